Context: an optimization exercise on an open-source flow, tuned for small area. The choices shown serve that exercise and are no tape-out recipe. Where RTL was checked, it was by simulation tests only, not by an equivalence proof against the original. The runs stand in the order in which they began. Some may have run side by side, so a run need not build on the results above it, and the first need not be the original design. Some runs may be left out. An edit can pass the tests and still lose a function that they never use. The RTL of runs 1 and 3 to 5 was laid out without a check of its function. Power and IR drop assume default switching activity.

[design/flow/config.mk]
export PLATFORM = sky130hd
export DESIGN_NAME = synth_core
export DESIGN_NICKNAME = synth_core
export VERILOG_FILES = /design/flow/design.v
export SDC_FILE = /design/flow/constraint.sdc
export NUM_CORES = 4
export LEC_CHECK = 0
export CAP_MARGIN = 20
export CORE_MARGIN = 2
export CORE_UTILIZATION = 30
export PLACE_DENSITY = 0.5
export SLEW_MARGIN = 20
[design/flow/constraint.sdc]
create_clock -name core_clock -period 45.0 [get_ports {clk}]
set_input_delay 9.0000 -clock core_clock [delete_from_list [all_inputs] [get_ports {clk}]]
set_output_delay 9.0000 -clock core_clock [all_outputs]
set_load 0.01 [all_outputs]
[design/flow/design.v]
module coefficient_mapper(
    input [2:0] coefficient_select,      
    output reg [7:0] coefficient         
);
    always @(*) begin
        case(coefficient_select)
            3'b000: coefficient = 8'd0;     
            3'b001: coefficient = 8'd36;    
            3'b010: coefficient = 8'd73;    
            3'b011: coefficient = 8'd109;   
            3'b100: coefficient = 8'd146;   
            3'b101: coefficient = 8'd182;   
            3'b110: coefficient = 8'd219;   
            3'b111: coefficient = 8'd255;   
            default: coefficient = 8'd0;
        endcase
    end
endmodule
module configurable_filter #(
    parameter DATA_WIDTH = 32,
    parameter FILTER_ORDER = 4
)(
    input                               clk,
    input                               reset,
    input                               enable,
    input [2:0]                         coefficient_select,
    input signed [DATA_WIDTH-1:0]       audio_in,
    output reg signed [DATA_WIDTH-1:0]  audio_out
);
    reg signed [DATA_WIDTH-1:0] delay_line [0:FILTER_ORDER-1];
    reg signed [DATA_WIDTH+8-1:0] weighted_sum;  
    reg signed [DATA_WIDTH-1:0] delay_line_average;
    wire [7:0] coefficient;
    integer i;
    coefficient_mapper coeff_map(
        .coefficient_select(coefficient_select),
        .coefficient(coefficient)
    );
    always @(posedge clk) begin
        if (reset) begin
            for (i = 0; i < FILTER_ORDER; i = i + 1) begin
                delay_line[i] <= 0;
            end
            audio_out <= 0;
            weighted_sum <= 0;
            delay_line_average <= 0;
        end
        else if (enable) begin
            for (i = FILTER_ORDER-1; i > 0; i = i - 1) begin
                delay_line[i] <= delay_line[i-1];
            end
            delay_line[0] <= audio_in;
            delay_line_average <= 0;
            for (i = 0; i < FILTER_ORDER; i = i + 1) begin
                delay_line_average <= delay_line_average + (delay_line[i] / FILTER_ORDER);
            end
            weighted_sum <= (audio_in * (8'd255 - coefficient) + 
                           delay_line_average * coefficient);
            audio_out <= weighted_sum[DATA_WIDTH+8-1:8];  
        end
        else begin
            audio_out <= audio_in;
        end
    end
endmodule
module individual_note_selector (
    input sel,
    input [1:0] octave_sel,
    input [18:0] note_period_low,
    input [18:0] note_period_high,
    output reg [18:0] output_period
);
    always @(*) begin
        if (sel && octave_sel[1])
            output_period = note_period_low;
        else if (sel && octave_sel[0])
            output_period = note_period_high;
        else
            output_period = 19'b0;
    end
endmodule
module waveform_generator(
    input CLOCK_50,
    input reset,                  
    input [18:0] note_period,     
    input [1:0] wave_select,
    input note_enable,
    output reg signed [31:0] wave_out
);
    parameter AMPLITUDE = 32'd10000000;
    reg [18:0] phase_counter;
    wire [19:0] full_period = {note_period, 1'b0};  
    always @(posedge CLOCK_50) begin
        if (reset) begin
            phase_counter <= 0;
            wave_out <= 0;
        end else begin
        if (phase_counter >= full_period)
            phase_counter <= 0;
        else
            phase_counter <= phase_counter + 1;
        if (!note_enable)
            wave_out <= 0;
        else begin
            case (wave_select)
                2'b00: begin  
                    wave_out <= (phase_counter < note_period) ?   
                               AMPLITUDE : -AMPLITUDE;
                end
                2'b01: begin  
                    wave_out <= (phase_counter < (note_period >> 1)) ? 
                               AMPLITUDE : -AMPLITUDE;
                end
                2'b10: begin  
                    wave_out <= (phase_counter < note_period) ?   
                               (AMPLITUDE >> 2) : -(AMPLITUDE >> 2);
                end
                2'b11: begin  
                    wave_out <= (phase_counter < (note_period >> 2)) ? 
                               AMPLITUDE : -AMPLITUDE;
                end
            endcase
        end
        end
    end
endmodule
module total_tone_generator(
    input [11:0] GPIO_0,
    input [1:0] octave_sel,
    input [1:0] wave_select,
    output [31:0] total_sound,
    input CLOCK_50,
    input reset,
    input [7:0] uart_data,
    input SW
);
    parameter C4   = 19'b0010111010100000101;
    parameter Cs4  = 19'b0010110000001001010;
    parameter D4   = 19'b0010100110001111110;
    parameter Ds4  = 19'b0010011101000100101;
    parameter E4   = 19'b0010010100010110011;
    parameter F4   = 19'b0010001100000010100;
    parameter Fs4  = 19'b0010000111111011111;
    parameter G4   = 19'b0001111101000111111;
    parameter Gs4  = 19'b0001110101101100110;
    parameter A4   = 19'b0001101110111110010;
    parameter As4  = 19'b0001101001001001101;
    parameter B4   = 19'b0001100011110111010;
    parameter C5   = 19'b0001011101010000010;
    parameter Cs5  = 19'b0001010111111100101;
    parameter D5   = 19'b0001010011000111110;
    parameter Ds5  = 19'b0001001110100010101;
    parameter E5   = 19'b0001001010001011001;
    parameter F5   = 19'b0001000110000001010;
    parameter Fs5  = 19'b0001000011111101111;
    parameter G5   = 19'b0000111110100011111;
    parameter Gs5  = 19'b0000111010110011001;
    parameter A5   = 19'b0000110111101110010;
    parameter As5  = 19'b0000110101001001101;
    parameter B5   = 19'b0000110011110111010;
    reg [18:0] delay_cnt[0:11];
    wire [18:0] delay[0:11];
    wire [18:0] delay_prime[0:11];
    reg snd[0:11];
    wire signed [31:0] note_sounds[0:11];  
    individual_note_selector U1  (GPIO_0[0],  octave_sel, C4,  C5,  delay[0]);
    individual_note_selector U2  (GPIO_0[1],  octave_sel, Cs4, Cs5, delay[1]);
    individual_note_selector U3  (GPIO_0[2],  octave_sel, D4,  D5,  delay[2]);
    individual_note_selector U4  (GPIO_0[3],  octave_sel, Ds4, Ds5, delay[3]);
    individual_note_selector U5  (GPIO_0[4],  octave_sel, E4,  E5,  delay[4]);
    individual_note_selector U6  (GPIO_0[5],  octave_sel, F4,  F5,  delay[5]);
    individual_note_selector U7  (GPIO_0[6],  octave_sel, Fs4, Fs5, delay[6]);
    individual_note_selector U8  (GPIO_0[7],  octave_sel, G4,  G5,  delay[7]);
    individual_note_selector U9  (GPIO_0[8],  octave_sel, Gs4, Gs5, delay[8]);
    individual_note_selector U10 (GPIO_0[9],  octave_sel, A4,  A5,  delay[9]);
    individual_note_selector U11 (GPIO_0[10], octave_sel, As4, As5, delay[10]);
    individual_note_selector U12 (GPIO_0[11], octave_sel, B4,  B5,  delay[11]);
    genvar i;
    generate
        for (i = 0; i < 6; i = i + 1) begin : wave_gen_first_half
            assign delay_prime[i] = SW ? (delay[i] * (200 - uart_data) / 100) : delay[i];
            waveform_generator wave_gen (
                .CLOCK_50(CLOCK_50),
                .reset(reset),
                .note_period(delay_prime[i]),
                .wave_select(wave_select),
                .note_enable(GPIO_0[i]),
                .wave_out(note_sounds[i])
            );
        end
    endgenerate
    generate
        for (i = 6; i < 12; i = i + 1) begin : wave_gen_second_half
            assign delay_prime[i] = SW ? (delay[i] * (200 - uart_data) / 100) : delay[i];
            waveform_generator wave_gen (
                .CLOCK_50(CLOCK_50),
                .reset(reset),
                .note_period(delay_prime[i]),
                .wave_select(wave_select),
                .note_enable(GPIO_0[i]),
                .wave_out(note_sounds[i])
            );
        end
    endgenerate
    wire signed [31:0] sound [0:11];
    genvar j;
    generate
        for (j = 0; j < 12; j = j + 1) begin : sound_gen
            assign sound[j] = (GPIO_0[j] == 0) ? 0 : 
                            snd[j] ? 32'd10000000 : -32'd10000000;
        end
    endgenerate
    reg [31:0] total_sound_reg;
    integer k;
    always @(*) begin
        total_sound_reg = 0;
        for (k = 0; k < 12; k = k + 1) begin
            total_sound_reg = total_sound_reg + note_sounds[k];
        end
    end
    assign total_sound = total_sound_reg;
endmodule
module note_decoder (
    input [18:0] note_freq,
    output reg [11:0] note_select
);
    parameter C4   = 19'b0010111010100000101;
    parameter Cs4  = 19'b0010110000001001010;
    parameter D4   = 19'b0010100110001111110;
    parameter Ds4  = 19'b0010011101000100101;
    parameter E4   = 19'b0010010100010110011;
    parameter F4   = 19'b0010001100000010100;
    parameter Fs4  = 19'b0010000111111011111;
    parameter G4   = 19'b0001111101000111111;
    parameter Gs4  = 19'b0001110101101100110;
    parameter A4   = 19'b0001101110111110010;
    parameter As4  = 19'b0001101001001001101;
    parameter B4   = 19'b0001100011110111010;
    parameter Rest = 19'b0000000000000000000;
    always @(*) begin
        case(note_freq)
            C4:  note_select = 12'b000000000001;
            Cs4: note_select = 12'b000000000010;
            D4:  note_select = 12'b000000000100;
            Ds4: note_select = 12'b000000001000;
            E4:  note_select = 12'b000000010000;
            F4:  note_select = 12'b000000100000;
            Fs4: note_select = 12'b000001000000;
            G4:  note_select = 12'b000010000000;
            Gs4: note_select = 12'b000100000000;
            A4:  note_select = 12'b001000000000;
            As4: note_select = 12'b010000000000;
            B4:  note_select = 12'b100000000000;
            Rest: note_select = 12'b000000000000;
            default: note_select = 12'b000000000000;
        endcase
    end
endmodule
module song_player (
    input CLOCK_50,  
    input [9:0] SW,
    input [1:0] KEY,          
    output reg [18:0] out_note  
);
    parameter C4   = 19'b0010111010100000101;
    parameter Cs4  = 19'b0010110000001001010;
    parameter D4   = 19'b0010100110001111110;
    parameter Ds4  = 19'b0010011101000100101;
    parameter E4   = 19'b0010010100010110011;
    parameter F4   = 19'b0010001100000010100;
    parameter Fs4  = 19'b0010000111111011111;
    parameter G4   = 19'b0001111101000111111;
    parameter Gs4  = 19'b0001110101101100110;
    parameter A4   = 19'b0001101110111110010;
    parameter As4  = 19'b0001101001001001101;
    parameter B4   = 19'b0001100011110111010;
    parameter C5   = 19'b0001011101010000010;
    parameter Cs5  = 19'b0001010111111100101;
    parameter D5   = 19'b0001010011000111110;
    parameter Ds5  = 19'b0001001110100010101;
    parameter E5   = 19'b0001001010001011001;
    parameter F5   = 19'b0001000110000001010;
    parameter Fs5  = 19'b0001000011111101111;
    parameter G5   = 19'b0000111110100011111;
    parameter Gs5  = 19'b0000111010110011001;
    parameter A5   = 19'b0000110111101110010;
    parameter As5  = 19'b0000110101001001101;
    parameter B5   = 19'b0000110011110111010;
    parameter Rest = 19'b0000000000000000000;
    parameter QUARTER_NOTE = 3_000;   
    parameter EIGHTH_NOTE = QUARTER_NOTE/2;
    parameter HALF_NOTE = QUARTER_NOTE*2;
    parameter WHOLE_NOTE = QUARTER_NOTE*4;
    parameter SIXTEENTH_NOTE = QUARTER_NOTE/4;
    reg [18:0] song_note_rom;        
    reg [31:0] note_duration_rom;    
    integer note_index;              
    reg [31:0] note_timer;
    always @(*) begin
        case (note_index)
            0:  begin song_note_rom = E5;   note_duration_rom = QUARTER_NOTE;   end
            1:  begin song_note_rom = Rest; note_duration_rom = SIXTEENTH_NOTE; end
            2:  begin song_note_rom = E5;   note_duration_rom = QUARTER_NOTE;   end
            3:  begin song_note_rom = Rest; note_duration_rom = SIXTEENTH_NOTE; end
            4:  begin song_note_rom = E5;   note_duration_rom = QUARTER_NOTE;   end
            5:  begin song_note_rom = Rest; note_duration_rom = QUARTER_NOTE;   end
            6:  begin song_note_rom = C5;   note_duration_rom = QUARTER_NOTE;   end
            7:  begin song_note_rom = E5;   note_duration_rom = QUARTER_NOTE;   end
            8:  begin song_note_rom = G5;   note_duration_rom = HALF_NOTE;      end
            9:  begin song_note_rom = Rest; note_duration_rom = QUARTER_NOTE;   end
            10: begin song_note_rom = G4;   note_duration_rom = QUARTER_NOTE;   end
            11: begin song_note_rom = Rest; note_duration_rom = QUARTER_NOTE;   end
            12: begin song_note_rom = C5;   note_duration_rom = QUARTER_NOTE;   end
            13: begin song_note_rom = Rest; note_duration_rom = EIGHTH_NOTE;    end
            14: begin song_note_rom = G4;   note_duration_rom = QUARTER_NOTE;   end
            15: begin song_note_rom = Rest; note_duration_rom = EIGHTH_NOTE;    end
            16: begin song_note_rom = E4;   note_duration_rom = QUARTER_NOTE;   end
            17: begin song_note_rom = Rest; note_duration_rom = EIGHTH_NOTE;    end
            18: begin song_note_rom = A4;   note_duration_rom = QUARTER_NOTE;   end
            19: begin song_note_rom = Rest; note_duration_rom = SIXTEENTH_NOTE; end
            20: begin song_note_rom = B4;   note_duration_rom = QUARTER_NOTE;   end
            21: begin song_note_rom = Rest; note_duration_rom = SIXTEENTH_NOTE; end
            22: begin song_note_rom = As4;  note_duration_rom = QUARTER_NOTE;   end
            23: begin song_note_rom = A4;   note_duration_rom = QUARTER_NOTE;   end
            24: begin song_note_rom = G4;   note_duration_rom = QUARTER_NOTE * 3/2; end
            25: begin song_note_rom = E5;   note_duration_rom = QUARTER_NOTE * 3/2; end
            26: begin song_note_rom = G5;   note_duration_rom = QUARTER_NOTE * 3/2; end
            27: begin song_note_rom = A5;   note_duration_rom = QUARTER_NOTE;   end
            default: begin song_note_rom = Rest; note_duration_rom = QUARTER_NOTE; end
        endcase
    end
    reg playing;
    reg prev_key;
    always @(posedge CLOCK_50) begin
        if (!KEY[0]) begin   
            note_index <= 0;
            note_timer <= 0;
            out_note <= Rest;
            playing <= 0;
            prev_key <= 1;
        end else begin
            if (prev_key && !KEY[1]) begin   
                playing <= !playing;          
            end
            prev_key <= KEY[1];
            if (playing) begin
                if (note_timer == 0) begin
                    out_note <= song_note_rom;
                    note_timer <= note_duration_rom;
                    if (note_index >= 31)
                        note_index <= 0;
                    else
                        note_index <= note_index + 1;
                end else begin
                    note_timer <= note_timer - 1;
                end
            end else begin
                out_note <= Rest;
                note_timer <= 0;
                note_index <= 0;
            end
        end
    end
endmodule
module uart_receiver(
    input              CLOCK_50,
    input      [1:0]   KEY,
    input      [9:0]   SW,
    output reg [9:0]   LEDR,     
    output reg [6:0]   HEX0,      
    output reg [6:0]   HEX1,      
    output reg [6:0]   HEX2,      
    input              GPIO_1,    
    output [7:0] output_data
);
    wire reset_n = KEY[0];
    wire rxd;
    assign rxd = GPIO_1 ? 1'b1 : 1'b0;
    reg [2:0] rx_sync;
    reg rx_data;
    reg [7:0] buffer_reg;
    reg rx_data_prev;
    wire rx_falling_edge;
    function [6:0] seg7_patterns;
        input [7:0] digit;
        case (digit)
            8'd0: seg7_patterns = 7'b1000000;
            8'd1: seg7_patterns = 7'b1111001;
            8'd2: seg7_patterns = 7'b0100100;
            8'd3: seg7_patterns = 7'b0110000;
            8'd4: seg7_patterns = 7'b0011001;
            8'd5: seg7_patterns = 7'b0010010;
            8'd6: seg7_patterns = 7'b0000010;
            8'd7: seg7_patterns = 7'b1111000;
            8'd8: seg7_patterns = 7'b0000000;
            8'd9: seg7_patterns = 7'b0010000;
            default: seg7_patterns = 7'b0000000;
        endcase
    endfunction
    always @(posedge CLOCK_50) begin
        if (!reset_n) begin
            rx_sync <= 3'b111;
            rx_data <= 1'b1;
            rx_data_prev <= 1'b1;
        end else begin
            rx_sync <= {rx_sync[1:0], rxd};
            rx_data <= rx_sync[2];
            rx_data_prev <= rx_data;
        end
    end
    assign rx_falling_edge = rx_data_prev & ~rx_data;
    parameter IDLE = 0, START_BIT = 1, DATA_BITS = 2, STOP_BIT = 3;
    parameter CLOCK_FREQ = 50000000;
    parameter BAUD_RATE = 9600;
    parameter CLKS_PER_BIT = CLOCK_FREQ/BAUD_RATE;
    parameter CLKS_PER_HALF_BIT = CLKS_PER_BIT/2;
    reg [15:0] clk_count;
    reg [2:0] bit_index;
    reg [7:0] rx_byte;
    reg [2:0] state;
    reg data_valid;
    reg [7:0] prev_rx_byte;
    always @(posedge CLOCK_50) begin
        if (!reset_n) begin
            state <= IDLE;
            clk_count <= 0;
            bit_index <= 0;
            rx_byte <= 0;
            buffer_reg <= 0;
            data_valid <= 0;
            prev_rx_byte <= 0;
            LEDR <= 0;
            HEX0 <= 7'b1111111;
            HEX1 <= 7'b1111111;
            HEX2 <= 7'b1111111;
        end else begin
            case (state)
                IDLE: begin
                    clk_count <= 0;
                    bit_index <= 0;
                    data_valid <= 0;
                    if (rx_falling_edge) begin
                        state <= START_BIT;
                    end
                end
                START_BIT: begin
                    if (clk_count < CLKS_PER_HALF_BIT - 1) begin
                        clk_count <= clk_count + 1;
                    end else begin
                        if (rx_data == 0) begin
                            clk_count <= 0;
                            state <= DATA_BITS;
                        end else
                            state <= IDLE;
                    end
                end
                DATA_BITS: begin
                    if (clk_count < CLKS_PER_BIT - 1)
                        clk_count <= clk_count + 1;
                    else begin
                        clk_count <= 0;
                        rx_byte[bit_index] <= rx_data;
                        bit_index <= bit_index + 1;
                        if (bit_index == 7) begin
                            bit_index <= 0;
                            state <= STOP_BIT;
                        end
                    end
                end
                STOP_BIT: begin
                    if (clk_count < CLKS_PER_BIT - 1)
                        clk_count <= clk_count + 1;
                    else begin
                        state <= IDLE;
                        if (rx_data == 1) begin
                            if (rx_byte <= 200) begin
                                buffer_reg <= rx_byte;
                                LEDR[7:0] <= rx_byte;
                                HEX0 <= seg7_patterns(rx_byte % 10);
                                HEX1 <= seg7_patterns((rx_byte / 10) % 10);
                                HEX2 <= seg7_patterns(rx_byte / 100);
                                prev_rx_byte <= rx_byte;
                                data_valid <= 1;
                            end
                        end
                    end
                end
                default: state <= IDLE;
            endcase
        end
    end
    assign output_data = rx_byte;
endmodule
module synth_core (
    input             clk,       
    input             rst_n,     
    input             play_n,    
    input      [9:0]  SW,
    input      [11:0] GPIO_0,    
    input             uart_rx,   
    output     [31:0] audio_out,
    output     [9:0]  LEDR,
    output     [6:0]  HEX0,
    output     [6:0]  HEX1,
    output     [6:0]  HEX2
);
wire [1:0]  KEY = {play_n, rst_n};
wire [31:0] sound;
wire [31:0] filtered_sound;
wire [7:0]  uart_rx_data;
wire [18:0] song_note;
wire [11:0] note_select;
wire [11:0] final_note_select;
wire [11:0] gpio_notes = GPIO_0[11:0];
song_player song_inst (
    .CLOCK_50(clk),
    .KEY(KEY),
    .SW(SW),
    .out_note(song_note)
);
note_decoder decoder_inst (
    .note_freq(song_note),
    .note_select(note_select)
);
assign final_note_select = SW[0] ? note_select : gpio_notes;
total_tone_generator T1 (
    .GPIO_0(final_note_select),
    .octave_sel(SW[9:8]),
    .wave_select(SW[6:5]),
    .total_sound(sound),
    .CLOCK_50(clk),
    .reset(~KEY[0]),
    .uart_data(uart_rx_data),
    .SW(SW[7])
);
uart_receiver uart_rx_inst (
    .CLOCK_50(clk),
    .KEY(KEY),
    .SW(SW),
    .LEDR(LEDR),
    .HEX0(HEX0),
    .HEX1(HEX1),
    .HEX2(HEX2),
    .GPIO_1(uart_rx),
    .output_data(uart_rx_data)
);
configurable_filter #(
    .DATA_WIDTH(32),
    .FILTER_ORDER(4)
) audio_filter (
    .clk(clk),
    .reset(~KEY[0]),
    .enable(SW[4]),
    .coefficient_select(SW[3:1]),
    .audio_in(sound),
    .audio_out(filtered_sound)
);
assign audio_out = filtered_sound;
endmodule
[design/flow/run.sh]
#!/bin/bash
# synth_recipe.tcl (not shown) runs the flow's synth.tcl, then flattens the netlist and writes it again
# the make line also repeats each setting of config.mk as NAME=value (left out here)
make -C /OpenROAD-flow-scripts/flow DESIGN_CONFIG=/design/flow/config.mk WORK_HOME=/design/flow/orfs CLKGATE_MAP_FILE= SYNTH_SCRIPT=/design/flow/synth_recipe.tcl finish
==> run notes, run 1 <==
Timing
The shortest period the worst path allows is 40.12 ns. Adding up every negative setup slack in the final design gives 0 ns. Setup slack closes at 4.88 ns. The count of final max-slew check failures is 0. The clock skew is about 0.11 ns. Setup violations remaining at the end of the flow were counted as 0.

Setup repair after global routing left no endpoint under its margin. The headroom to the max-slew limit is 0.248. Final hold analysis gives a worst-case slack of 0.416 ns.

The hold violation total from the final report was 0. Based on the critical path, the design can be clocked at up to 0.0249 GHz. At the pin with the least slew margin, the transition time is 1.12 ns. The share of the cycle needed by the critical path after routing is 0.892.

Placed design
The number of buffer cells added on primary ports is 86. The cell area reported after detailed placement is 0.208 mm². OpenSTA, run right after detailed placement, puts the worst setup slack at 4.07 ns. Summed over all nets, the half-perimeter wirelength after detailed placement is 480,000 µm. The placer congestion estimate is 0.867.

Routing
The number of DRC markers in iteration 0 is 11,900. The number of vias in the routed layout is 177,000. The pre-antenna-repair detailed-routing pass consisted of 7 iterations. Using the TritonRoute via totals, the vias-per-cell ratio works out to 5.34. The count of antenna-violating nets left after detailed routing is 0. The DRC violation count after routing is 0. In the final routed layout, each cell accounts on average for 17.8 µm. For this block, the routed nets add up to 588,000 µm of wire.

Critical path
The worst register-to-register path begins at uart_rx_inst.rx_byte[0]. The cell that appears most often on the critical path is a21oi_1. The setup path with the least slack is of type in2reg. The worst reg-to-reg setup slack is 12.07 ns.

The category of the worst setup path capture point is a flip-flop. STA puts the critical path data arrival time at 40.88 ns. The source of the critical timing path is SW[0].

The largest individual stage delay along the critical path comes from the cell clkdlybuf4s50_1. The worst setup path is launched from an input pin. The delay of the slowest critical-path stage is 1.13 ns.

The number of cells on the worst reg-to-reg path is 115. The largest fanout on the critical path is 19. The required time of the critical path is between 40 and 50 ns.

Clock network
TritonCTS built the clock tree. The clock tree buffer depth is 4. The CTS buffer count is 95. Clock-pin slew was measured on the worst setup and hold paths at 0.06 ns.

The worst-skew pair later-pin latency is 0.90 ns. The buffer cell driving the clock tree root is clkbuf_16. In this run, post-CTS repair resized a total of 0 instances. The H-tree level count is 3. The number of hold buffers added after CTS is 0. The tree built by TritonCTS fans out to 685 sinks. The number of setup buffers added after CTS is 0.

Die
After floorplanning, the core was divided into around 300 placement rows. Measured along the x axis, the die boundary spans 815 µm. The floorplan die area is 0.664 mm². The initial standard-cell utilization of the core is 0.301. The die outline height is 815 µm. In this run the count of I/O pins placed on the die edge is 89.

The core region is 0.654 mm².

Synth
The synthesized design contains 685 register bits. Of the total synthesized cell area, the portion taken by full adders, half adders and majority gates is 0.338. In this run, synthesis inferred 0 flip-flops with an integrated enable.

For this run, the leading register cell type out of synthesis is dfxtp_1. The XOR/XNOR share of the synthesized area is 0.0583. The synthesized netlist occupies a cell area of between 0.15 and 0.2 mm². A synthesized cell averages roughly 8.0 µm². The synthesized-area fraction occupied by ao, oa, aoi and oai cells is 0.244. The post-synthesis async set-or-reset flop share is 0.

The count of mapped cells out of synthesis is 24,600. The number of warnings reported in the yosys synthesis log is 9. By area, the combinational part of the netlist is dominated by adder cells. The multiplexer share of the synthesized area is 0.0288. The sequential area share after synthesis is 0.0695. The simple-gate share of the synthesized area is 0.186. The count of distinct cell types in the synthesized netlist is 192.

Global route
The global-route usage over all layers is 0.172. The first global-routing pass estimated 956,000 µm of wire. The number of global-route vias before repair is 173,000. The maximum number of pins on one net before global-route repair is 165. The aggregate global routing overflow is 0.

The number of antenna violations at the first check in global routing is 30.

Worst hold path
The cell count of the worst hold path is 1. The startpoint identified for the worst hold timing path is uart_rx_inst.rx_sync[1]. The class of the tightest hold or removal check is reg2reg.

Finish
The total area of sequential cells is 0.0137 mm². Of the cells placed in the final design, the portion with a size suffix greater than 1 is 0.0548. Counting the fill cells in the layout gives 69,300.

The area of the multi-input gates is 0.169 mm². Summing all non-filler instances in the final layout gives an area of 0.211 mm². After the last flow step, the layout net total stands at 28,500. The library cells used most frequently in the layout, excluding fill and tap cells, are 3,082 x inv_1, 2,262 x ha_1, 1,894 x nor2_1. The leading cell type in the layout, fill and taps excluded is inv_1. Relative to the synthesized area, the layout overhead comes to 6.89%.

Status
The run finished with no timing, DRC or antenna violations.

Job
Max-cap violations in this run came to 0.
-- flip-flops by register name (all words and copies together) (netlist names), 2 cells and up, named ones only --
| register | cells |
|---|---|
| uart_rx_inst.LEDR | 8 |
| T1.wave_gen_second_half.wave_gen.wave_out | 42 |
| song_inst.out_note | 17 |
| song_inst.note_timer | 32 |
| T1.wave_gen_first_half.wave_gen.wave_out | 42 |
| uart_rx_inst.HEX0 | 7 |
| audio_filter.delay_line | 108 |
| T1.wave_gen_first_half.wave_gen.phase_counter | 114 |
| song_inst.note_index | 32 |
| audio_filter.delay_line_average | 29 |
| uart_rx_inst.state | 2 |
| uart_rx_inst.clk_count | 16 |
| uart_rx_inst.rx_byte | 8 |
| uart_rx_inst.bit_index | 3 |
| audio_filter.audio_out | 32 |
| uart_rx_inst.HEX2 | 6 |
| T1.wave_gen_second_half.wave_gen.phase_counter | 114 |
| audio_filter.weighted_sum | 32 |
| uart_rx_inst.rx_sync | 3 |
| uart_rx_inst.HEX1 | 7 |
-- Yosys cell counts, types with 65 or more instances --
library cell / instances / area [µm²]
o21ai_1: 213 / 1070
a311oi_1: 81 / 709
xor2_1: 437 / 3830
ha_1: 2263 / 28300
a2111oi_0: 71 / 622
a22o_1: 65 / 569
or3_1: 175 / 1090
a31oi_1: 293 / 1830
and2_1: 395 / 2470
clkbuf_1: 467 / 1750
a21oi_1: 1369 / 6850
o21ai_0: 1020 / 5100
nor2b_1: 429 / 2680
nand3_1: 647 / 3240
nand2b_1: 316 / 1980
mux2i_1: 400 / 4000
o31ai_1: 166 / 1250
a31o_2: 73 / 639
a211o_1: 132 / 1160
dfxtp_1: 685 / 13700
xnor2_1: 808 / 7080
a211oi_1: 285 / 2140
inv_1: 3083 / 11600
nand4_1: 271 / 1700
nor2_1: 1899 / 7130
o221ai_1: 83 / 727
nor4_1: 143 / 895
nand2_1: 1619 / 6080
fa_1: 1876 / 37600
o2111ai_1: 90 / 788
o22ai_1: 134 / 838
a21boi_0: 80 / 601
mux2_2: 125 / 1410
a21o_1: 472 / 3540
o211a_1: 95 / 951
buf_2: 104 / 521
o211ai_1: 309 / 2320
or2_2: 146 / 913
and3_1: 255 / 1600
nor3_1: 537 / 2690
o21a_1: 219 / 1640
maj3_1: 70 / 701
o21bai_1: 188 / 1410
or4_1: 72 / 541
-- worst min-delay path by stage --
stage                                    to  slack [ns]
floorplan              uart_rx_inst.rx_data        0.39
global placement       uart_rx_inst.rx_data        0.41
detailed placement     uart_rx_inst.rx_data        0.40
CTS                  song_inst.out_note[15]        0.42
global route         song_inst.out_note[15]        0.44
finish              uart_rx_inst.rx_sync[2]        0.42
-- layer usage --
metal,global-route usage,part of all wire
met1,0.246,0.49
met2,0.280,0.45
met3,0.0152,0.039
met4,0.0358,0.021
met5,0,0.000046
-- through the flow --
| step | utilization | instances |
|---|---|---|
| 2_1_floorplan | - | 24600 |
| 3_3_place_gp | 0.317 | 32900 |
| 3_5_place_dp | 0.317 | 32900 |
| 4_1_cts | 0.322 | 33000 |
| 5_1_grt | 0.322 | 33100 |
| 6_report | 0.322 | 33100 |
-- logic make-up after synthesis --
family / after synthesis
buf+inv: 3794
mux: 543
flops: 685
fa+ha+maj: 4218
xor+xnor: 1279
compound gates: 6729
simple gates: 7340
other cells: 2
-- critical path: cells and delay by family --
family          cells  cell delay (ns)
buf+inv             6             2.00
simple gates       29             6.24
compound gates     59            17.63
xor+xnor            4             1.50
fa+ha+maj           8             3.40
mux                 3             1.03
-- cell type report --
type,count,area share
multi-input cells,20200,0.802
flip-flops and latches,685,0.0651
clock buffers,120,0.0124
well taps,8671,0.0515
repair buffers,272,0.0108
clock inverters,47,0.00278
inverters,3092,0.0551
diodes,14,0.000166
Power of run 1 is not shown: default switching activity piles up to over one toggle a cycle in this logic, so the estimate is an artifact.
==> inputs of run 2 (changes only) <==
==> design/flow/design.v (replaced) <==
module sc_add #(parameter W = 8) (
    input  [W-1:0] a,
    input  [W-1:0] b,
    input          ci,
    output [W-1:0] s
);
    wire [W:0] c;
    assign c[0] = ci;
    genvar k;
    generate
        for (k = 0; k < W; k = k + 1) begin : bit_
            assign s[k]   = a[k] ^ b[k] ^ c[k];
            assign c[k+1] = (a[k] & b[k]) | (a[k] & c[k]) | (b[k] & c[k]);
        end
    endgenerate
endmodule
module sc_uart (
    input            clk,
    input            rst,
    input            uart_rx,
    output reg [7:0] rx_byte,
    output reg [2:0] bidx,
    output           flip,       
    output           new_bit,    
    output     [9:0] LEDR,
    output     [6:0] HEX0,
    output     [6:0] HEX1,
    output     [6:0] HEX2
);
    localparam S_IDLE = 2'd0, S_START = 2'd1, S_DATA = 2'd2, S_STOP = 2'd3;
    reg [2:0]  rx_sync;
    reg        rx_data, rx_prev;
    reg [1:0]  state;
    reg [12:0] cnt;
    reg [7:0]  led;
    reg        hex_ok;
    wire cnt_half = (cnt & 13'd2603) == 13'd2603;
    wire cnt_full = (cnt & 13'd5207) == 13'd5207;
    wire cnt_end  = (state == S_START) ? cnt_half : cnt_full;
    wire data_end = (state == S_DATA) & cnt_full;
    wire start_ok = (state == S_START) & cnt_half & ~rx_data;
    assign new_bit = start_ok | (data_end & (bidx != 3'd7));
    assign flip    = data_end & (rx_data != rx_byte[bidx]);
    always @(posedge clk) begin
        if (rst) begin
            rx_sync <= 3'b111;
            rx_data <= 1'b1;
            rx_prev <= 1'b1;
            state   <= S_IDLE;
            bidx    <= 3'd0;
            rx_byte <= 8'd0;
            led     <= 8'd0;
            hex_ok  <= 1'b0;
        end else begin
            rx_sync <= {rx_sync[1:0], uart_rx};
            rx_data <= rx_sync[2];
            rx_prev <= rx_data;
            case (state)
                S_IDLE:  if (rx_prev & ~rx_data) state <= S_START;
                S_START: if (cnt_half) state <= rx_data ? S_IDLE : S_DATA;
                S_DATA:  if (cnt_full) begin
                             rx_byte[bidx] <= rx_data;
                             bidx <= bidx + 3'd1;
                             if (bidx == 3'd7) state <= S_STOP;
                         end
                S_STOP:  if (cnt_full) begin
                             state <= S_IDLE;
                             if (rx_data && rx_byte <= 8'd200) begin
                                 led    <= rx_byte;
                                 hex_ok <= 1'b1;
                             end
                         end
            endcase
        end
    end
    always @(posedge clk)
        cnt <= (state == S_IDLE || cnt_end) ? 13'd0 : cnt + 13'd1;
    function [6:0] seg7;
        input [3:0] d;
        case (d)
            4'd0: seg7 = 7'b1000000;
            4'd1: seg7 = 7'b1111001;
            4'd2: seg7 = 7'b0100100;
            4'd3: seg7 = 7'b0110000;
            4'd4: seg7 = 7'b0011001;
            4'd5: seg7 = 7'b0010010;
            4'd6: seg7 = 7'b0000010;
            4'd7: seg7 = 7'b1111000;
            4'd8: seg7 = 7'b0000000;
            4'd9: seg7 = 7'b0010000;
            default: seg7 = 7'b0000000;
        endcase
    endfunction
    wire [7:0] led_ones = led % 8'd10;
    wire [7:0] led_tens = (led / 8'd10) % 8'd10;
    wire [7:0] led_hund = led / 8'd100;
    assign LEDR = {2'b00, led};
    assign HEX0 = hex_ok ? seg7(led_ones[3:0]) : 7'b1111111;
    assign HEX1 = hex_ok ? seg7(led_tens[3:0]) : 7'b1111111;
    assign HEX2 = hex_ok ? seg7(led_hund[3:0]) : 7'b1111111;
endmodule
module sc_song (
    input             clk,
    input             rst,
    input             play_n,
    output reg [11:0] song_sel
);
    reg        playing, prev_key;
    reg [4:0]  nidx;
    reg [12:0] ntimer;
    reg [12:0] dur;
    always @(*) begin
        case (nidx)
            5'd1, 5'd3, 5'd19, 5'd21: dur = 13'd750;
            5'd8:                     dur = 13'd6000;
            5'd13, 5'd15, 5'd17:      dur = 13'd1500;
            5'd24, 5'd25, 5'd26:      dur = 13'd4500;
            default:                  dur = 13'd3000;
        endcase
    end
    always @(*) begin
        case (nidx)
            5'd11, 5'd15, 5'd25: song_sel = 12'b000010000000;  
            5'd17:               song_sel = 12'b000000010000;  
            5'd19, 5'd24:        song_sel = 12'b001000000000;  
            5'd21:               song_sel = 12'b100000000000;  
            5'd23:               song_sel = 12'b010000000000;  
            default:             song_sel = 12'b000000000000;
        endcase
    end
    always @(posedge clk) begin
        if (rst) begin
            nidx     <= 5'd0;
            playing  <= 1'b0;
            prev_key <= 1'b1;
        end else begin
            if (prev_key & ~play_n) playing <= ~playing;
            prev_key <= play_n;
            if (playing) begin
                if (ntimer == 13'd0) nidx <= nidx + 5'd1;
            end else
                nidx <= 5'd0;
        end
    end
    always @(posedge clk) begin
        if (playing) begin
            if (ntimer == 13'd0) ntimer <= dur;
            else                 ntimer <= ntimer - 13'd1;
        end else
            ntimer <= 13'd0;
    end
endmodule
module sc_bend (
    input               clk,
    input               rst,
    input               flip,
    input               new_bit,
    input  [7:0]        rx_byte,
    input  [2:0]        bidx,
    output reg [419:0] mainv,
    output reg          bvalid      
);
    reg [419:0] sh;      
    reg [4:0]   wi, bp;   
    reg [2:0]   w5;       
    reg [24:0]  cr;       
    reg [16:0] d;
    always @(*) begin
        case (wi)
            5'd0: d = 17'd26554;
            5'd1: d = 17'd95493;
            5'd2: d = 17'd90186;
            5'd3: d = 17'd85118;
            5'd4: d = 17'd80421;
            5'd5: d = 17'd75955;
            5'd6: d = 17'd71700;
            5'd7: d = 17'd69599;
            5'd8: d = 17'd64063;
            5'd9: d = 17'd60262;
            5'd10: d = 17'd56818;
            5'd11: d = 17'd53837;
            5'd12: d = 17'd51130;
            5'd13: d = 17'd47746;
            5'd14: d = 17'd45029;
            5'd15: d = 17'd42558;
            5'd16: d = 17'd40213;
            5'd17: d = 17'd37977;
            5'd18: d = 17'd35850;
            5'd19: d = 17'd34799;
            5'd20: d = 17'd32031;
            5'd21: d = 17'd30105;
            5'd22: d = 17'd28530;
            5'd23: d = 17'd27213;
            default: d = 17'd0;
        endcase
    end
    wire [7:0]  uc    = rx_byte ^ (8'd1 << bidx);
    wire [8:0]  z     = 9'd200 - {1'b0, uc};
    wire        neg   = z[8];
    wire        cw    = (w5 == 3'd1);
    wire        ew    = (w5 == 3'd0);
    wire        nw17  = (wi == 5'd0) | (wi >= 5'd13);    
    wire [4:0]  mk    = nw17 ? bp - 5'd1 : bp;            
    wire        mul   = cw & (mk <= 5'd8);
    wire        first = mul & (mk == 5'd8);
    wire        zk    = z[mk[3:0]];
    wire        addon = mul & zk;
    wire [24:0] base  = first ? (neg ? 25'd17408 : 25'd0) : cr;
    wire [24:0] addend = addon ? ({8'd0, d} ^ {25{first}}) : 25'd0;
    wire [24:0] sum;
    sc_add #(25) add_cr (.a({base[23:0], 1'b0}), .b(addend), .ci(addon & first), .s(sum));
    wire [7:0]  t     = cr[24:17];
    wire        q     = t >= 8'd100;
    wire [7:0]  tq    = t - 8'd100;
    wire [6:0]  rn    = q ? tq[6:0] : t[6:0];
    always @(posedge clk) begin
        cr <= {mul ? sum[24:18] : rn, sum[17:0]};
        sh <= {sh[418:0], ew ? q : sh[419]};
        if (new_bit) begin
            wi <= 5'd9;
            bp <= 5'd4;
            w5 <= 3'd2;
        end else if (bp == 5'd0) begin
            wi <= (wi == 5'd0) ? 5'd23 : wi - 5'd1;
            bp <= nw17 ? 5'd16 : 5'd17;
            w5 <= (w5 == 3'd0) ? 3'd4 : w5 - 3'd1;
        end else
            bp <= bp - 5'd1;
    end
    always @(posedge clk) begin
        if (rst) bvalid <= 1'b0;
        else if (flip) bvalid <= 1'b1;
        if (flip) mainv <= sh;
    end
endmodule
module sc_voice #(
    parameter [18:0] D4 = 19'd0,
    parameter [18:0] D5 = 19'd0
) (
    input        clk,
    input        rst,
    input [17:0] m4,
    input [16:0] m5,
    input        neg,
    input        oct4,
    input        octon,
    input        bend,
    input        bvalid,
    input        en,
    input [1:0]  wsel,
    output       cmp
);
    wire [18:0] b4    = {neg, neg | m4[17], m4[16:0]};
    wire [18:0] b5    = {neg, neg, m5};
    wire [18:0] bentv = oct4 ? b4 : b5;
    wire [18:0] dbl   = oct4 ? {D4[17:0], 1'b0} : {D5[17:0], 1'b0};
    wire [18:0] plain = oct4 ? D4 : D5;
    wire [18:0] dp    = (en & octon) ? (bend ? (bvalid ? bentv : dbl) : plain) : 19'd0;
    wire [18:0] thr   = (wsel == 2'b01) ? {1'b0, dp[18:1]} :
                        (wsel == 2'b11) ? {2'b00, dp[18:2]} : dp;
    reg  [18:0] ph;
    wire [18:0] a1 = {1'b0, ph[18:1]};
    wire [19:0] c1, c2;    
    assign c1[0] = 1'b0;
    assign c2[0] = 1'b0;
    genvar k;
    generate
        for (k = 0; k < 19; k = k + 1) begin : cmp_
            assign c1[k+1] = (~a1[k] & dp[k])  | ((~a1[k] | dp[k])  & c1[k]);
            assign c2[k+1] = (~ph[k] & thr[k]) | ((~ph[k] | thr[k]) & c2[k]);
        end
    endgenerate
    wire clr = ~c1[19];    
    always @(posedge clk)
        ph <= (rst | clr) ? 19'd0 : ph + 19'd1;
    assign cmp = c2[19];
endmodule
module sc_filter (
    input             clk,
    input             rst,
    input             en,
    input      [2:0]  s,
    input      [5:0]  code,
    output reg [31:0] aout
);
    reg [26:0] a;    
    always @(*) begin
        case (code)
            6'b000000: a = 27'd130467728;
            6'b000001: a = 27'd130780228;
            6'b000010: a = 27'd131092728;
            6'b000011: a = 27'd131405228;
            6'b000100: a = 27'd131717728;
            6'b000101: a = 27'd132030228;
            6'b000110: a = 27'd132342728;
            6'b000111: a = 27'd132655228;
            6'b001000: a = 27'd132967728;
            6'b001001: a = 27'd133280228;
            6'b001010: a = 27'd133592728;
            6'b001011: a = 27'd133905228;
            6'b001100: a = 27'd0;
            6'b001101: a = 27'd312500;
            6'b001110: a = 27'd625000;
            6'b001111: a = 27'd937500;
            6'b010000: a = 27'd1250000;
            6'b010001: a = 27'd1562500;
            6'b010010: a = 27'd1875000;
            6'b010011: a = 27'd2187500;
            6'b010100: a = 27'd2500000;
            6'b010101: a = 27'd2812500;
            6'b010110: a = 27'd3125000;
            6'b010111: a = 27'd3437500;
            6'b011000: a = 27'd3750000;
            6'b100000: a = 27'd133280228;
            6'b100001: a = 27'd133358353;
            6'b100010: a = 27'd133436478;
            6'b100011: a = 27'd133514603;
            6'b100100: a = 27'd133592728;
            6'b100101: a = 27'd133670853;
            6'b100110: a = 27'd133748978;
            6'b100111: a = 27'd133827103;
            6'b101000: a = 27'd133905228;
            6'b101001: a = 27'd133983353;
            6'b101010: a = 27'd134061478;
            6'b101011: a = 27'd134139603;
            6'b101100: a = 27'd0;
            6'b101101: a = 27'd78125;
            6'b101110: a = 27'd156250;
            6'b101111: a = 27'd234375;
            6'b110000: a = 27'd312500;
            6'b110001: a = 27'd390625;
            6'b110010: a = 27'd468750;
            6'b110011: a = 27'd546875;
            6'b110100: a = 27'd625000;
            6'b110101: a = 27'd703125;
            6'b110110: a = 27'd781250;
            6'b110111: a = 27'd859375;
            6'b111000: a = 27'd937500;
            default: a = 27'd0;
        endcase
    end
    reg  [5:0]  dl0, dl1, dl2, dl3;
    reg  [28:0] avgp;      
    reg  [31:0] wsum;      
    reg [28:0] x;    
    always @(*) begin
        case (dl3)
            6'b000000: x = 29'd533120912;
            6'b000001: x = 29'd533433412;
            6'b000010: x = 29'd533745912;
            6'b000011: x = 29'd534058412;
            6'b000100: x = 29'd534370912;
            6'b000101: x = 29'd534683412;
            6'b000110: x = 29'd534995912;
            6'b000111: x = 29'd535308412;
            6'b001000: x = 29'd535620912;
            6'b001001: x = 29'd535933412;
            6'b001010: x = 29'd536245912;
            6'b001011: x = 29'd536558412;
            6'b001100: x = 29'd0;
            6'b001101: x = 29'd312500;
            6'b001110: x = 29'd625000;
            6'b001111: x = 29'd937500;
            6'b010000: x = 29'd1250000;
            6'b010001: x = 29'd1562500;
            6'b010010: x = 29'd1875000;
            6'b010011: x = 29'd2187500;
            6'b010100: x = 29'd2500000;
            6'b010101: x = 29'd2812500;
            6'b010110: x = 29'd3125000;
            6'b010111: x = 29'd3437500;
            6'b011000: x = 29'd3750000;
            6'b100000: x = 29'd535933412;
            6'b100001: x = 29'd536011537;
            6'b100010: x = 29'd536089662;
            6'b100011: x = 29'd536167787;
            6'b100100: x = 29'd536245912;
            6'b100101: x = 29'd536324037;
            6'b100110: x = 29'd536402162;
            6'b100111: x = 29'd536480287;
            6'b101000: x = 29'd536558412;
            6'b101001: x = 29'd536636537;
            6'b101010: x = 29'd536714662;
            6'b101011: x = 29'd536792787;
            6'b101100: x = 29'd0;
            6'b101101: x = 29'd78125;
            6'b101110: x = 29'd156250;
            6'b101111: x = 29'd234375;
            6'b110000: x = 29'd312500;
            6'b110001: x = 29'd390625;
            6'b110010: x = 29'd468750;
            6'b110011: x = 29'd546875;
            6'b110100: x = 29'd625000;
            6'b110101: x = 29'd703125;
            6'b110110: x = 29'd781250;
            6'b110111: x = 29'd859375;
            6'b111000: x = 29'd937500;
            default: x = 29'd0;
        endcase
    end
    wire [28:0] avgn;
    sc_add #(29) add_avg (.a(avgp), .b(x), .ci(1'b0), .s(avgn));
    wire [28:0] ap = {a, 2'b00};
    wire [28:0] r0 = s[0] ? avgp : ap;
    wire [28:0] r1 = s[1] ? avgp : ap;
    wire [28:0] r2 = s[2] ? avgp : ap;
    wire [30:0] t1;
    sc_add #(31) add_t1 (.a({2'b00, r1}), .b({1'b0, r2, 1'b0}), .ci(1'b0), .s(t1));
    wire [31:0] w2;
    sc_add #(32) add_w2 (.a({1'b0, t1}), .b({1'b0, r0, 2'b00}), .ci(1'b0), .s(w2));
    wire [36:0] o1 = {t1, 6'd0};
    wire [36:0] o2 = {5'd0, w2};
    wire [36:0] o3 = {2'b00, w2, 3'd0};
    wire [36:0] cs = o1 ^ o2 ^ o3;
    wire [36:0] cc = (o1 & o2) | (o1 & o3) | (o2 & o3);
    wire [36:0] f;
    sc_add #(37) add_f (.a(cs), .b({cc[35:0], 1'b0}), .ci(1'b0), .s(f));
    always @(posedge clk) begin
        if (rst) begin
            dl0  <= 6'd12;
            dl1  <= 6'd12;
            dl2  <= 6'd12;
            dl3  <= 6'd12;
            avgp <= 29'd0;
            wsum <= 32'd0;
            aout <= 32'd0;
        end else if (en) begin
            dl0  <= code;
            dl1  <= dl0;
            dl2  <= dl1;
            dl3  <= dl2;
            avgp <= avgn;
            wsum <= f[36:5];
            aout <= wsum;
        end else
            aout <= {a, 5'd0};
    end
endmodule
module synth_core (
    input             clk,
    input             rst_n,
    input             play_n,
    input      [9:0]  SW,
    input      [11:0] GPIO_0,
    input             uart_rx,
    output     [31:0] audio_out,
    output     [9:0]  LEDR,
    output     [6:0]  HEX0,
    output     [6:0]  HEX1,
    output     [6:0]  HEX2
);
    wire rst = ~rst_n;
    wire [7:0]  rx_byte;
    wire [2:0]  bidx;
    wire        flip, new_bit;
    sc_uart uart (
        .clk(clk), .rst(rst), .uart_rx(uart_rx), .rx_byte(rx_byte), .bidx(bidx),
        .flip(flip), .new_bit(new_bit), .LEDR(LEDR), .HEX0(HEX0), .HEX1(HEX1),
        .HEX2(HEX2));
    wire [11:0] song_sel;
    sc_song song (.clk(clk), .rst(rst), .play_n(play_n), .song_sel(song_sel));
    wire [11:0] nsel = SW[0] ? song_sel : GPIO_0;
    wire [419:0] mainv;
    wire         bvalid;
    sc_bend bend (
        .clk(clk), .rst(rst), .flip(flip), .new_bit(new_bit), .rx_byte(rx_byte),
        .bidx(bidx), .mainv(mainv), .bvalid(bvalid));
    wire [17:0] m4_0 = mainv[17:0];
    wire [16:0] m5_0 = mainv[232:216];
    wire [17:0] m4_1 = mainv[35:18];
    wire [16:0] m5_1 = mainv[249:233];
    wire [17:0] m4_2 = mainv[53:36];
    wire [16:0] m5_2 = mainv[266:250];
    wire [17:0] m4_3 = mainv[71:54];
    wire [16:0] m5_3 = mainv[283:267];
    wire [17:0] m4_4 = mainv[89:72];
    wire [16:0] m5_4 = mainv[300:284];
    wire [17:0] m4_5 = mainv[107:90];
    wire [16:0] m5_5 = mainv[317:301];
    wire [17:0] m4_6 = mainv[125:108];
    wire [16:0] m5_6 = mainv[334:318];
    wire [17:0] m4_7 = mainv[143:126];
    wire [16:0] m5_7 = mainv[351:335];
    wire [17:0] m4_8 = mainv[161:144];
    wire [16:0] m5_8 = mainv[368:352];
    wire [17:0] m4_9 = mainv[179:162];
    wire [16:0] m5_9 = mainv[385:369];
    wire [17:0] m4_10 = mainv[197:180];
    wire [16:0] m5_10 = mainv[402:386];
    wire [17:0] m4_11 = mainv[215:198];
    wire [16:0] m5_11 = mainv[419:403];
    wire neg   = rx_byte > 8'd200;
    wire octon = SW[9] | SW[8];
    wire [11:0] cmp;
    sc_voice #(.D4(19'd95493), .D5(19'd47746)) v0 (
        .clk(clk), .rst(rst), .m4(m4_0), .m5(m5_0), .neg(neg), .oct4(SW[9]),
        .octon(octon), .bend(SW[7]), .bvalid(bvalid), .en(nsel[0]), .wsel(SW[6:5]),
        .cmp(cmp[0]));
    sc_voice #(.D4(19'd90186), .D5(19'd45029)) v1 (
        .clk(clk), .rst(rst), .m4(m4_1), .m5(m5_1), .neg(neg), .oct4(SW[9]),
        .octon(octon), .bend(SW[7]), .bvalid(bvalid), .en(nsel[1]), .wsel(SW[6:5]),
        .cmp(cmp[1]));
    sc_voice #(.D4(19'd85118), .D5(19'd42558)) v2 (
        .clk(clk), .rst(rst), .m4(m4_2), .m5(m5_2), .neg(neg), .oct4(SW[9]),
        .octon(octon), .bend(SW[7]), .bvalid(bvalid), .en(nsel[2]), .wsel(SW[6:5]),
        .cmp(cmp[2]));
    sc_voice #(.D4(19'd80421), .D5(19'd40213)) v3 (
        .clk(clk), .rst(rst), .m4(m4_3), .m5(m5_3), .neg(neg), .oct4(SW[9]),
        .octon(octon), .bend(SW[7]), .bvalid(bvalid), .en(nsel[3]), .wsel(SW[6:5]),
        .cmp(cmp[3]));
    sc_voice #(.D4(19'd75955), .D5(19'd37977)) v4 (
        .clk(clk), .rst(rst), .m4(m4_4), .m5(m5_4), .neg(neg), .oct4(SW[9]),
        .octon(octon), .bend(SW[7]), .bvalid(bvalid), .en(nsel[4]), .wsel(SW[6:5]),
        .cmp(cmp[4]));
    sc_voice #(.D4(19'd71700), .D5(19'd35850)) v5 (
        .clk(clk), .rst(rst), .m4(m4_5), .m5(m5_5), .neg(neg), .oct4(SW[9]),
        .octon(octon), .bend(SW[7]), .bvalid(bvalid), .en(nsel[5]), .wsel(SW[6:5]),
        .cmp(cmp[5]));
    sc_voice #(.D4(19'd69599), .D5(19'd34799)) v6 (
        .clk(clk), .rst(rst), .m4(m4_6), .m5(m5_6), .neg(neg), .oct4(SW[9]),
        .octon(octon), .bend(SW[7]), .bvalid(bvalid), .en(nsel[6]), .wsel(SW[6:5]),
        .cmp(cmp[6]));
    sc_voice #(.D4(19'd64063), .D5(19'd32031)) v7 (
        .clk(clk), .rst(rst), .m4(m4_7), .m5(m5_7), .neg(neg), .oct4(SW[9]),
        .octon(octon), .bend(SW[7]), .bvalid(bvalid), .en(nsel[7]), .wsel(SW[6:5]),
        .cmp(cmp[7]));
    sc_voice #(.D4(19'd60262), .D5(19'd30105)) v8 (
        .clk(clk), .rst(rst), .m4(m4_8), .m5(m5_8), .neg(neg), .oct4(SW[9]),
        .octon(octon), .bend(SW[7]), .bvalid(bvalid), .en(nsel[8]), .wsel(SW[6:5]),
        .cmp(cmp[8]));
    sc_voice #(.D4(19'd56818), .D5(19'd28530)) v9 (
        .clk(clk), .rst(rst), .m4(m4_9), .m5(m5_9), .neg(neg), .oct4(SW[9]),
        .octon(octon), .bend(SW[7]), .bvalid(bvalid), .en(nsel[9]), .wsel(SW[6:5]),
        .cmp(cmp[9]));
    sc_voice #(.D4(19'd53837), .D5(19'd27213)) v10 (
        .clk(clk), .rst(rst), .m4(m4_10), .m5(m5_10), .neg(neg), .oct4(SW[9]),
        .octon(octon), .bend(SW[7]), .bvalid(bvalid), .en(nsel[10]), .wsel(SW[6:5]),
        .cmp(cmp[10]));
    sc_voice #(.D4(19'd51130), .D5(19'd26554)) v11 (
        .clk(clk), .rst(rst), .m4(m4_11), .m5(m5_11), .neg(neg), .oct4(SW[9]),
        .octon(octon), .bend(SW[7]), .bvalid(bvalid), .en(nsel[11]), .wsel(SW[6:5]),
        .cmp(cmp[11]));
    wire [11:0] up = nsel & cmp;
    wire [11:0] nd = ~nsel | cmp;
    reg  [4:0]  cnt;
    integer vi;
    always @(*) begin
        cnt = 5'd0;
        for (vi = 0; vi < 12; vi = vi + 1)
            cnt = cnt + up[vi] + nd[vi];
    end
    reg [4:0] vc;     
    reg       low;    
    always @(posedge clk) begin
        vc  <= rst ? 5'd12 : cnt;
        low <= (SW[6:5] == 2'b10);
    end
    wire [31:0] aout;
    sc_filter filt (
        .clk(clk), .rst(rst), .en(SW[4]), .s(SW[3:1]), .code({low, vc}),
        .aout(aout));
    assign audio_out = aout;
endmodule
--- a/design/flow/config.mk
+++ b/design/flow/config.mk
@@ -7,6 +7,7 @@
 export LEC_CHECK = 0
+export ABC_AREA = 1
 export CAP_MARGIN = 20
 export CORE_MARGIN = 2
-export CORE_UTILIZATION = 30
-export PLACE_DENSITY = 0.5
+export CORE_UTILIZATION = 55
+export PLACE_DENSITY = 0.65
 export SLEW_MARGIN = 20
==> run notes, run 2 <==
Status
The flow ran to the end and the layout has no timing, DRC or antenna violations.

Finish
The library cell used most frequently in the layout, excluding fill and tap cells, is nand2_1. Leaving out fill and tap cells, the most frequent cells in the layout are 1,539 x nand2_1, 923 x dfxtp_1, 899 x inv_1. The largest registers in the layout are bend.mainv (420), bend.sh (420). The proportion of layout cells with a drive suffix above 1 is 0.0780 (+0.0232). From synthesis to final layout, the design area changed by 10.9%. The number of fill cells is 9,905 (-86%). The number of nets in the final layout is 7,625 (-73%).

Timing
The timing-limited maximum frequency is 0.0395 GHz (+59%). The measured slew at the worst slew-check pin is 1.09 ns (-0.0360 ns). The share of the cycle needed by the critical path after routing was 0.562 (-0.330). Setup repair after global routing left no endpoint under its margin. The setup TNS after final layout was 0 ns (unchanged). The count of final max-slew check failures was 0 (unchanged).

The shortest period the worst path allows is 25.29 ns (-14.84 ns). The clock skew was 0.0388 ns (-0.0721 ns). The headroom to the max-slew limit is 0.275 (+0.0265). The final setup violation count is 0 (unchanged). The hold violation total from the final report is 0 (unchanged). The worst hold slack is 0.338 ns (-0.0790 ns).

Critical path
The required time of the critical path came to 45.59 ns (-0.17 ns). The number of cell instances on the worst register-to-register path is 48 (-58%). The category of the worst setup path capture point is a flip-flop. The kind of start point of the critical path is an input pin.

The worst flop-to-flop path startpoint is low. The largest fanout on the critical path was 28 (+9). The data arrival time of the critical path came to 25.88 ns (-15.00 ns). The worst reg-to-reg setup slack was 28.02 ns (+15.95 ns). The critical path class is in2reg. The endpoint identified for the worst register-to-register timing path is filt.wsum[30]. The largest individual stage delay along the critical path comes from the cell clkinv_1. The delay of the slowest critical-path stage is 0.59 ns (-0.54 ns). The most numerous cell on the critical path is fa_1.

Synth
The most common cell in the synthesized netlist is nand2_1. The count of distinct cell types in the synthesized netlist was 80 (-58%). The largest total area in the synthesized netlist belongs to dfxtp_1. The area of the mapped netlist is 0.0629 mm² (-68%). The area fraction of the dominant cell type after synthesis is 0.294 (+0.104). The sequential area share after synthesis is 0.494 (+0.425). The number of synthesized flops with an enable pin is 420 (+420).

The most used flip-flop cell after synthesis is dfxtp_1. The count of mapped cells out of synthesis is 7,333 (-70%). The mean post-synth cell area is 8.58 µm² (+7.0%). After synthesis, the most frequently instantiated cells are 1,543 x nand2_1, 924 x dfxtp_1, 905 x inv_1. The post-synthesis sequential element count is 1,344 (+96%). Sorting the synthesized cells by area gives the leading types as dfxtp_1 29%, edfxtp_1 20%, nand2_1 9.2%, inv_1 5.4%, fa_1 4.2%. The number of warnings reported in the yosys synthesis log is 17 (+8). The post-synthesis async set-or-reset flop share was 0 (unchanged).

Clock network
The buffer cell driving the clock tree root is clkbuf_16. The number of hold buffers added after CTS was 0 (unchanged). The post-CTS clock slew at the launch and capture registers of the worst setup and hold paths was 0.06 ns (about the same).

The clock tree buffer depth is 3 (-1). The number of setup buffers added after CTS was 0 (unchanged). The worst-skew pair later-pin latency is 0.76 ns (-0.14 ns). The CTS buffer count is 139 (+46%).

The post-cts gate resize count is 0 (unchanged). The CTS sink count is 1,344 (+96%). The H-tree level count is 4 (+1).

TritonCTS built the clock tree.

Die
The number of standard-cell rows in the floorplan is 124 (-58%). The initial standard-cell utilization of the core is 0.552 (+0.251). The core area is 0.114 mm² (-83%).

The die boundary width is 342 µm (-58%). The floorplan die area is 0.117 mm² (-82%). The die outline height came to 342 µm (-58%). The number of ports placed on the die boundary is 89 (unchanged).

Routing
The routed wire length per instance is 17.6 µm (-1.0%). The number of vias in the routed layout was 49,000 (-72%). The first-pass detailed-route iteration total is 6 (-1).

The count of antenna-violating nets left after detailed routing was 0 (unchanged). The total wire length is 158,000 µm (-73%). The DRC violation count after routing is 0 (unchanged).

The number of vias per cell is 5.45 (+2.1%). The number of DRC markers in iteration 0 is 4,281 (-64%).

Worst hold path
The endpoint with the worst hold slack is bend.sh[60]. The worst hold path belongs to the class reg2reg. The cell count of the worst hold path is 0 (-1).

The worst hold path startpoint is bend.sh[59].

Job
The number of maximum-capacitance constraint violations is 0 (unchanged).

Power and ir drop
The leakage power summed over all cells is 0.0269 µW. The maximum vdd ir drop is 0.0389 mV. The design draws 3290 µW. The areal power density over the cells is 47.2 mW/mm².

Global route
The maximum number of pins on one net before global-route repair came to 164 (-0.61%). The aggregate global routing overflow is 0 (unchanged). The number of antenna violations at the first check in global routing is 2 (-93%). The wire length of the first global-routing pass was 250,000 µm (-74%). The global-route usage over all layers is 0.268 (+0.0961). The number of global-route vias before repair was 46,100 (-73%).

Placed design
The number of buffer cells added on primary ports is 86 (unchanged). The post-DP HPWL is 107,000 µm (-78%). The placer congestion estimate is 0.888 (+2.5%).
[run 2: layout make-up]
cell class                      instances  area (µm²)  share of cell area
Tap cell                             1512        1890              0.0271
Antenna cell                            1        2.50           0.0000359
Sequential cell                      1344       31100               0.446
Clock buffer                          191        3830              0.0550
Clock inverter                         67         863              0.0124
Multi-Input combinational cell       4805       27300               0.391
Timing Repair Buffer                  135        1260              0.0181
Inverter                              932        3520              0.0504
[run 2: metal layers]
metal | track usage | vias to the layer above | wire [µm]
li1 | - | 24300 | -
met1 | 0.362 | 22900 | 70000
met2 | 0.444 | 1541 | 74300
met3 | 0.0394 | 261 | 9890
met4 | 0.0842 | 0 | 4170
met5 | 0 | - | 0
[run 2: how the worst max path moves through the flow]
stage | start | to | slack, ns | cells past startpoint
floorplan | uart.bidx[0] | bend.mainv[0] | 19.98 | 6
global placement | SW[3] | filt.wsum[30] | 19.24 | 49
detailed placement | SW[3] | filt.wsum[30] | 19.06 | 49
CTS | SW[3] | filt.wsum[30] | 19.81 | 49
global route | SW[3] | filt.wsum[30] | 19.03 | 49
finish | SW[3] | filt.wsum[30] | 19.71 | 49
[run 2: cells by family (layout without fill, tap and decap cells)]
group                    count (synthesis)  after routing  synth area share
AO/OA/AOI/OAI                         1190           1190             0.117
multiplexers                             7              7           0.00111
buffers and inverters                 1185           1325            0.0729
adder cells (fa/ha/maj)                247            247            0.0646
AND/OR/NAND/NOR                       3071           3071             0.210
other                                    1              3         0.0000596
XOR/XNOR                               288            288            0.0405
flip-flops                            1344           1344             0.494
[run 2: critical path, delay by kind of cell]
kind	cells	cell delay [ns]
buf+inv	7	1.66
compound gates	4	0.63
fa+ha+maj	35	13.94
simple gates	2	0.30
xor+xnor	1	0.31
[run 2: power breakdown]
| group | total, µW | internal [µW] | switching (µW) |
|---|---|---|---|
| combinational | 787 | 305 | 482 |
| sequential | 1340 | 1310 | 33.8 |
| clock | 1160 | 662 | 499 |
| total | 3290 | 2280 | 1010 |
[run 2: stage by stage]
step	std cells	utilization	instance area, µm²	worst slack [ns]
final	8987	0.613	69800	19.71
after global routing	8986	0.613	69800	19.03
after CTS	8986	0.613	69800	19.81
after detailed placement	8728	0.571	65100	19.06
after global placement	8727	0.571	65000	19.24
after floorplan	7334	-	62900	19.98
==> inputs of run 3 (changes only) <==
--- a/design/flow/design.v
+++ b/design/flow/design.v
@@ -105,3 +105,3 @@
     input             play_n,
-    output reg [11:0] song_sel
+    output     [11:0] song_sel
 );
@@ -110,22 +110,15 @@
     reg [12:0] ntimer;
-    reg [12:0] dur;
-    always @(*) begin
-        case (nidx)
-            5'd1, 5'd3, 5'd19, 5'd21: dur = 13'd750;
-            5'd8:                     dur = 13'd6000;
-            5'd13, 5'd15, 5'd17:      dur = 13'd1500;
-            5'd24, 5'd25, 5'd26:      dur = 13'd4500;
-            default:                  dur = 13'd3000;
-        endcase
-    end
-    always @(*) begin
-        case (nidx)
-            5'd11, 5'd15, 5'd25: song_sel = 12'b000010000000;  
-            5'd17:               song_sel = 12'b000000010000;  
-            5'd19, 5'd24:        song_sel = 12'b001000000000;  
-            5'd21:               song_sel = 12'b100000000000;  
-            5'd23:               song_sel = 12'b010000000000;  
-            default:             song_sel = 12'b000000000000;
-        endcase
-    end
+    wire [12:0] dur =
+        (nidx == 5'd1 || nidx == 5'd3 || nidx == 5'd19 || nidx == 5'd21) ? 13'd750 :
+        (nidx == 5'd8) ? 13'd6000 :
+        (nidx == 5'd13 || nidx == 5'd15 || nidx == 5'd17) ? 13'd1500 :
+        (nidx == 5'd24 || nidx == 5'd25 || nidx == 5'd26) ? 13'd4500 : 13'd3000;
+    assign song_sel = {nidx == 5'd21,                                    
+                       nidx == 5'd23,                                    
+                       nidx == 5'd19 || nidx == 5'd24,                   
+                       1'b0,
+                       nidx == 5'd11 || nidx == 5'd15 || nidx == 5'd25,  
+                       2'b00,
+                       nidx == 5'd17,                                    
+                       4'b0000};
     always @(posedge clk) begin
@@ -166,5 +159,11 @@
     reg [24:0]  cr;       
+    wire [7:0]  uc    = rx_byte ^ (8'd1 << bidx);
+    wire [8:0]  z     = 9'd200 - {1'b0, uc};
+    wire        neg   = z[8];
+    wire        cw    = (w5 == 3'd1);
+    wire        ew    = (w5 == 3'd0);
+    wire [4:0] da = wi & {5{cw}};
     reg [16:0] d;
     always @(*) begin
-        case (wi)
+        case (da)
             5'd0: d = 17'd26554;
@@ -193,10 +192,5 @@
             5'd23: d = 17'd27213;
-            default: d = 17'd0;
+            default: d = 17'bx;
         endcase
     end
-    wire [7:0]  uc    = rx_byte ^ (8'd1 << bidx);
-    wire [8:0]  z     = 9'd200 - {1'b0, uc};
-    wire        neg   = z[8];
-    wire        cw    = (w5 == 3'd1);
-    wire        ew    = (w5 == 3'd0);
     wire        nw17  = (wi == 5'd0) | (wi >= 5'd13);    
@@ -288,53 +282,53 @@
         case (code)
-            6'b000000: a = 27'd130467728;
-            6'b000001: a = 27'd130780228;
-            6'b000010: a = 27'd131092728;
-            6'b000011: a = 27'd131405228;
-            6'b000100: a = 27'd131717728;
-            6'b000101: a = 27'd132030228;
-            6'b000110: a = 27'd132342728;
-            6'b000111: a = 27'd132655228;
-            6'b001000: a = 27'd132967728;
-            6'b001001: a = 27'd133280228;
-            6'b001010: a = 27'd133592728;
-            6'b001011: a = 27'd133905228;
-            6'b001100: a = 27'd0;
-            6'b001101: a = 27'd312500;
-            6'b001110: a = 27'd625000;
-            6'b001111: a = 27'd937500;
-            6'b010000: a = 27'd1250000;
-            6'b010001: a = 27'd1562500;
-            6'b010010: a = 27'd1875000;
-            6'b010011: a = 27'd2187500;
-            6'b010100: a = 27'd2500000;
-            6'b010101: a = 27'd2812500;
-            6'b010110: a = 27'd3125000;
-            6'b010111: a = 27'd3437500;
-            6'b011000: a = 27'd3750000;
-            6'b100000: a = 27'd133280228;
-            6'b100001: a = 27'd133358353;
-            6'b100010: a = 27'd133436478;
-            6'b100011: a = 27'd133514603;
-            6'b100100: a = 27'd133592728;
-            6'b100101: a = 27'd133670853;
-            6'b100110: a = 27'd133748978;
-            6'b100111: a = 27'd133827103;
-            6'b101000: a = 27'd133905228;
-            6'b101001: a = 27'd133983353;
-            6'b101010: a = 27'd134061478;
-            6'b101011: a = 27'd134139603;
-            6'b101100: a = 27'd0;
-            6'b101101: a = 27'd78125;
-            6'b101110: a = 27'd156250;
-            6'b101111: a = 27'd234375;
-            6'b110000: a = 27'd312500;
-            6'b110001: a = 27'd390625;
-            6'b110010: a = 27'd468750;
-            6'b110011: a = 27'd546875;
-            6'b110100: a = 27'd625000;
-            6'b110101: a = 27'd703125;
-            6'b110110: a = 27'd781250;
-            6'b110111: a = 27'd859375;
-            6'b111000: a = 27'd937500;
-            default: a = 27'd0;
+            6'd0: a = 27'd130467728;
+            6'd1: a = 27'd130780228;
+            6'd2: a = 27'd131092728;
+            6'd3: a = 27'd131405228;
+            6'd4: a = 27'd131717728;
+            6'd5: a = 27'd132030228;
+            6'd6: a = 27'd132342728;
+            6'd7: a = 27'd132655228;
+            6'd8: a = 27'd132967728;
+            6'd9: a = 27'd133280228;
+            6'd10: a = 27'd133592728;
+            6'd11: a = 27'd133905228;
+            6'd12: a = 27'd0;
+            6'd13: a = 27'd312500;
+            6'd14: a = 27'd625000;
+            6'd15: a = 27'd937500;
+            6'd16: a = 27'd1250000;
+            6'd17: a = 27'd1562500;
+            6'd18: a = 27'd1875000;
+            6'd19: a = 27'd2187500;
+            6'd20: a = 27'd2500000;
+            6'd21: a = 27'd2812500;
+            6'd22: a = 27'd3125000;
+            6'd23: a = 27'd3437500;
+            6'd24: a = 27'd3750000;
+            6'd32: a = 27'd133280228;
+            6'd33: a = 27'd133358353;
+            6'd34: a = 27'd133436478;
+            6'd35: a = 27'd133514603;
+            6'd36: a = 27'd133592728;
+            6'd37: a = 27'd133670853;
+            6'd38: a = 27'd133748978;
+            6'd39: a = 27'd133827103;
+            6'd40: a = 27'd133905228;
+            6'd41: a = 27'd133983353;
+            6'd42: a = 27'd134061478;
+            6'd43: a = 27'd134139603;
+            6'd44: a = 27'd0;
+            6'd45: a = 27'd78125;
+            6'd46: a = 27'd156250;
+            6'd47: a = 27'd234375;
+            6'd48: a = 27'd312500;
+            6'd49: a = 27'd390625;
+            6'd50: a = 27'd468750;
+            6'd51: a = 27'd546875;
+            6'd52: a = 27'd625000;
+            6'd53: a = 27'd703125;
+            6'd54: a = 27'd781250;
+            6'd55: a = 27'd859375;
+            6'd56: a = 27'd937500;
+            default: a = 27'bx;
         endcase
@@ -344,56 +338,57 @@
     reg  [31:0] wsum;      
-    reg [28:0] x;    
+    wire [5:0] xa = dl3 & {6{en}};
+    reg [28:0] x;
     always @(*) begin
-        case (dl3)
-            6'b000000: x = 29'd533120912;
-            6'b000001: x = 29'd533433412;
-            6'b000010: x = 29'd533745912;
-            6'b000011: x = 29'd534058412;
-            6'b000100: x = 29'd534370912;
-            6'b000101: x = 29'd534683412;
-            6'b000110: x = 29'd534995912;
-            6'b000111: x = 29'd535308412;
-            6'b001000: x = 29'd535620912;
-            6'b001001: x = 29'd535933412;
-            6'b001010: x = 29'd536245912;
-            6'b001011: x = 29'd536558412;
-            6'b001100: x = 29'd0;
-            6'b001101: x = 29'd312500;
-            6'b001110: x = 29'd625000;
-            6'b001111: x = 29'd937500;
-            6'b010000: x = 29'd1250000;
-            6'b010001: x = 29'd1562500;
-            6'b010010: x = 29'd1875000;
-            6'b010011: x = 29'd2187500;
-            6'b010100: x = 29'd2500000;
-            6'b010101: x = 29'd2812500;
-            6'b010110: x = 29'd3125000;
-            6'b010111: x = 29'd3437500;
-            6'b011000: x = 29'd3750000;
-            6'b100000: x = 29'd535933412;
-            6'b100001: x = 29'd536011537;
-            6'b100010: x = 29'd536089662;
-            6'b100011: x = 29'd536167787;
-            6'b100100: x = 29'd536245912;
-            6'b100101: x = 29'd536324037;
-            6'b100110: x = 29'd536402162;
-            6'b100111: x = 29'd536480287;
-            6'b101000: x = 29'd536558412;
-            6'b101001: x = 29'd536636537;
-            6'b101010: x = 29'd536714662;
-            6'b101011: x = 29'd536792787;
-            6'b101100: x = 29'd0;
-            6'b101101: x = 29'd78125;
-            6'b101110: x = 29'd156250;
-            6'b101111: x = 29'd234375;
-            6'b110000: x = 29'd312500;
-            6'b110001: x = 29'd390625;
-            6'b110010: x = 29'd468750;
-            6'b110011: x = 29'd546875;
-            6'b110100: x = 29'd625000;
-            6'b110101: x = 29'd703125;
-            6'b110110: x = 29'd781250;
-            6'b110111: x = 29'd859375;
-            6'b111000: x = 29'd937500;
-            default: x = 29'd0;
+        case (xa)
+            6'd0: x = 29'd533120912;
+            6'd1: x = 29'd533433412;
+            6'd2: x = 29'd533745912;
+            6'd3: x = 29'd534058412;
+            6'd4: x = 29'd534370912;
+            6'd5: x = 29'd534683412;
+            6'd6: x = 29'd534995912;
+            6'd7: x = 29'd535308412;
+            6'd8: x = 29'd535620912;
+            6'd9: x = 29'd535933412;
+            6'd10: x = 29'd536245912;
+            6'd11: x = 29'd536558412;
+            6'd12: x = 29'd0;
+            6'd13: x = 29'd312500;
+            6'd14: x = 29'd625000;
+            6'd15: x = 29'd937500;
+            6'd16: x = 29'd1250000;
+            6'd17: x = 29'd1562500;
+            6'd18: x = 29'd1875000;
+            6'd19: x = 29'd2187500;
+            6'd20: x = 29'd2500000;
+            6'd21: x = 29'd2812500;
+            6'd22: x = 29'd3125000;
+            6'd23: x = 29'd3437500;
+            6'd24: x = 29'd3750000;
+            6'd32: x = 29'd535933412;
+            6'd33: x = 29'd536011537;
+            6'd34: x = 29'd536089662;
+            6'd35: x = 29'd536167787;
+            6'd36: x = 29'd536245912;
+            6'd37: x = 29'd536324037;
+            6'd38: x = 29'd536402162;
+            6'd39: x = 29'd536480287;
+            6'd40: x = 29'd536558412;
+            6'd41: x = 29'd536636537;
+            6'd42: x = 29'd536714662;
+            6'd43: x = 29'd536792787;
+            6'd44: x = 29'd0;
+            6'd45: x = 29'd78125;
+            6'd46: x = 29'd156250;
+            6'd47: x = 29'd234375;
+            6'd48: x = 29'd312500;
+            6'd49: x = 29'd390625;
+            6'd50: x = 29'd468750;
+            6'd51: x = 29'd546875;
+            6'd52: x = 29'd625000;
+            6'd53: x = 29'd703125;
+            6'd54: x = 29'd781250;
+            6'd55: x = 29'd859375;
+            6'd56: x = 29'd937500;
+            default: x = 29'bx;
         endcase
--- a/design/flow/config.mk
+++ b/design/flow/config.mk
@@ -11,2 +11,4 @@
 export CORE_UTILIZATION = 55
+export CTS_BUF_LIST = sky130_fd_sc_hd__clkbuf_4
+export GPL_TIMING_DRIVEN = 0
 export PLACE_DENSITY = 0.65
==> run notes, run 3 <==
Routing
The total wire length is 198,000 µm (+25%). The number of vias per cell is 5.54 (+1.7%). The number of DRC markers in iteration 0 is 5,716 (+34%). The DRC violation count after routing came to 0 (unchanged). The routed wire length per instance is 21.3 µm (+21%). The count of antenna-violating nets left after detailed routing is 0 (unchanged). The number of vias in the routed layout came to 51,300 (+4.8%). The first-pass detailed-route iteration total is 6 (unchanged).

Timing
The worst hold slack is 0.291 ns (-0.0469 ns). The hold violation total from the final report is 0 (unchanged). The timing-limited maximum frequency is 0.0405 GHz (+2.3%). The shortest period the worst path allows was 24.72 ns (-0.566 ns). The clock skew is 0.108 ns (+0.0694 ns). Setup repair after global routing left no endpoint under its margin. The headroom to the max-slew limit was 0.156 (-0.118). The final setup violation count is 0 (unchanged). The measured slew at the worst slew-check pin is 1.27 ns (+0.177 ns).

The setup TNS after final layout came to 0 ns (unchanged). The count of final max-slew check failures is 0 (unchanged). The share of the cycle needed by the critical path after routing is 0.549 (-0.0126).

Synth
The post-synthesis async set-or-reset flop share came to 0 (unchanged). The post-synthesis sequential element count came to 1,290 (-4.0%). The largest area contributor in the synthesized netlist is dfxtp_1. The sequential area share after synthesis is 0.492 (-0.00274).

The area fraction of the dominant cell type after synthesis came to 0.285 (-0.00881). The dominant synthesized flop cell is dfxtp_1. In the synthesized netlist, the cells that appear most often are 1,559 x nand2_1, 870 x dfxtp_1, 819 x inv_1. Yosys instantiated no cell more often than nand2_1. The area of the mapped netlist is 0.0611 mm² (-2.9%). The number of synthesized flops with an enable pin came to 420 (unchanged). The number of warnings reported in the yosys synthesis log came to 17 (unchanged). In the post-synthesis netlist, the biggest area contributors are dfxtp_1 29%, edfxtp_1 21%, nand2_1 9.6%, inv_1 5.0%, fa_1 4.3%.

The count of mapped cells out of synthesis was 7,081 (-3.4%). The count of distinct cell types in the synthesized netlist is 80 (unchanged). The mean post-synth cell area is 8.62 µm² (+0.52%).

Die
The number of standard-cell rows in the floorplan was 122 (-1.6%). The die outline height is 337 µm (-1.5%). The die boundary width is 337 µm (-1.5%). The number of ports placed on the die boundary is 89 (unchanged). The floorplan die area came to 0.114 mm² (-2.9%). The core area is 0.110 mm² (-3.1%).

The initial standard-cell utilization of the core was 0.553 (+0.000855).

Clock network
The number of hold buffers added after CTS is 0 (unchanged). The buffer cell driving the clock tree root is clkbuf_4. The post-cts gate resize count was 0 (unchanged). The number of setup buffers added after CTS was 0 (unchanged). The CTS sink count is 1,290 (-4.0%). TritonCTS built the clock tree. The H-tree level count is 5 (+1). The CTS buffer count came to 339 (+140%).

The worst-skew pair later-pin latency came to 1.21 ns (+0.45 ns). The clock tree buffer depth is 4 (+1). The post-CTS clock slew at the launch and capture registers of the worst setup and hold paths is 0.07 ns (about the same).

Status
The flow ran to the end and the layout has no timing, DRC or antenna violations.

Global route
The number of antenna violations at the first check in global routing was 5 (+3). The wire length of the first global-routing pass is 291,000 µm (+16%). The aggregate global routing overflow was 0 (unchanged). The maximum number of pins on one net before global-route repair is 25 (-85%).

The number of global-route vias before repair is 47,800 (+3.6%). The global-route usage over all layers came to 0.344 (+0.0764).

Finish
The leading cell type in the layout, fill and taps excluded is nand2_1. In the final layout, the registers with the most flip-flops are bend.mainv (420), bend.sh (420). From synthesis to final layout, the design area changed by 12.5%. The number of nets in the final layout came to 7,801 (+2.3%). The number of fill cells is 9,742 (-1.6%).

The final cell area excluding filler cells is 0.0687 mm² (-1.5%). The top cell types in the final layout, fill and taps aside, are 1,559 x nand2_1, 870 x dfxtp_1, 819 x inv_1. The proportion of layout cells with a drive suffix above 1 is 0.105 (+0.0272).

Critical path
The required time of the critical path is 46.05 ns (+0.46 ns). The largest fanout on the critical path is 10 (-64%). Among all stages on the critical path, the largest delay is contributed by clkdlybuf4s50_1. The worst setup path is captured at a flip-flop. The kind of start point of the critical path is an input pin.

The delay of the slowest critical-path stage is 0.61 ns (+0.02 ns). The critical path is of the in2reg type. The data arrival time of the critical path is 25.77 ns (-0.11 ns). The worst path buffer plus inverter count was 8 (+1). The worst flop-to-flop path startpoint is vc[4]. The source of the critical timing path is SW[2]. Among cell families on the critical path, the largest total delay comes from adder cells. The most numerous cell on the critical path is fa_1.

Placed design
The number of buffer cells added on primary ports is 83 (-3.5%). The placer congestion estimate was 0.968 (+9.0%). The cell area reported after detailed placement is 0.0644 mm² (-0.98%).

The post-DP HPWL was 154,000 µm (+44%).

Power and ir drop
The maximum vdd ir drop is 0.0405 mV (+4.1%). The areal power density over the cells is 47.0 mW/mm² (-0.45%). The leakage power summed over all cells was 0.0268 µW (-0.36%).

Worst hold path
The worst hold path startpoint is bend.sh[287]. The class of the tightest hold or removal check is reg2reg.

Job
The number of maximum-capacitance constraint violations is 0 (unchanged).
-- run 3: cell types whose count changed in the layout (fill, tap and decap cells not counted), sizes merged, moves of 56 or more --
cell    previous run  this run
or2              207       104
clkbuf           191       675
maj3               5        67
nand3            486       377
inv              930       833
buf               53       109
-- run 3: path summary, 6_finish.rpt --
| path | end | slack (ns) | cells after the start |
|---|---|---|---|
| worst min-delay path | bend.sh[288] | 0.29 | 0 |
| worst max register to register | filt.wsum[30] | 28.50 | 50 |
| worst min register to register | bend.sh[288] | 0.29 | 0 |
| worst max-delay path | filt.wsum[30] | 20.28 | 52 |
-- run 3: layout make-up --
cell class              count  area, µm²  area share
flip-flops and latches   1290      30000       0.437
multi-input cells        4699      26900       0.391
clock buffers             507       3810      0.0554
inverters                 841       3160      0.0460
well taps                1488       1860      0.0271
repair buffers            108       1450      0.0212
plain buffers             252       1040      0.0151
clock inverters            75        474     0.00690
diodes                      3       7.51    0.000109
-- run 3: worst reg2reg max path: cells and delay by family, from the launching register on --
| family | cells | cell delay, ns |
|---|---|---|
| xor gates and xnor gates | 1 | 0.39 |
| and+or+nand+nor | 5 | 0.66 |
| adders and majority gates | 36 | 14.12 |
| DFF | 1 | 0.40 |
| buffers and inverters | 5 | 0.30 |
| AOI/OAI and AO/OA | 3 | 0.54 |
-- run 3: layer usage --
| metal | global-route usage | vias to the layer above | routed length (µm) |
|---|---|---|---|
| met2 | 0.546 | 2234 | 89300 |
| met3 | 0.0738 | 426 | 16500 |
| li1 | - | 24700 | - |
| met4 | 0.168 | 4 | 9630 |
| met1 | 0.447 | 24000 | 82300 |
| met5 | 0 | - | 33 |
-- run 3: logic make-up (layout without fill, tap and decap cells) --
kind of cell	after synthesis	in the layout	synth area share
buffers and inverters	1093	1783	0.0687
AOI/OAI and AO/OA	1212	1212	0.124
other	1	5	0.0000614
muxes	8	8	0.00131
DFF	1290	1290	0.492
and+or+nand+nor	2913	2913	0.201
adders and majority gates	311	311	0.0772
xor gates and xnor gates	253	253	0.0367
-- run 3: where the power goes --
group,internal (µW),switching (µW)
Combinational,358,560
Sequential,1250,33.7
Clock,547,479
-- run 3: metrics by stage --
stage	power [µW]	setup slack (ns)	utilization	cells
final	3230	20.28	0.623	9263
after global routing	3450	19.74	0.623	9262
after CTS	3240	20.44	0.622	9260
after detailed placement	2210	19.22	0.584	8678
after global placement	2200	8.29	0.578	8653
after floorplan	1990	19.98	-	7082
==> inputs of run 4 (changes only) <==
--- a/design/flow/design.v
+++ b/design/flow/design.v
@@ -251,3 +251,4 @@
     wire [18:0] plain = oct4 ? D4 : D5;
-    wire [18:0] dp    = (en & octon) ? (bend ? (bvalid ? bentv : dbl) : plain) : 19'd0;
+    wire        act   = en & octon;
+    wire [18:0] dp    = bend ? (bvalid ? bentv : dbl) : plain;
     wire [18:0] thr   = (wsel == 2'b01) ? {1'b0, dp[18:1]} :
@@ -266,6 +267,6 @@
     endgenerate
-    wire clr = ~c1[19];    
+    wire clr = ~act | ~c1[19];    
     always @(posedge clk)
         ph <= (rst | clr) ? 19'd0 : ph + 19'd1;
-    assign cmp = c2[19];
+    assign cmp = act & c2[19];
 endmodule
==> design/flow/flow/run.sh (new file) <==
#!/bin/bash
# Own layout flow: the standard flow (standard.sh) unchanged, except that
# the synthesis maps logic with a stronger ABC area script
# (flow/abc_area_own.script). The synthesis script is the standard flow's
# synth_recipe.tcl, with Yosys's abc command wrapped so that it reads that
# script; every other step, and the registers, are the standard flow's.
set -euo pipefail
W=$(pwd)
cp flow/abc_area_own.script "$W/abc_area_own.script"
{
  echo 'proc abc {args} {'
  echo '  set i [lsearch -exact $args -script]'
  echo "  if {\$i >= 0} { lset args [expr {\$i + 1}] {$W/abc_area_own.script} }"
  echo '  yosys abc {*}$args'
  echo '}'
  cat synth_recipe.tcl
} > "$W/own_synth.tcl"
sed "s#SYNTH_SCRIPT=[^ ]*#SYNTH_SCRIPT=$W/own_synth.tcl#" standard.sh > "$W/own_standard.sh"
grep -q "SYNTH_SCRIPT=$W/own_synth.tcl" "$W/own_standard.sh"
bash "$W/own_standard.sh" > "$W/own_flow_make.log" 2>&1
test -s out/final.def
==> design/flow/flow/abc_area_own.script (new file) <==
strash
balance; rewrite; refactor; balance; rewrite; rewrite -z; balance; refactor -z; rewrite -z; balance
balance; rewrite; refactor; balance; rewrite; rewrite -z; balance; refactor -z; rewrite -z; balance
dch -f
amap
strash
dch -f
amap
topo
==> design/flow/standard.sh (new file) <==
#!/bin/bash
# synth_recipe.tcl (not shown) runs the flow's synth.tcl, then flattens the netlist and writes it again
# the make line also repeats each setting of config.mk as NAME=value (left out here)
make -C /OpenROAD-flow-scripts/flow DESIGN_CONFIG=/design/flow/config.mk WORK_HOME=/design/flow/orfs CLKGATE_MAP_FILE= SYNTH_SCRIPT=/design/flow/synth_recipe.tcl "${@:-finish}"
--- a/design/flow/config.mk
+++ b/design/flow/config.mk
@@ -11,4 +11,2 @@
 export CORE_UTILIZATION = 55
-export CTS_BUF_LIST = sky130_fd_sc_hd__clkbuf_4
-export GPL_TIMING_DRIVEN = 0
 export PLACE_DENSITY = 0.65
removed: design/flow/run.sh
==> run notes, run 4 <==
Synth
In the post-synthesis netlist, the biggest area contributors are dfxtp_1 31%, edfxtp_1 22%, nor2_1 6.7%, fa_1 4.6%, clkinv_1 4.3%. The simple-gate share of the synthesized area is 0.125 (-0.0757). The mean post-synth cell area was 9.71 µm² (+13%). The arithmetic-cell share of the synthesized area counting full adders, half adders and majority gates is 0.0708 (-0.00640). The multiplexer share of the synthesized area came to 0 (-0.00131). The area fraction of the dominant cell type after synthesis is 0.307 (+0.0217). In the synthesized netlist, the cells that appear most often are 1,011 x nor2_1, 870 x dfxtp_1, 653 x clkinv_1. The XOR/XNOR share of the synthesized area is 0.000309 (-0.0364). The most common cell in the synthesized netlist is nor2_1. The post-synthesis sequential element count came to 1,290 (unchanged). The number of synthesized flops with an enable pin is 420 (unchanged). The count of distinct cell types in the synthesized netlist came to 54 (-33%). The area of the mapped netlist is 0.0567 mm² (-7.1%).

The number of warnings reported in the yosys synthesis log is 17 (unchanged). The sequential area share after synthesis is 0.529 (+0.0375). The count of mapped cells out of synthesis was 5,841 (-18%).

By area, the combinational part of the netlist is dominated by compound AO/OA/AOI/OAI gates. The dominant synthesized flop cell is dfxtp_1. The synthesized-area fraction occupied by ao, oa, aoi and oai cells is 0.231 (+0.107). The post-synthesis async set-or-reset flop share was 0 (unchanged). The largest area contributor in the synthesized netlist is dfxtp_1.

Clock network
TritonCTS built the clock tree. The clock tree buffer depth is 3 (-1). The CTS buffer count was 135 (-60%). The CTS sink count is 1,290 (unchanged). The buffer cell driving the clock tree root is clkbuf_16. The post-cts gate resize count is 0 (unchanged).

The worst-skew pair later-pin latency was 0.75 ns (-0.46 ns). The number of setup buffers added after CTS was 0 (unchanged). The H-tree level count is 4 (-1). The post-CTS clock slew at the launch and capture registers of the worst setup and hold paths was 0.06 ns (about the same).

The number of hold buffers added after CTS is 0 (unchanged).

Timing
The shortest period the worst path allows was 25.91 ns (+1.19 ns). The final setup violation count was 0 (unchanged). The setup TNS after final layout was 0 ns (unchanged). The share of the cycle needed by the critical path after routing is 0.576 (+0.0265). The hold violation total from the final report is 0 (unchanged). The clock skew was 0.0289 ns (-0.0793 ns).

Setup repair after global routing left no endpoint under its margin. The count of final max-slew check failures came to 0 (unchanged). The timing-limited maximum frequency came to 0.0386 GHz (-4.6%). The measured slew at the worst slew-check pin came to 1.06 ns (-0.209 ns). The headroom to the max-slew limit was 0.296 (+0.140).

Placed design
The total placed cells including tap cells came to 7,358 (-15%). The number of buffer cells added on primary ports was 86 (+3.6%). The post-DP HPWL is 97,900 µm (-36%). The placer congestion estimate is 0.888 (-8.2%).

Critical path
The worst reg-to-reg setup slack is 27.11 ns (-1.39 ns). The worst setup path is of the in2reg kind. The most numerous cell on the critical path is fa_1. The delay of the slowest critical-path stage is 0.71 ns (+0.10 ns). The largest fanout on the critical path was 31 (+21). The endpoint identified for the worst register-to-register timing path is filt.wsum[31].

The number of cell instances on the worst register-to-register path is 54 (+8.0%). The startpoint identified for the worst register-to-register timing path is low. The worst setup path is captured at a flip-flop.

The slowest stage of the critical path is the clkinv_1 cell. The kind of start point of the critical path is an input pin. The required time of the critical path was 45.58 ns (-0.47 ns).

The data arrival time of the critical path was 26.49 ns (+0.72 ns).

Routing
The count of antenna-violating nets left after detailed routing is 0 (unchanged). The first-pass detailed-route iteration total is 8 (+2). The number of vias in the routed layout is 45,400 (-12%).

The DRC violation count after routing is 0 (unchanged). The total wire length came to 148,000 µm (-25%). The routed wire length per instance is 19.4 µm (-9.0%). The number of DRC markers in iteration 0 was 4,208 (-26%). The number of vias per cell is 5.96 (+7.6%).

Finish
In the final layout, the registers with the most flip-flops are bend.mainv (420), bend.sh (420). Leaving out fill and tap cells, the most frequent cell in the layout is nor2_1. The number of nets in the final layout came to 6,396 (-18%). The number of non-filler instances in the completed layout was 7,610 (-18%). The synthesis-to-finish area growth is 13.7%. The library cells used most frequently in the layout, excluding fill and tap cells, are 1,005 x nor2_1, 869 x dfxtp_1, 654 x clkinv_1. The proportion of layout cells with a drive suffix above 1 is 0.0487 (-0.0565).

Global route
The wire length of the first global-routing pass is 234,000 µm (-20%). The number of global-route vias before repair was 42,500 (-11%). The global-route usage over all layers is 0.276 (-0.0686).

The maximum number of pins on one net before global-route repair came to 164 (+560%). The number of antenna violations at the first check in global routing was 7 (+2). The aggregate global routing overflow was 0 (unchanged).

Die
The number of standard-cell rows in the floorplan is 117 (-4.1%). The initial standard-cell utilization of the core came to 0.556 (+0.00276). The die boundary width came to 325 µm (-3.6%). The core area is 0.102 mm² (-7.5%). The number of ports placed on the die boundary is 89 (unchanged). The die outline height is 325 µm (-3.6%). The floorplan die area is 0.106 mm² (-7.0%).

Job
The number of maximum-capacitance constraint violations is 0 (unchanged).

Power and ir drop
The leakage power summed over all cells is 0.0213 µW (-21%). The maximum vdd ir drop came to 0.0621 mV (+53%). The total chip power is 3810 µW (+18%). The areal power density over the cells is 59.0 mW/mm² (+26%).

Status
The flow ran to the end and the layout has no timing, DRC or antenna violations.

Worst hold path
The worst hold path startpoint is bend.sh[325]. The cell count of the worst hold path is 0 (unchanged). The path with the worst hold slack has its endpoint at bend.sh[326]. The worst hold path belongs to the class reg2reg.
==> run 4: cells by family after synthesis <==
family | Yosys count
DFF | 1290
buffers and inverters | 657
and+or+nand+nor | 1721
AOI/OAI and AO/OA | 1927
other | 1
xor gates and xnor gates | 2
adders and majority gates | 243
==> run 4: worst max-delay path, delay by kind of cell <==
kind | cells | cell delay [ns]
compound gates | 8 | 1.59
fa+ha+maj | 35 | 13.67
simple gates | 4 | 0.35
buf+inv | 7 | 1.84
==> run 4: worst max-delay path by stage <==
stage / slack [ns] / to / start
finish: 19.09 / filt.wsum[31] / SW[2]
global route: 18.26 / filt.wsum[31] / SW[2]
CTS: 19.20 / filt.wsum[31] / SW[2]
detailed placement: 18.44 / filt.wsum[31] / SW[2]
global placement: 18.48 / filt.wsum[31] / SW[2]
floorplan: 11.14 / bend.mainv[0] / uart.cnt[0]
==> run 4: through the flow <==
step	hold WS, ns	area [µm²]	setup slack, ns	util
final	0.338	64500	19.09	0.632
after global routing	0.338	64500	18.26	0.632
after CTS	0.335	64500	19.20	0.632
after detailed placement	0.332	59900	18.44	0.587
after global placement	0.329	59900	18.48	0.587
after floorplan	0.327	56700	11.14	-
==> run 4: power by group <==
group	switching (µW)	internal, µW	leakage [µW]
combinational	844	549	0.00876
clock	475	656	0.00220
sequential	30.8	1250	0.0103
==> run 4: routing by layer <==
layer | share of wire | track usage | wire, µm | vias to the layer above
met5 | 0.00014 | 0 | 21 | -
met2 | 0.45 | 0.439 | 67100 | 1420
met4 | 0.028 | 0.0871 | 4130 | 4
met3 | 0.060 | 0.0392 | 8890 | 280
met1 | 0.46 | 0.390 | 67800 | 21500
li1 | - | - | - | 22100
==> run 4: cell type report <==
type                            count  area, µm²
Clock inverter                     75        836
Clock buffer                      176       3720
Fill cell                        8611      37500
Tap cell                         1368       1710
Inverter                          653       2460
Sequential cell                  1290      30000
Antenna cell                        1       2.50
Multi-Input combinational cell   3895      24300
Timing Repair Buffer              152       1400
==> inputs of run 5 (changes only) <==
--- a/design/flow/design.v
+++ b/design/flow/design.v
@@ -36,4 +36,5 @@
     reg        hex_ok;
-    wire cnt_half = (cnt & 13'd2603) == 13'd2603;
-    wire cnt_full = (cnt & 13'd5207) == 13'd5207;
+    wire [12:0] cstep = {cnt[11:0], cnt[12] ^ cnt[3] ^ cnt[2] ^ cnt[0]};
+    wire cnt_half = cnt == 13'd3518;
+    wire cnt_full = cnt == 13'd4887;
     wire cnt_end  = (state == S_START) ? cnt_half : cnt_full;
@@ -76,3 +77,3 @@
     always @(posedge clk)
-        cnt <= (state == S_IDLE || cnt_end) ? 13'd0 : cnt + 13'd1;
+        cnt <= (state == S_IDLE || cnt_end) ? 13'd1 : cstep;
     function [6:0] seg7;
@@ -111,6 +112,8 @@
     wire [12:0] dur =
-        (nidx == 5'd1 || nidx == 5'd3 || nidx == 5'd19 || nidx == 5'd21) ? 13'd750 :
-        (nidx == 5'd8) ? 13'd6000 :
-        (nidx == 5'd13 || nidx == 5'd15 || nidx == 5'd17) ? 13'd1500 :
-        (nidx == 5'd24 || nidx == 5'd25 || nidx == 5'd26) ? 13'd4500 : 13'd3000;
+        (nidx == 5'd1 || nidx == 5'd3 || nidx == 5'd19 || nidx == 5'd21) ? 13'd5137 :
+        (nidx == 5'd8) ? 13'd1173 :
+        (nidx == 5'd13 || nidx == 5'd15 || nidx == 5'd17) ? 13'd2353 :
+        (nidx == 5'd24 || nidx == 5'd25 || nidx == 5'd26) ? 13'd483 : 13'd5497;
+    wire [12:0] tstep = {ntimer[11:0], ntimer[12] ^ ntimer[3] ^ ntimer[2] ^ ntimer[0]};
+    wire        tzero = ntimer == 13'd1;
     assign song_sel = {nidx == 5'd21,                                    
@@ -132,3 +135,3 @@
             if (playing) begin
-                if (ntimer == 13'd0) nidx <= nidx + 5'd1;
+                if (tzero) nidx <= nidx + 5'd1;
             end else
@@ -138,7 +141,4 @@
     always @(posedge clk) begin
-        if (playing) begin
-            if (ntimer == 13'd0) ntimer <= dur;
-            else                 ntimer <= ntimer - 13'd1;
-        end else
-            ntimer <= 13'd0;
+        if (playing) ntimer <= tzero ? dur : tstep;
+        else         ntimer <= 13'd1;
     end
@@ -152,6 +152,6 @@
     input  [2:0]        bidx,
-    output reg [419:0] mainv,
+    output reg [409:0] mainv,
     output reg          bvalid      
 );
-    reg [419:0] sh;      
+    reg [409:0] sh;      
     reg [4:0]   wi, bp;   
@@ -195,4 +195,9 @@
     end
-    wire        nw17  = (wi == 5'd0) | (wi >= 5'd13);    
-    wire [4:0]  mk    = nw17 ? bp - 5'd1 : bp;            
+    wire        ng0   = (wi == 5'd1) | (wi == 5'd2) | (wi == 5'd3) | (wi == 5'd4) | (wi == 5'd5) | (wi == 5'd6) | (wi == 5'd7);
+    wire        ng1   = (wi == 5'd8) | (wi == 5'd9) | (wi == 5'd10) | (wi == 5'd11) | (wi == 5'd12) | (wi == 5'd13) | (wi == 5'd14) | (wi == 5'd15) | (wi == 5'd16) | (wi == 5'd17) | (wi == 5'd18) | (wi == 5'd19);
+    wire        ng2   = (wi == 5'd0) | (wi == 5'd20) | (wi == 5'd21) | (wi == 5'd22) | (wi == 5'd23);
+    wire [4:0]  nlast = ng0 ? 5'd17 : ng1 ? 5'd16 : 5'd15;
+    wire [4:0]  npre  = ng0 ? 5'd0 : ng1 ? 5'd1 : 5'd2;
+    wire [24:0] kinit = ng0 ? 25'd43008 : ng1 ? 25'd17408 : 25'd4608;
+    wire [4:0]  mk    = bp - npre;                        
     wire        mul   = cw & (mk <= 5'd8);
@@ -201,3 +206,3 @@
     wire        addon = mul & zk;
-    wire [24:0] base  = first ? (neg ? 25'd17408 : 25'd0) : cr;
+    wire [24:0] base  = first ? (neg ? kinit : 25'd0) : cr;
     wire [24:0] addend = addon ? ({8'd0, d} ^ {25{first}}) : 25'd0;
@@ -211,6 +216,6 @@
         cr <= {mul ? sum[24:18] : rn, sum[17:0]};
-        sh <= {sh[418:0], ew ? q : sh[419]};
+        sh <= {sh[408:0], ew ? q : sh[409]};
         if (new_bit) begin
-            wi <= 5'd9;
-            bp <= 5'd4;
+            wi <= 5'd16;
+            bp <= 5'd7;
             w5 <= 3'd2;
@@ -218,3 +223,3 @@
             wi <= (wi == 5'd0) ? 5'd23 : wi - 5'd1;
-            bp <= nw17 ? 5'd16 : 5'd17;
+            bp <= nlast;
             w5 <= (w5 == 3'd0) ? 3'd4 : w5 - 3'd1;
@@ -235,5 +240,4 @@
     input        rst,
-    input [17:0] m4,
-    input [16:0] m5,
-    input        neg,
+    input [18:0] b4,      
+    input [18:0] b5,
     input        oct4,
@@ -246,4 +250,2 @@
 );
-    wire [18:0] b4    = {neg, neg | m4[17], m4[16:0]};
-    wire [18:0] b5    = {neg, neg, m5};
     wire [18:0] bentv = oct4 ? b4 : b5;
@@ -458,3 +460,3 @@
     wire [11:0] nsel = SW[0] ? song_sel : GPIO_0;
-    wire [419:0] mainv;
+    wire [409:0] mainv;
     wire         bvalid;
@@ -463,27 +465,27 @@
         .bidx(bidx), .mainv(mainv), .bvalid(bvalid));
-    wire [17:0] m4_0 = mainv[17:0];
-    wire [16:0] m5_0 = mainv[232:216];
-    wire [17:0] m4_1 = mainv[35:18];
-    wire [16:0] m5_1 = mainv[249:233];
-    wire [17:0] m4_2 = mainv[53:36];
-    wire [16:0] m5_2 = mainv[266:250];
-    wire [17:0] m4_3 = mainv[71:54];
-    wire [16:0] m5_3 = mainv[283:267];
-    wire [17:0] m4_4 = mainv[89:72];
-    wire [16:0] m5_4 = mainv[300:284];
-    wire [17:0] m4_5 = mainv[107:90];
-    wire [16:0] m5_5 = mainv[317:301];
-    wire [17:0] m4_6 = mainv[125:108];
-    wire [16:0] m5_6 = mainv[334:318];
-    wire [17:0] m4_7 = mainv[143:126];
-    wire [16:0] m5_7 = mainv[351:335];
-    wire [17:0] m4_8 = mainv[161:144];
-    wire [16:0] m5_8 = mainv[368:352];
-    wire [17:0] m4_9 = mainv[179:162];
-    wire [16:0] m5_9 = mainv[385:369];
-    wire [17:0] m4_10 = mainv[197:180];
-    wire [16:0] m5_10 = mainv[402:386];
-    wire [17:0] m4_11 = mainv[215:198];
-    wire [16:0] m5_11 = mainv[419:403];
     wire neg   = rx_byte > 8'd200;
+    wire [18:0] b4_0 = {neg, mainv[17:0]};
+    wire [18:0] b4_1 = {neg, mainv[35:18]};
+    wire [18:0] b4_2 = {neg, mainv[53:36]};
+    wire [18:0] b4_3 = {neg, mainv[71:54]};
+    wire [18:0] b4_4 = {neg, mainv[89:72]};
+    wire [18:0] b4_5 = {neg, mainv[107:90]};
+    wire [18:0] b4_6 = {neg, mainv[125:108]};
+    wire [18:0] b4_7 = {neg, neg, mainv[142:126]};
+    wire [18:0] b4_8 = {neg, neg, mainv[159:143]};
+    wire [18:0] b4_9 = {neg, neg, mainv[176:160]};
+    wire [18:0] b4_10 = {neg, neg, mainv[193:177]};
+    wire [18:0] b4_11 = {neg, neg, mainv[210:194]};
+    wire [18:0] b5_0 = {neg, neg, mainv[227:211]};
+    wire [18:0] b5_1 = {neg, neg, mainv[244:228]};
+    wire [18:0] b5_2 = {neg, neg, mainv[261:245]};
+    wire [18:0] b5_3 = {neg, neg, mainv[278:262]};
+    wire [18:0] b5_4 = {neg, neg, mainv[295:279]};
+    wire [18:0] b5_5 = {neg, neg, mainv[312:296]};
+    wire [18:0] b5_6 = {neg, neg, mainv[329:313]};
+    wire [18:0] b5_7 = {neg, neg, neg, mainv[345:330]};
+    wire [18:0] b5_8 = {neg, neg, neg, mainv[361:346]};
+    wire [18:0] b5_9 = {neg, neg, neg, mainv[377:362]};
+    wire [18:0] b5_10 = {neg, neg, neg, mainv[393:378]};
+    wire [18:0] b5_11 = {neg, neg, neg, mainv[409:394]};
     wire octon = SW[9] | SW[8];
@@ -491,3 +493,3 @@
     sc_voice #(.D4(19'd95493), .D5(19'd47746)) v0 (
-        .clk(clk), .rst(rst), .m4(m4_0), .m5(m5_0), .neg(neg), .oct4(SW[9]),
+        .clk(clk), .rst(rst), .b4(b4_0), .b5(b5_0), .oct4(SW[9]),
         .octon(octon), .bend(SW[7]), .bvalid(bvalid), .en(nsel[0]), .wsel(SW[6:5]),
@@ -495,3 +497,3 @@
     sc_voice #(.D4(19'd90186), .D5(19'd45029)) v1 (
-        .clk(clk), .rst(rst), .m4(m4_1), .m5(m5_1), .neg(neg), .oct4(SW[9]),
+        .clk(clk), .rst(rst), .b4(b4_1), .b5(b5_1), .oct4(SW[9]),
         .octon(octon), .bend(SW[7]), .bvalid(bvalid), .en(nsel[1]), .wsel(SW[6:5]),
@@ -499,3 +501,3 @@
     sc_voice #(.D4(19'd85118), .D5(19'd42558)) v2 (
-        .clk(clk), .rst(rst), .m4(m4_2), .m5(m5_2), .neg(neg), .oct4(SW[9]),
+        .clk(clk), .rst(rst), .b4(b4_2), .b5(b5_2), .oct4(SW[9]),
         .octon(octon), .bend(SW[7]), .bvalid(bvalid), .en(nsel[2]), .wsel(SW[6:5]),
@@ -503,3 +505,3 @@
     sc_voice #(.D4(19'd80421), .D5(19'd40213)) v3 (
-        .clk(clk), .rst(rst), .m4(m4_3), .m5(m5_3), .neg(neg), .oct4(SW[9]),
+        .clk(clk), .rst(rst), .b4(b4_3), .b5(b5_3), .oct4(SW[9]),
         .octon(octon), .bend(SW[7]), .bvalid(bvalid), .en(nsel[3]), .wsel(SW[6:5]),
@@ -507,3 +509,3 @@
     sc_voice #(.D4(19'd75955), .D5(19'd37977)) v4 (
-        .clk(clk), .rst(rst), .m4(m4_4), .m5(m5_4), .neg(neg), .oct4(SW[9]),
+        .clk(clk), .rst(rst), .b4(b4_4), .b5(b5_4), .oct4(SW[9]),
         .octon(octon), .bend(SW[7]), .bvalid(bvalid), .en(nsel[4]), .wsel(SW[6:5]),
@@ -511,3 +513,3 @@
     sc_voice #(.D4(19'd71700), .D5(19'd35850)) v5 (
-        .clk(clk), .rst(rst), .m4(m4_5), .m5(m5_5), .neg(neg), .oct4(SW[9]),
+        .clk(clk), .rst(rst), .b4(b4_5), .b5(b5_5), .oct4(SW[9]),
         .octon(octon), .bend(SW[7]), .bvalid(bvalid), .en(nsel[5]), .wsel(SW[6:5]),
@@ -515,3 +517,3 @@
     sc_voice #(.D4(19'd69599), .D5(19'd34799)) v6 (
-        .clk(clk), .rst(rst), .m4(m4_6), .m5(m5_6), .neg(neg), .oct4(SW[9]),
+        .clk(clk), .rst(rst), .b4(b4_6), .b5(b5_6), .oct4(SW[9]),
         .octon(octon), .bend(SW[7]), .bvalid(bvalid), .en(nsel[6]), .wsel(SW[6:5]),
@@ -519,3 +521,3 @@
     sc_voice #(.D4(19'd64063), .D5(19'd32031)) v7 (
-        .clk(clk), .rst(rst), .m4(m4_7), .m5(m5_7), .neg(neg), .oct4(SW[9]),
+        .clk(clk), .rst(rst), .b4(b4_7), .b5(b5_7), .oct4(SW[9]),
         .octon(octon), .bend(SW[7]), .bvalid(bvalid), .en(nsel[7]), .wsel(SW[6:5]),
@@ -523,3 +525,3 @@
     sc_voice #(.D4(19'd60262), .D5(19'd30105)) v8 (
-        .clk(clk), .rst(rst), .m4(m4_8), .m5(m5_8), .neg(neg), .oct4(SW[9]),
+        .clk(clk), .rst(rst), .b4(b4_8), .b5(b5_8), .oct4(SW[9]),
         .octon(octon), .bend(SW[7]), .bvalid(bvalid), .en(nsel[8]), .wsel(SW[6:5]),
@@ -527,3 +529,3 @@
     sc_voice #(.D4(19'd56818), .D5(19'd28530)) v9 (
-        .clk(clk), .rst(rst), .m4(m4_9), .m5(m5_9), .neg(neg), .oct4(SW[9]),
+        .clk(clk), .rst(rst), .b4(b4_9), .b5(b5_9), .oct4(SW[9]),
         .octon(octon), .bend(SW[7]), .bvalid(bvalid), .en(nsel[9]), .wsel(SW[6:5]),
@@ -531,3 +533,3 @@
     sc_voice #(.D4(19'd53837), .D5(19'd27213)) v10 (
-        .clk(clk), .rst(rst), .m4(m4_10), .m5(m5_10), .neg(neg), .oct4(SW[9]),
+        .clk(clk), .rst(rst), .b4(b4_10), .b5(b5_10), .oct4(SW[9]),
         .octon(octon), .bend(SW[7]), .bvalid(bvalid), .en(nsel[10]), .wsel(SW[6:5]),
@@ -535,3 +537,3 @@
     sc_voice #(.D4(19'd51130), .D5(19'd26554)) v11 (
-        .clk(clk), .rst(rst), .m4(m4_11), .m5(m5_11), .neg(neg), .oct4(SW[9]),
+        .clk(clk), .rst(rst), .b4(b4_11), .b5(b5_11), .oct4(SW[9]),
         .octon(octon), .bend(SW[7]), .bvalid(bvalid), .en(nsel[11]), .wsel(SW[6:5]),
--- a/design/flow/config.mk
+++ b/design/flow/config.mk
@@ -10,4 +10,6 @@
 export CORE_MARGIN = 2
-export CORE_UTILIZATION = 55
-export PLACE_DENSITY = 0.65
+export CORE_UTILIZATION = 68
+export CTS_CLUSTER_DIAMETER = 100
+export CTS_CLUSTER_SIZE = 30
+export PLACE_DENSITY = 0.75
 export SLEW_MARGIN = 20
==> run notes, run 5 <==
Status
The flow ran to the end and the layout has no timing, DRC or antenna violations.

Synth
The most common cell in the synthesized netlist is nor2_1. The area of the mapped netlist came to 0.0563 mm² (-0.86%). The post-synthesis sequential element count is 1,270 (-1.6%).

The post-synthesis async set-or-reset flop share is 0 (unchanged). The mean post-synth cell area is 9.59 µm² (-1.2%). The number of synthesized flops with an enable pin is 410 (-2.4%).

The area fraction of the dominant cell type after synthesis is 0.306 (-0.000896). Summed over all instances, the cell type with the most area after synthesis is dfxtp_1. The number of warnings reported in the yosys synthesis log is 17 (unchanged). Ranked by total cell area, the synthesized netlist is headed by dfxtp_1 31%, edfxtp_1 22%, nor2_1 6.9%, fa_1 4.7%, clkinv_1 4.3%.

The commonest cells after synthesis are 1,030 x nor2_1, 860 x dfxtp_1, 641 x clkinv_1. The count of distinct cell types in the synthesized netlist came to 53 (-1.9%). Among all flip-flop cells after synthesis, the most frequent one is dfxtp_1. The count of mapped cells out of synthesis is 5,864 (+0.39%).

The sequential area share after synthesis came to 0.525 (-0.00431).

Critical path
The worst setup path is launched from an input pin. The most numerous cell type found on the critical path is fa_1. The most critical setup path has its startpoint at SW[2]. The worst reg-to-reg setup slack is 27.74 ns (+0.63 ns). The largest fanout on the critical path is 29 (-6.5%). The worst flop-to-flop path startpoint is vc[3].

The number of cell instances on the worst register-to-register path was 53 (-1.9%). The capture point of the worst path is filt.wsum[30]. The critical path is of the in2reg type. The data arrival time of the critical path is 26.42 ns (-0.07 ns). The delay of the slowest critical-path stage was 0.66 ns (-0.05 ns). The required time of the critical path is 45.49 ns (-0.09 ns).

Among all stages on the critical path, the largest delay is contributed by clkinv_1. The endpoint identified for the worst register-to-register timing path is filt.wsum[30]. The category of the worst setup path capture point is a flip-flop.

Timing
The hold violation total from the final report is 0 (unchanged). The final setup violation count is 0 (unchanged). The share of the cycle needed by the critical path after routing is 0.576 (about the same). The timing-limited maximum frequency is 0.0386 GHz (about the same).

The shortest period the worst path allows is 25.93 ns (+0.0123 ns). The headroom to the max-slew limit came to 0.282 (-0.0142). The measured slew at the worst slew-check pin was 1.07 ns (+0.0174 ns). Setup repair after global routing left no endpoint under its margin.

The setup TNS after final layout is 0 ns (unchanged). The clock skew is 0.0354 ns (+0.00650 ns). The count of final max-slew check failures was 0 (unchanged).

Clock network
The number of setup buffers added after CTS is 0 (unchanged). The buffer cell driving the clock tree root is clkbuf_16. The CTS sink count is 1,270 (-1.6%).

The post-cts gate resize count is 0 (unchanged). The H-tree level count is 2 (-2). The CTS buffer count came to 50 (-63%).

The number of hold buffers added after CTS was 0 (unchanged). The post-CTS clock slew at the launch and capture registers of the worst setup and hold paths was 0.12 ns (+0.06 ns). The clock tree from TritonCTS is done.

The worst-skew pair later-pin latency came to 0.67 ns (-0.08 ns). The clock tree buffer depth is 3 (unchanged).

Placed design
The number of buffer cells added on primary ports is 86 (unchanged). The placer congestion estimate is 0.910 (+2.5%). The post-DP HPWL is 91,300 µm (-6.8%).

Die
The initial standard-cell utilization of the core came to 0.686 (+0.130). The die boundary width was 292 µm (-10%). The core area came to 0.0820 mm² (-20%). The floorplan die area is 0.0850 mm² (-20%). The die outline height is 292 µm (-10%). The number of standard-cell rows in the floorplan is 105 (-10%).

The number of ports placed on the die boundary is 89 (unchanged).

Job
The number of maximum-capacitance constraint violations came to 0 (unchanged).

Routing
The DRC violation count after routing is 0 (unchanged). The routed wire length per instance is 18.8 µm (-3.0%). The number of vias per cell was 6.27 (+5.2%). The total wire length is 135,000 µm (-8.6%). The number of DRC markers in iteration 0 came to 5,115 (+22%).

The count of antenna-violating nets left after detailed routing is 0 (unchanged). The number of vias in the routed layout is 45,000 (-0.81%). The first-pass detailed-route iteration total came to 10 (+2).

Global route
The maximum number of pins on one net before global-route repair is 170 (+3.7%). The number of global-route vias before repair is 41,500 (-2.3%). The wire length of the first global-routing pass is 217,000 µm (-7.2%).

The global-route usage over all layers is 0.313 (+0.0372). The number of antenna violations at the first check in global routing is 1 (-6). The aggregate global routing overflow came to 0 (unchanged).

Finish
The leading cell type in the layout, fill and taps excluded is nor2_1. From synthesis to final layout, the design area changed by 7.77%. Leaving out fill and tap cells, the most frequent cells in the layout are 1,025 x nor2_1, 859 x dfxtp_1, 633 x clkinv_1. The number of nets in the final layout is 6,333 (-0.98%). The largest registers in the layout are bend.mainv (410), bend.sh (410). The number of fill cells is 6,118 (-29%). The proportion of layout cells with a drive suffix above 1 came to 0.0234 (-0.0253). The final core area utilization is 0.739 (+0.107).

Power and ir drop
The leakage power summed over all cells is 0.0205 µW (-3.7%). The areal power density over the cells is 53.7 mW/mm² (-8.9%). The maximum vdd ir drop was 0.0673 mV (+8.3%).

Worst hold path
The class of the tightest hold or removal check is reg2reg.
## run 5: cell count changes in the layout (fill, tap and decap cells not counted), sizes merged, moves of 30 or more
| cell | delta |
|---|---|
| clkbuf | -91 |
| a221oi | +33 |
| a21oi | +42 |
| o21ai | +54 |
| clkinv | -49 |
| o221ai | -30 |
## run 5: worst min path at each step
stage	startpoint	to	slack, ns	cells after the start
after floorplan	bend.sh[99]	bend.sh[100]	0.33	0
after global placement	bend.sh[284]	bend.sh[285]	0.33	0
after detailed placement	bend.sh[9]	bend.sh[10]	0.33	0
after CTS	bend.sh[263]	bend.sh[264]	0.34	0
after global routing	bend.sh[263]	bend.sh[264]	0.34	0
final	bend.sh[349]	bend.sh[350]	0.34	0
## run 5: area by class of cell
| cell class | count | area (µm²) | share of cell area |
|---|---|---|---|
| antenna | 4 | 10.0 | 0.000165 |
| inverter | 641 | 2420 | 0.0399 |
| sequential | 1270 | 29500 | 0.487 |
| multi-input combinational | 3950 | 24400 | 0.402 |
| tap | 1070 | 1340 | 0.0221 |
| clock inverter | 8 | 131 | 0.00217 |
| clock buffer | 85 | 1440 | 0.0237 |
| timing repair buffer | 148 | 1380 | 0.0228 |
## run 5: through the flow
| stage | hold WS [ns] | total power [µW] | instance area (µm²) | setup slack, ns | instances |
|---|---|---|---|---|---|
| global placement | 0.328 | 2660 | 59000 | 18.73 | 7078 |
| CTS | 0.339 | 3260 | 60600 | 19.22 | 7171 |
| floorplan | 0.327 | 2320 | 56300 | 17.36 | 5865 |
| detailed placement | 0.332 | 2680 | 59000 | 18.59 | 7078 |
| global route | 0.344 | 3520 | 60600 | 18.30 | 7172 |
| finish | 0.337 | 3260 | 60600 | 19.07 | 7176 |
## run 5: cell families after synthesis
group	synth area share
DFF	0.525
adders and majority gates	0.0722
xor gates and xnor gates	0.000156
and+or+nand+nor	0.128
other	0.0000667
buffers and inverters	0.0432
AOI/OAI and AO/OA	0.231
## run 5: critical path: cells and delay by family
kind                       cells  cell delay, ns
adders and majority gates     35           13.74
buffers and inverters          7            1.77
AOI/OAI and AO/OA              7            1.65
and+or+nand+nor                3            0.25
## run 5: power by group
group	internal, µW	switching, µW	total (µW)
Sequential	1240	34.0	1270
Clock	227	349	575
Combinational	555	857	1410
Total	2020	1240	3260
## run 5: layer usage
metal	part of all wire	track usage	vias up
met5	0	0	-
met4	0.026	0.0835	0
met3	0.081	0.0341	249
met2	0.46	0.508	1757
met1	0.44	0.450	21200
li1	-	-	21800
==> inputs of run 6 (changes only) <==
--- a/design/flow/design.v
+++ b/design/flow/design.v
@@ -66,3 +66,3 @@
                          end
-                S_STOP:  if (cnt_full) begin
+                default: if (cnt_full) begin           
                              state <= S_IDLE;
==> design/flow/flow/abc_area_own.script (replaced) <==
strash
&get -n
&deepsyn -T 20
&put
dch -f
amap
strash
dch -f
amap
topo
--- a/design/flow/config.mk
+++ b/design/flow/config.mk
@@ -10,6 +10,6 @@
 export CORE_MARGIN = 2
-export CORE_UTILIZATION = 68
+export CORE_UTILIZATION = 55
 export CTS_CLUSTER_DIAMETER = 100
 export CTS_CLUSTER_SIZE = 30
-export PLACE_DENSITY = 0.75
+export PLACE_DENSITY = 0.65
 export SLEW_MARGIN = 20
==> run notes, run 6 <==
Status
The flow ran to the end and the layout has no timing, DRC or antenna violations.

Finish
The final cell area excluding filler cells came to 0.0598 mm² (-1.3%). The area growth from synthesis to layout is 8.53%. The proportion of layout cells with a drive suffix above 1 is 0.0253 (+0.00183).

The final core area utilization is 0.600 (-0.140). The leading cell type in the layout, fill and taps excluded is nor2_1. In the layout the commonest cells are 917 x nor2_1, 860 x dfxtp_1, 696 x clkinv_1. The number of nets in the final layout is 6,085 (-3.9%). The number of fill cells was 8,627 (+41%). The largest registers in the layout are bend.mainv (410), bend.sh (410).

The diode insertion count for antenna repair is 0 (-4).

Timing
The timing-limited maximum frequency was 0.0391 GHz (+1.3%). Setup repair after global routing left no endpoint under its margin. The headroom to the max-slew limit came to 0.231 (-0.0506).

The setup TNS after final layout is 0 ns (unchanged). The count of final max-slew check failures came to 0 (unchanged). The hold violation total from the final report was 0 (unchanged). The shortest period the worst path allows is 25.59 ns (-0.333 ns). The clock skew was 0.0487 ns (+0.0133 ns). The measured slew at the worst slew-check pin is 1.15 ns (+0.0799 ns).

The worst hold slack is 0.327 ns (-0.0101 ns). The share of the cycle needed by the critical path after routing is 0.569 (-0.00740). The final setup violation count was 0 (unchanged).

Clock network
The buffer cell driving the clock tree root is clkbuf_16. The number of setup buffers added after CTS came to 0 (unchanged). TritonCTS built the clock tree. The clock tree buffer depth is 3 (unchanged). The post-cts gate resize count is 0 (unchanged). The CTS buffer count is 51 (+2.0%).

The CTS sink count came to 1,270 (unchanged). The H-tree level count is 2 (unchanged). The worst-skew pair later-pin latency came to 0.71 ns (+0.04 ns).

The number of hold buffers added after CTS was 0 (unchanged). The post-CTS clock slew at the launch and capture registers of the worst setup and hold paths is 0.11 ns (about the same).

Synth
The dominant synthesized flop cell is dfxtp_1. The largest area contributor in the synthesized netlist is dfxtp_1. The mean post-synth cell area is 9.81 µm² (+2.2%). The post-synthesis sequential element count was 1,270 (unchanged). The number of synthesized flops with an enable pin came to 410 (unchanged). The area of the mapped netlist was 0.0551 mm² (-2.0%). The sequential area share after synthesis is 0.536 (+0.0109). The post-synthesis async set-or-reset flop share is 0 (unchanged).

The count of mapped cells out of synthesis is 5,619 (-4.2%). The area fraction of the dominant cell type after synthesis is 0.312 (+0.00638). The count of distinct cell types in the synthesized netlist is 52 (-1.9%). The number of warnings reported in the yosys synthesis log is 17 (unchanged). By area the synthesized netlist is led by dfxtp_1 31%, edfxtp_1 22%, nor2_1 6.3%, clkinv_1 4.8%, fa_1 4.8%. In the synthesized netlist, the cells that appear most often are 928 x nor2_1, 860 x dfxtp_1, 700 x clkinv_1. nor2_1 is the most common cell in the netlist.

Critical path
Tracing the worst setup path back leads to its startpoint at SW[2]. On the critical path, the stage with the largest delay is an instance of clkinv_1. The critical path in this run is classified as in2reg. The required time of the critical path is 45.62 ns (+0.13 ns). The number of cell instances on the worst register-to-register path is 52 (-1.9%).

The data arrival time of the critical path came to 26.21 ns (-0.21 ns). The startpoint identified for the worst register-to-register timing path is vc[0]. The worst reg-to-reg setup slack is 27.93 ns (+0.19 ns). The worst setup path is captured at a flip-flop.

The largest fanout on the critical path came to 28 (-3.4%). The most numerous cell on the critical path is fa_1. The end of the worst register-to-register path is filt.wsum[31]. The delay of the slowest critical-path stage is 0.60 ns (-0.06 ns). The capture point of the worst path is filt.wsum[31]. The kind of start point of the critical path is an input pin.

Power and ir drop
The leakage power summed over all cells came to 0.0188 µW (-8.2%). The internal power consumption is 2000 µW (-0.71%). The part of the total power dissipated in sequential elements came to 0.395 (+0.005). The switching power share of the total was 0.377 (-0.00375). The total chip power is 3220 µW (-1.3%). The areal power density over the cells came to 53.8 mW/mm² (about the same).

The maximum vdd ir drop is 0.0635 mV (-5.7%). The clock network fraction of total power is 0.183 (+0.006). The switching power summed over all nets was 1210 µW (-2.3%).

The combinational share of power is 0.422 (-0.011).

Die
The number of ports placed on the die boundary is 89 (unchanged). The die boundary width is 321 µm (+9.9%). The number of standard-cell rows in the floorplan is 116 (+10%). The core area was 0.0997 mm² (+22%).

The die outline height is 321 µm (+9.9%). The initial standard-cell utilization of the core is 0.553 (-0.134). The floorplan die area is 0.103 mm² (+21%).

Job
The number of maximum-capacitance constraint violations is 0 (unchanged).

Placed design
The number of buffer cells added on primary ports is 86 (unchanged). The post-DP HPWL is 95,600 µm (+4.8%). The cell area reported after detailed placement was 0.0582 mm² (-1.4%). The placer congestion estimate was 0.895 (-1.7%).

Global route
The aggregate global routing overflow was 0 (unchanged). The number of global-route vias before repair is 40,100 (-3.4%). The number of antenna violations at the first check in global routing came to 5 (+4). The wire length of the first global-routing pass is 222,000 µm (+2.2%). The global-route usage over all layers is 0.271 (-0.0415).

The maximum number of pins on one net before global-route repair was 187 (+10%).

Routing
The number of vias in the routed layout came to 43,200 (-4.1%). The routed wire length per instance is 19.7 µm (+4.6%). The DRC violation count after routing came to 0 (unchanged). The count of antenna-violating nets left after detailed routing is 0 (unchanged).

The first-pass detailed-route iteration total is 9 (-1). The number of vias per cell is 6.03 (-3.9%). The total wire length is 141,000 µm (+4.3%).

The number of DRC markers in iteration 0 was 4,489 (-12%).

Worst hold path
The class of the tightest hold or removal check is reg2reg. The cell count of the worst hold path is 0 (unchanged). The worst hold path begins at bend.sh[238].
[run 6: cell count changes after synthesis, sizes merged, moves of 49 or more]
| cell | before | now |
|---|---|---|
| a21oi | 352 | 295 |
| o22ai | 274 | 323 |
| clkinv | 641 | 700 |
| or2 | 117 | 28 |
| a31oi | 95 | 18 |
| nor2 | 1030 | 928 |
[run 6: critical path: cells and delay by family]
family          cells  cell delay, ns
simple gates        3            0.34
compound gates      4            0.85
buf+inv             9            1.93
fa+ha+maj          36           14.02
[run 6: logic make-up (layout without fill, tap and decap cells)]
logic type,after synthesis,after routing,synth area share
buffers and inverters,704,943,0.0482
other,1,2,0.0000681
flip-flops,1270,1270,0.536
AND/OR/NAND/NOR,1539,1539,0.113
AO/OA/AOI/OAI,1863,1863,0.230
adder cells (fa/ha/maj),242,242,0.0728
[run 6: per-layer routing]
layer | vias to the layer above | track usage | part of all wire
li1 | 21000 | - | -
met1 | 20500 | 0.373 | 0.44
met2 | 1395 | 0.450 | 0.46
met3 | 251 | 0.0261 | 0.058
met4 | 0 | 0.0935 | 0.036
met5 | - | 0 | 0
[run 6: metrics by stage]
stage / worst slack, ns / instances
detailed placement: 18.80 / 7062
CTS: 19.52 / 7157
finish: 19.41 / 7157
global placement: 18.92 / 7062
global route: 18.66 / 7157
floorplan: 12.05 / 5620
[run 6: final cells by class]
type                       count  area [µm²]  area share
inverter                     700        2630      0.0440
tap                         1298        1620      0.0272
clock buffer                  81        1410      0.0236
clock inverter                14         184     0.00308
multi-input combinational   3646       23000       0.385
timing repair buffer         148        1390      0.0232
sequential                  1270       29500       0.494
[run 6: power by group through the flow]
stage | Sequential [µW] | Combinational [µW] | Clock (µW)
after floorplan | 1290 | 1010 | 0
after global placement | 1300 | 1330 | 0
after detailed placement | 1300 | 1340 | 0
after CTS | 1270 | 1360 | 603
after global routing | 1280 | 1560 | 641
final | 1270 | 1360 | 587
[run 6: how the worst min path moves through the flow]
stage | slack [ns] | endpoint
2_1_floorplan | 0.33 | bend.sh[100]
3_3_place_gp | 0.33 | bend.sh[228]
3_5_place_dp | 0.33 | bend.sh[306]
4_1_cts | 0.34 | bend.sh[239]
5_1_grt | 0.35 | bend.sh[68]
6_report | 0.33 | bend.sh[239]
==> inputs of run 7 (changes only) <==
--- a/design/flow/config.mk
+++ b/design/flow/config.mk
@@ -13,2 +13,3 @@
 export CTS_CLUSTER_SIZE = 30
+export GPL_TIMING_DRIVEN = 0
 export PLACE_DENSITY = 0.65
==> run notes, run 7 <==
Synth
The count of distinct cell types in the synthesized netlist came to 52 (unchanged). The post-synthesis sequential element count is 1,270 (unchanged). The area of the mapped netlist was 0.0551 mm² (unchanged).

nor2_1 is the most common cell in the netlist. The number of warnings reported in the yosys synthesis log is 17 (unchanged). By count the netlist is led by 928 x nor2_1, 860 x dfxtp_1, 700 x clkinv_1.

The count of mapped cells out of synthesis is 5,619 (unchanged). The dominant synthesized flop cell is dfxtp_1. After synthesis, the cell types taking the most area are dfxtp_1 31%, edfxtp_1 22%, nor2_1 6.3%, clkinv_1 4.8%, fa_1 4.8%. The largest area contributor in the synthesized netlist is dfxtp_1. The sequential area share after synthesis was 0.536 (unchanged). The post-synthesis async set-or-reset flop share is 0 (unchanged). The number of synthesized flops with an enable pin is 410 (unchanged). The area fraction of the dominant cell type after synthesis came to 0.312 (unchanged). The mean post-synth cell area came to 9.81 µm² (unchanged).

Timing
The measured slew at the worst slew-check pin is 1.06 ns (-0.0954 ns). Setup repair after global routing left no endpoint under its margin. The count of final max-slew check failures was 0 (unchanged). The shortest period the worst path allows was 26.46 ns (+0.870 ns). The clock skew is 0.0318 ns (-0.0169 ns).

The final setup violation count is 0 (unchanged). The share of the cycle needed by the critical path after routing is 0.588 (+0.0193). The timing-limited maximum frequency is 0.0378 GHz (-3.3%). The headroom to the max-slew limit is 0.284 (+0.0524). The hold violation total from the final report came to 0 (unchanged). The worst hold slack is 0.335 ns (+0.00734 ns).

Status
The flow ran to the end and the layout has no timing, DRC or antenna violations.

Clock network
The buffer cell driving the clock tree root is clkbuf_16. The CTS buffer count is 51 (unchanged). The number of setup buffers added after CTS is 0 (unchanged). The worst-skew pair later-pin latency is 0.69 ns (-0.02 ns). The post-CTS clock slew at the launch and capture registers of the worst setup and hold paths is 0.12 ns (about the same). TritonCTS built the clock tree.

The CTS sink count is 1,270 (unchanged). The H-tree level count came to 2 (unchanged). The post-cts gate resize count is 0 (unchanged). The clock tree buffer depth is 3 (unchanged). The number of hold buffers added after CTS is 0 (unchanged).

Placed design
The placer congestion estimate is 0.894 (-0.10%). The cell area reported after detailed placement is 0.0592 mm² (+1.8%). The number of buffer cells added on primary ports is 86 (unchanged). The total placed cells including tap cells was 7,083 (+0.30%). The post-DP HPWL was 96,900 µm (+1.3%).

Global route
The maximum number of pins on one net before global-route repair came to 72 (-61%). The wire length of the first global-routing pass is 220,000 µm (-0.96%). The global-route usage over all layers is 0.266 (-0.00495). The number of antenna violations at the first check in global routing came to 5 (unchanged). The number of global-route vias before repair was 40,500 (+1.0%).

The aggregate global routing overflow came to 0 (unchanged).

Critical path
The most critical setup path has its endpoint at filt.wsum[31]. The delay of the slowest critical-path stage was 1.14 ns (+0.54 ns). The worst setup path is launched from an input pin. The worst register-to-register path begins at vc[0]. The required time of the critical path is 45.60 ns (-0.02 ns). The number of cell instances on the worst register-to-register path is 52 (unchanged). The critical-path cell with the highest stage delay is clkdlybuf4s50_1. The largest fanout on the critical path is 28 (unchanged). The worst reg-to-reg setup slack is 27.80 ns (-0.13 ns). The critical path class is in2reg. The source of the critical timing path is SW[2]. In this run the critical register-to-register path is captured at filt.wsum[31]. The worst setup path is captured at a flip-flop.

The most numerous cell on the critical path is fa_1. The data arrival time of the critical path came to 27.07 ns (+0.86 ns).

Die
The core area is 0.0997 mm² (unchanged). The floorplan die area is 0.103 mm² (unchanged). The die boundary width is 321 µm (unchanged). The initial standard-cell utilization of the core is 0.553 (unchanged). The number of standard-cell rows in the floorplan came to 116 (unchanged). The die outline height is 321 µm (unchanged). The number of ports placed on the die boundary is 89 (unchanged).

Worst hold path
The class of the tightest hold or removal check is reg2reg.

Power and ir drop
The maximum vdd ir drop is 0.0517 mV (-19%). The leakage power summed over all cells is 0.0192 µW (+2.2%). The combinational share of power is 0.415 (-0.007). The internal power consumption came to 2000 µW (-0.34%). The total chip power is 3180 µW (-1.0%).

The areal power density over the cells is 52.3 mW/mm² (-2.7%). The part of the total power dissipated in sequential elements came to 0.399 (+0.004). The switching power share of the total is 0.372 (-0.00446). The switching power summed over all nets came to 1180 µW (-2.2%). The clock network fraction of total power is 0.186 (+0.003).

Finish
The final cell area excluding filler cells is 0.0608 mm² (+1.7%). The number of non-filler instances in the completed layout was 7,178 (+0.29%). Relative to the synthesized area, the layout overhead comes to 10.4%. The number of nets in the final layout was 6,106 (+0.35%).

The proportion of layout cells with a drive suffix above 1 was 0.0311 (+0.00586). The largest registers in the layout are bend.mainv (410), bend.sh (410). The final core area utilization is 0.610 (+0.0103). The leading cell type in the layout, fill and taps excluded is nor2_1. The diode insertion count for antenna repair is 0 (unchanged). The top cell types in the final layout, fill and taps aside, are 913 x nor2_1, 859 x dfxtp_1, 689 x clkinv_1.

Routing
The routed wire length per instance is 19.3 µm (-2.1%). The met2 wire length is 65,700 µm (+0.93%). The number of vias per cell is 6.02 (-0.21%). The count of antenna-violating nets left after detailed routing came to 0 (unchanged).

The number of vias in the routed layout is 43,200 (+0.083%). In this run the top signal layer used is met5. The detailed-routed wire length on met3 came to 7530 µm (-7.8%). The DRC violation count after routing is 0 (unchanged). The wire length the detailed router placed on met1 is 62,000 µm (-1.2%). The total wire length is 139,000 µm (-1.8%). The number of DRC markers in iteration 0 is 4,449 (-0.89%). The first-pass detailed-route iteration total is 13 (+4).

Job
The number of maximum-capacitance constraint violations came to 0 (unchanged).
[run 7: how the worst min path moves through the flow]
stage	start	to	slack, ns	depth (start not counted)
after floorplan	bend.sh[99]	bend.sh[100]	0.33	0
after global placement	bend.sh[178]	bend.sh[179]	0.33	0
after detailed placement	bend.sh[404]	bend.sh[405]	0.33	0
after CTS	bend.sh[391]	bend.sh[392]	0.33	0
after global routing	bend.sh[191]	bend.sh[192]	0.34	0
final	bend.sh[382]	bend.sh[383]	0.33	0
[run 7: layout make-up]
| type | instances | area (µm²) |
|---|---|---|
| fillers | 8455 | 38900 |
| repair buffers | 165 | 2330 |
| clock inverters | 13 | 169 |
| flip-flops and latches | 1270 | 29500 |
| plain buffers | 4 | 26.3 |
| well taps | 1298 | 1620 |
| multi-input cells | 3646 | 23000 |
| clock buffers | 82 | 1440 |
| inverters | 700 | 2660 |
[run 7: through the flow]
step | TNS, ns | setup slack [ns]
3_3_place_gp | -559.28 | -1.41
3_5_place_dp | 0 | 17.86
4_1_cts | 0 | 18.62
5_1_grt | 0 | 17.73
6_report | 0 | 18.54
2_1_floorplan | 0 | 12.05
[run 7: per-layer routing]
metal,GRT usage,up-vias
met2,0.453,1223
li1,-,21100
met3,0.0302,182
met1,0.363,20700
met5,0,-
met4,0.0691,2
[run 7: power by group through the flow]
stage	clock network [µW]	logic (µW)	registers, µW
2_1_floorplan	0	1010	1290
3_3_place_gp	0	1290	1300
3_5_place_dp	0	1310	1300
4_1_cts	605	1320	1270
5_1_grt	642	1530	1280
6_report	591	1320	1270
[run 7: worst max-delay path: cells and delay by family]
kind | cells | cell delay, ns
compound gates | 3 | 0.47
fa+ha+maj | 37 | 14.24
buf+inv | 8 | 2.65
simple gates | 4 | 0.67
[run 7: logic make-up (layout without fill, tap and decap cells)]
group                    after synthesis  after routing  share of synthesized area
buffers and inverters                704            964                     0.0482
AO/OA/AOI/OAI                       1863           1863                      0.230
AND/OR/NAND/NOR                     1539           1539                      0.113
adder cells (fa/ha/maj)              242            242                     0.0728
flip-flops                          1270           1270                      0.536
other                                  1              2                  0.0000681
==> inputs of run 8 (changes only) <==
--- a/design/flow/config.mk
+++ b/design/flow/config.mk
@@ -8,3 +8,3 @@
 export ABC_AREA = 1
-export CAP_MARGIN = 20
+export CAP_MARGIN = 10
 export CORE_MARGIN = 2
@@ -13,4 +13,3 @@
 export CTS_CLUSTER_SIZE = 30
-export GPL_TIMING_DRIVEN = 0
 export PLACE_DENSITY = 0.65
-export SLEW_MARGIN = 20
+export SLEW_MARGIN = 10
==> run notes, run 8 <==
Timing
The shortest period the worst path allows is 25.60 ns (-0.865 ns). The final setup violation count is 0 (unchanged). The count of final max-slew check failures is 0 (unchanged).

The hold violation total from the final report is 0 (unchanged). The clock skew was 0.0493 ns (+0.0175 ns). The worst hold slack was 0.327 ns (-0.00736 ns). The setup TNS after final layout is 0 ns (unchanged). The timing-limited maximum frequency is 0.0391 GHz (+3.4%). The share of the cycle needed by the critical path after routing is 0.569 (-0.0192).

The measured slew at the worst slew-check pin was 1.15 ns (+0.0970 ns). The headroom to the max-slew limit is 0.230 (-0.0535). Setup repair after global routing left no endpoint under its margin.

Placed design
The placer congestion estimate is 0.895 (+0.10%). The number of buffer cells added on primary ports is 86 (unchanged). The post-DP HPWL was 95,600 µm (-1.3%).

Routing
The number of vias in the routed layout is 43,200 (-0.11%). The number of DRC markers in iteration 0 came to 4,489 (+0.90%). The routed wire length per instance is 19.7 µm (+2.1%). The total wire length came to 141,000 µm (+1.8%). The first-pass detailed-route iteration total is 10 (-3).

The number of vias per cell is 6.03 (+0.18%). The count of antenna-violating nets left after detailed routing is 0 (unchanged). The DRC violation count after routing is 0 (unchanged).

Critical path
The critical-path cell with the highest stage delay is clkinv_1. The number of cell instances on the worst register-to-register path is 52 (unchanged). The delay of the slowest critical-path stage is 0.60 ns (-0.54 ns). STA classifies the critical path startpoint as an input pin.

The worst reg-to-reg setup slack is 27.92 ns (+0.12 ns). In this run the critical register-to-register path is captured at filt.wsum[31]. In this run the worst setup path begins at SW[2]. The data arrival time of the critical path is 26.21 ns (-0.86 ns).

Following the worst setup path forward leads to its endpoint at filt.wsum[31]. The required time of the critical path is 45.61 ns (about the same). The largest fanout on the critical path was 28 (unchanged). The startpoint identified for the worst register-to-register timing path is vc[0]. The setup path with the least slack is of type in2reg. Counting stages on the worst path, the most repeated cell is fa_1. The category of the worst setup path capture point is a flip-flop.

Global route
The maximum number of pins on one net before global-route repair was 187 (+160%). The aggregate global routing overflow is 0 (unchanged). The global-route usage over all layers is 0.271 (+0.00495). The number of antenna violations at the first check in global routing is 5 (unchanged).

The wire length of the first global-routing pass is 222,000 µm (+0.97%). The number of global-route vias before repair came to 40,100 (-1.0%).

Job
The number of maximum-capacitance constraint violations came to 0 (unchanged).

Synth
The largest area contributor in the synthesized netlist is dfxtp_1. The area of the mapped netlist is 0.0551 mm² (unchanged). The multiplexer share of the synthesized area is 0 (unchanged). The simple-gate share of the synthesized area is 0.113 (unchanged). Counting instances in the post-synthesis netlist gives the leading cell types as 928 x nor2_1, 860 x dfxtp_1, 700 x clkinv_1. After synthesis, the largest family of logic cells by area is compound AO/OA/AOI/OAI gates. The arithmetic-cell share of the synthesized area counting full adders, half adders and majority gates was 0.0728 (unchanged). The number of synthesized flops with an enable pin is 410 (unchanged). The most common cell in the synthesized netlist is nor2_1. The count of distinct cell types in the synthesized netlist was 52 (unchanged).

The post-synthesis sequential element count is 1,270 (unchanged). The XOR/XNOR share of the synthesized area was 0 (unchanged). By area the synthesized netlist is led by dfxtp_1 31%, edfxtp_1 22%, nor2_1 6.3%, clkinv_1 4.8%, fa_1 4.8%. The area fraction of the dominant cell type after synthesis is 0.312 (unchanged). The count of mapped cells out of synthesis is 5,619 (unchanged).

The sequential area share after synthesis was 0.536 (unchanged). The synthesized-area fraction occupied by ao, oa, aoi and oai cells is 0.230 (unchanged). The number of warnings reported in the yosys synthesis log came to 17 (unchanged). Among all flip-flop cells after synthesis, the most frequent one is dfxtp_1. The post-synthesis async set-or-reset flop share is 0 (unchanged). The mean post-synth cell area is 9.81 µm² (unchanged).

Finish
The library cells used most frequently in the layout, excluding fill and tap cells, are 917 x nor2_1, 860 x dfxtp_1, 696 x clkinv_1. The largest registers in the layout are bend.mainv (410), bend.sh (410). The library cell used most frequently in the layout, excluding fill and tap cells, is nor2_1. The number of nets in the final layout came to 6,085 (-0.34%). The synthesis-to-finish area growth is 8.51%.

The diode insertion count for antenna repair is 0 (unchanged). The proportion of layout cells with a drive suffix above 1 is 0.0253 (-0.00586).

Power and ir drop
The maximum vdd ir drop is 0.0635 mV (+23%). The leakage power summed over all cells is 0.0188 µW (-2.1%). The areal power density over the cells is 53.8 mW/mm² (+2.8%).

Clock network
The number of setup buffers added after CTS was 0 (unchanged). The post-cts gate resize count is 0 (unchanged). The number of hold buffers added after CTS came to 0 (unchanged).

The worst-skew pair later-pin latency is 0.71 ns (+0.02 ns). The H-tree level count is 2 (unchanged). The post-CTS clock slew at the launch and capture registers of the worst setup and hold paths came to 0.11 ns (about the same).

TritonCTS built the clock tree. The tree is rooted in a clkbuf_16. The CTS buffer count is 51 (unchanged). The clock tree buffer depth is 3 (unchanged). The CTS sink count is 1,270 (unchanged).

Worst hold path
The worst hold path belongs to the class reg2reg.

Die
The core area is 0.0997 mm² (unchanged). The die boundary width came to 321 µm (unchanged). The number of ports placed on the die boundary came to 89 (unchanged).

The die outline height is 321 µm (unchanged). The number of standard-cell rows in the floorplan was 116 (unchanged). The floorplan die area was 0.103 mm² (unchanged). The initial standard-cell utilization of the core is 0.553 (unchanged).

Status
The flow ran to the end and the layout has no timing, DRC or antenna violations.
==> run 8: logic make-up (layout without fill, tap and decap cells) <==
group	count (synthesis)	in the layout
other	1	2
buffers and inverters	704	943
adder cells (fa/ha/maj)	242	242
flip-flops	1270	1270
AO/OA/AOI/OAI	1863	1863
AND/OR/NAND/NOR	1539	1539
==> run 8: worst min path at each step <==
stage,from,endpoint,slack [ns],depth (start not counted)
6_report,bend.sh[238],bend.sh[239],0.33,0
5_1_grt,bend.sh[67],bend.sh[68],0.35,0
4_1_cts,bend.sh[238],bend.sh[239],0.34,0
3_5_place_dp,bend.sh[305],bend.sh[306],0.33,0
3_3_place_gp,bend.sh[227],bend.sh[228],0.33,0
2_1_floorplan,bend.sh[99],bend.sh[100],0.33,0
==> run 8: stage by stage <==
stage,instances,worst slack (ns),util,power (µW),area (µm²)
2_1_floorplan,5620,12.05,-,2300,55100
3_3_place_gp,7062,18.92,0.584,2630,58200
3_5_place_dp,7062,18.80,0.584,2640,58200
4_1_cts,7157,19.52,0.600,3230,59800
5_1_grt,7157,18.65,0.600,3480,59800
6_report,7157,19.40,0.600,3220,59800
==> run 8: power breakdown <==
| part | internal (µW) | switching, µW |
|---|---|---|
| combinational | 538 | 819 |
| sequential | 1240 | 32.1 |
| clock | 227 | 360 |
| total | 2000 | 1210 |
==> run 8: cell type report <==
type / instances / area, µm²
Sequential cell: 1270 / 29500
Clock inverter: 14 / 184
Clock buffer: 81 / 1410
Tap cell: 1298 / 1620
Inverter: 700 / 2630
Multi-Input combinational cell: 3646 / 23000
Timing Repair Buffer: 148 / 1380
Fill cell: 8630 / 39900
==> run 8: worst max-delay path, delay by kind of cell <==
kind	cells	cell delay (ns)
AND/OR/NAND/NOR	3	0.34
buffers and inverters	9	1.93
adder cells (fa/ha/maj)	36	14.02
AO/OA/AOI/OAI	4	0.85
==> run 8: per-layer routing <==
metal  global-route usage  up-vias  wire length (µm)
met5                    0        -                 0
met4               0.0935        0              4900
met3               0.0261      239              8020
met2                0.450     1387             65200
met1                0.373    20500             63000
li1                     -    21000                 -

re-timing with driven ports:
How much do the figures lean on ideal ports? The routed layouts below were timed once more, with nothing changed but the port constraints.
Step 1 assumes that a clkbuf_16 drives the clock port and a buf_2 every other input.
Step 2 also shifts input and output timing later by t, the mid clock arrival at the registers, as if the neighbouring blocks saw the same clock.
Slacks: ideal ports / drivers / drivers and shift; pairs: ideal ports / drivers.
run | shift t [ns] | slack for setup (ns) | hold WS [ns] | slew at the worst register clock pin (ns) | cell pins on the clock port's net
run 1 | 0.967 | 4.877 / 4.976 / 4.010 | 0.416 / 0.416 / 0.416 | 0.08 / 0.08 | 1
run 2 | 0.823 | 19.714 / 19.764 / 18.941 | 0.338 / 0.338 / 0.338 | 0.07 / 0.07 | 1
run 3 | 1.229 | 20.280 / 20.287 / 19.058 | 0.291 / 0.291 / 0.291 | 0.08 / 0.08 | 1
run 4 | 0.810 | 19.085 / 19.126 / 18.315 | 0.338 / 0.338 / 0.338 | 0.07 / 0.07 | 1
run 5 | 0.726 | 19.073 / 19.123 / 18.398 | 0.337 / 0.337 / 0.337 | 0.12 / 0.12 | 1
run 6 | 0.752 | 19.406 / 19.448 / 18.696 | 0.327 / 0.327 / 0.327 | 0.12 / 0.12 | 1
run 7 | 0.745 | 18.536 / 18.555 / 17.810 | 0.335 / 0.335 / 0.335 | 0.12 / 0.12 | 1
run 8 | 0.752 | 19.401 / 19.443 / 18.691 | 0.327 / 0.327 / 0.327 | 0.12 / 0.12 | 1
After both steps every run listed still meets setup and hold. The setup slack of run 3, which loses most, moves by +0.007 ns with the drivers and by -1.222 ns with both steps.
